What follows belongs to an exercise in optimizing a design on an open flow for small area and a short achievable clock period; a production flow would make more cautious choices.
RTL that was checked went through simulation tests only; none was proved equivalent to the original.
The runs stand in the order in which they began. Some may have run side by side, so a run need not build on the results above it, and the first need not be the original design.
Not every run is shown, and edits may drop behaviour that the tests do not exercise.
No functional check of the RTL was part of runs 1 and 2.
No activity file was given, so power comes from the tool's default toggle rates.

==> design/flow/run.sh <==
#!/bin/bash
# synth_recipe.tcl (not shown) runs the flow's synth.tcl, then flattens the netlist and writes it again
# the make line also repeats each setting of config.mk as NAME=value (left out here)
make -C /OpenROAD-flow-scripts/flow DESIGN_CONFIG=/design/flow/config.mk WORK_HOME=/design/flow/orfs CLKGATE_MAP_FILE= SYNTH_SCRIPT=/design/flow/synth_recipe.tcl finish
==> design/flow/design.v <==
`timescale 1ns / 1ps
module Instruction_Fetch( clk,
                          reset,
                          imem_data,
                          instruction,
                          pc
                        );
    input clk;
    input reset;
    input [31:0] imem_data;                                              
    output [31:0] instruction;
    output [31:0] pc;
    reg [31:0] instruction;
    reg [31:0] pc;
    always@(posedge clk or posedge reset) begin
        if (reset) begin
            pc <= 0;
            instruction <= 0;
        end
        else begin
            instruction <= imem_data;                                    
            pc <= pc +4;                                                 
        end
    end
endmodule
`timescale 1ns / 1ps
module Instruction_decode( instruction,
                           rs1,
                           rs2,
                           rd,
                           opcode,
                           funct3,
                           funct7,
                           imm
                        );
    input [31:0] instruction;
    output [4:0] rs1;                                            
    output [4:0] rs2;                                            
    output [4:0] rd;                                             
    output [6:0] opcode;                                         
    output [2:0] funct3;
    output [6:0] funct7;
    output [31:0] imm;                                           
    assign opcode = instruction [6:0];
    assign rd     = instruction [11:7];
    assign funct3 = instruction[14:12];
    assign rs1    = instruction[19:15];
    assign rs2    = instruction[24:20];
    assign funct7 = instruction[31:25];
    assign imm = {{20{instruction[31]}}, instruction[31:20]};    
endmodule
`timescale 1ns / 1ps
module Register_File( clk,
                      we,
                      rs1,
                      rs2,
                      rd,
                      rd1,
                      rd2,
                      wd
                    );
    input clk;
    input we;                                                                
    input [4:0] rs1;
    input [4:0] rs2;
    input [4:0] rd;
    input [31:0] wd;                                                         
    output [31:0] rd1;
    output [31:0] rd2;
    reg [31:0] regfile [0:31];
    assign rd1 = (rs1 == 0) ? 0 : regfile[rs1];
    assign rd2 = (rs2 == 0) ? 0 : regfile[rs2];
    always@(posedge clk) begin
        if (rd !== 0 && we) begin
            regfile[rd] <= wd;
        end
    end
endmodule
`timescale 1ns / 1ps
module Execution_Unit_ALU( op1,
                           op2,
                           opcode,
                           funct3,
                           funct7,
                           result
                         );
    input [31:0] op1;
    input [31:0] op2;
    input [6:0] opcode;
    input [2:0] funct3;
    input [6:0] funct7;
    output reg [31:0] result;
    always@(*) begin
        case(opcode)
            7'b0010011: begin 
                case (funct3)
                    3'b000: result = op1 + op2;                                                      
                    3'b010: result = ($signed(op1) < $signed(op2)) ? 32'b1 : 32'b0;                  
                    3'b011: result = (op1 < op2) ? 32'b1 : 32'b0;                                    
                    3'b100: result = op1 ^ op2;                                                      
                    3'b110: result = op1 | op2;                                                      
                    3'b111: result = op1 & op2;                                                      
                    3'b001: result = op1 << op2[4:0];                                                
                    3'b101: begin
                                if (funct7 == 7'b0000000)
                                    result = op1 >> op2[4:0];                                        
                                else if (funct7 == 7'b0100000)
                                    result = $signed(op1) >>> op2[4:0];                              
                                else
                                    result = 32'b0;                                                  
                            end
                    default: result = 32'b0;                                                         
                endcase
            end
            7'b0110011 : begin
                case ({funct7, funct3})
                    10'b0000000000: result = op1 + op2;                                              
                    10'b0100000000: result = op1 - op2;                                              
                    10'b0000000111: result = op1 & op2;                                              
                    10'b0000000110: result = op1 | op2;                                              
                    10'b0000000100: result = op1 ^ op2;                                              
                    10'b0000000001: result = op1 << op2[4:0];                                        
                    10'b0000000101: result = op1 >> op2[4:0];                                        
                    10'b0100000101: result = $signed(op1) >>> op2[4:0];                              
                    10'b0000000010: result = ($signed(op1) < $signed(op2)) ? 32'b1 : 32'b0;          
                    10'b0000000011: result = (op1 < op2) ? 32'b1 : 32'b0;                            
                    default: result = 32'b0;                                                         
                endcase
            end
            default : result = 32'b0;
        endcase
    end     
endmodule
`timescale 1ns / 1ps
module Top_Phase1( clk,
            reset,
            imem_data,
            pc,
            wb_rd,
            wb_data
    );
    input clk;
    input reset;
    input [31:0] imem_data;                                              
    output [31:0] pc;                                                    
    output [4:0] wb_rd;                                                  
    output [31:0] wb_data;                                               
    wire [31:0] instruction;
    wire [6:0] opcode;
    wire [6:0] funct7;
    wire [2:0] funct3;
    wire [4:0] rs1;
    wire [4:0] rs2;
    wire [4:0] rd;
    wire [31:0] rd1, rd2, imm, alu_result;
    Instruction_Fetch IF( .clk(clk),
                       .reset(reset),
                       .imem_data(imem_data),
                       .instruction(instruction),
                       .pc(pc)
                        );
    Instruction_decode ID( .instruction(instruction),
                        .rs1(rs1),
                        .rs2(rs2),
                        .rd(rd),
                        .opcode(opcode),
                        .funct3(funct3),
                        .funct7(funct7),
                        .imm(imm)
                        );
    Register_File RF( .clk(clk),
                   .we(1'b1),                                            
                   .rs1(rs1),
                   .rs2(rs2),
                   .rd(rd),
                   .rd1(rd1),
                   .rd2(rd2),
                   .wd(alu_result)
                    );
    Execution_Unit_ALU ALU( .op1(rd1),
                        .op2((opcode == 7'b0010011) ? imm : rd2),        
                        .opcode(opcode),
                        .funct3(funct3),
                        .funct7(funct7),
                        .result(alu_result)
                         );
    assign wb_rd   = rd;
    assign wb_data = alu_result;
endmodule
==> design/flow/config.mk <==
export PLATFORM = sky130hd
export DESIGN_NAME = Top_Phase1
export DESIGN_NICKNAME = Top_Phase1
export VERILOG_FILES = /design/flow/design.v
export SDC_FILE = /design/flow/constraint.sdc
export NUM_CORES = 4
export LEC_CHECK = 0
export CAP_MARGIN = 20
export CORE_MARGIN = 2
export CORE_UTILIZATION = 40
export SLEW_MARGIN = 20
==> design/flow/constraint.sdc <==
create_clock -name core_clock -period 10.0 [get_ports {clk}]
set_input_delay 2.0000 -clock core_clock [delete_from_list [all_inputs] [get_ports {clk}]]
set_output_delay 2.0000 -clock core_clock [all_outputs]
set_load 0.01 [all_outputs]
==> results of run 1 <==
registers in the layout, indices dropped and copies added, names as in the netlist:
| register | cells |
|---|---|
| IF.pc | 30 |
| IF.instruction | 32 |
| RF.regfile | 1024 |
cell families (layout without fill, tap and decap cells):
kind of cell    count (synthesis)  in the layout  share of synthesized area, %
flops                        1086           1086                          52.7
buf+inv                       473            719                          3.63
simple gates                  884            884                          6.68
other cells                     1             36                       0.00612
compound gates               1138           1138                          12.7
xor+xnor                       69             69                         0.986
fa+ha+maj                     103            103                          2.13
mux                           871            871                          21.1
repair_timing:
action / CTS / global route
endpoints found under the setup margin: 7 / 10
gates resized for setup: 4 / 12
pin swaps: 1 / 2
hold buffers: 0 / 0
gates cloned: 0 / 0
setup buffers: 1 / 17
cell type report:
cell class	instances	area (µm²)	area share, %
clock buffer	150	3050	4.38
inverter	106	403	0.578
timing repair buffer	402	3540	5.09
tap	2030	2540	3.65
clock inverter	61	477	0.684
multi-input combinational	3099	27300	39.2
sequential	1086	32300	46.4
antenna	2	5.00	0.00718
worst max-delay path: stages, from the launching register on:
cell       delay (ps)
dfrtp_4           630
buf_16            400
buf_6             350
mux4_2            360
a221oi_1          350
nand3_2           390
nand2_1           370
inv_1             110
ha_2              480
nand2b_1          180
a21oi_1            80
o21bai_1          180
a21oi_1           150
nor3_1            420
buf_4             200
o21ai_0           200
a221o_1           360
xnor2_1           130
o2111ai_1         240
nor2_1             60
o21a_1            170
o211ai_1          750
buf_4             270
buf_4             120
how the worst max path moves through the flow:
stage                                   from  cells past startpoint  slack (ps)           to
after CTS                 IF.instruction[16]                     22          50  wb_data[29]
final                     IF.instruction[17]                     23         130  wb_data[29]
after global routing      IF.instruction[15]                     25          10  wb_data[29]
after floorplan           IF.instruction[20]                     25        1280  wb_data[29]
after global placement    IF.instruction[15]                     22         310  wb_data[29]
after detailed placement  IF.instruction[15]                     23         510  wb_data[29]
synthesized netlist by cell type, types with 17 or more instances:
library cell	instances	area, µm²
edfxtp_1	1024	30700
mux2i_1	498	4980
mux4_2	333	7500
nor2_1	265	995
nand2_1	253	950
a21oi_1	231	1160
a22oi_1	219	1640
clkbuf_1	188	706
o21ai_0	172	861
nand3_1	130	651
ha_1	101	1260
inv_1	99	372
buf_2	92	460
dfrtp_1	62	1550
o22ai_1	62	388
xnor2_1	57	499
nor3_1	46	230
o221ai_1	43	377
a211oi_1	40	300
mux2_2	40	450
buf_4	37	278
a21o_1	36	270
o211ai_1	35	263
o21a_1	30	225
a22o_1	29	254
nor2b_1	27	169
and3_1	26	163
buf_6	26	293
nand4_1	26	163
a221oi_1	24	210
a31oi_1	24	150
buf_1	24	90.1
and2_1	20	125
a211o_1	17	149
nand2b_1	17	106
per-stage QoR:
stage	utilization [%]	total power, mW
after floorplan	-	6.57
after global placement	43.3	7.50
after detailed placement	43.3	7.48
after CTS	45.7	11.5
after global routing	45.8	11.8
final	45.8	11.6
per-layer routing:
layer / routed length, µm / GRT usage [%] / up-vias
met5: 22 / 0 / -
met4: 15000 / 16.1 / 4
met3: 27000 / 7.18 / 699
met2: 116000 / 49.6 / 3058
met1: 97400 / 41.9 / 23797
li1: - / - / 18852
power by group through the flow:
stage | Combinational (mW) | Clock (mW) | Sequential, mW
after global routing | 2.57 | 4.26 | 5.02
after CTS | 2.38 | 4.09 | 5.02
final | 2.48 | 4.06 | 5.02
after detailed placement | 2.36 | 0 | 5.12
after global placement | 2.39 | 0 | 5.12
after floorplan | 1.48 | 0 | 5.09
==> summary.md, run 1 <==
| Metric | Value |
|---|---|
| Final Skew | between 90 and 100 ps |
| Area of the core | around 0.15 mm² |
| Synth Area per Inst | 13.2 µm² |
| Dominant synthesized flop cell | edfxtp_1 |
| Post-DP HPWL | approximately 170000 µm |
| RSZ-0062 raised after global routing | false |
| Slew Limit Fails | 0 |
| Logic pwr share | 21.5% |
| Synth Register Bits | between 1000 and 1500 |
| Num CTS Buffers | approximately 120 |
| Worst r2r dst | RF.regfile[12][29] |
| WP data arrival | 7870 ps |
| Status | no timing/DRC/antenna violations |
| Via count | 46410 |
| Port buffer count | 100 |
| Rel. slew slack | 14.6% |
| Reg clk slew, reported paths | approximately 60 ps |
| Hold/Removal Path Class | reg2reg |
| Max Freq | 101 MHz |
| Row count | 143 |
| Reg2reg start | IF.instruction[17] |
| Switching share of power | 30.6% |
| Layout cell share with drive strength beyond 1 | 19.6% |
| Yosys synthesis warning count | 3 |
| Die height | 395 µm |
| Ys async rst share | ~5.7% |
| Register area share after synthesis | approximately 53% |
| H-tree depth | 3 |
| Number of clock sinks | 1086 |
| Drt wl/cell | ~37 µm |
| Critical path startpoint category | flip-flop |
| Hold Violations, Final | 0 |
| Static Leak | ~24 nW |
| Tmin final | 9870 ps |
| Clock Tree Buf Depth | 3 |
| Worst Path Max Fanout | 70 |
| Largest net degree at the start of global routing | 73 |
| P per Cell Area | between 150 and 200 mW/mm² |
| Clk network pwr share | 35.1% |
| Post-Route Setup TNS | 0 ps |
| First-pass GRT wire length | approximately 350000 µm |
| Hold Path Depth | 1 |
| Gpl congestion | 1.04 |
| DRT iter0 DRCs | 6662 |
| Placed cells | ~6700 |
| Vias in the first global route | roughly 45000 |
| DRT antenna net count | 0 |
| I/O pins | 103 |
| Unique masters post-synth | 97 |
| Fill count | 13619 |
| DIE AREA | 0.156 mm² |
| Area of the mapped netlist | roughly 0.061 mm² |
| Initial antenna violation count | 7 |
| DRC | 0 |
| Worst R2R Path Depth | 23 |
| Seq pwr share | 43.4% |
| Nets | between 4000 and 5000 |
| Setup-failing EPs final | 0 |
| Hold Crit Start | IF.pc[31] |
| Number of enable flip-flop cells after synthesis | 1024 |
| Die width | roughly 400 µm |
| Crit end category | output pin |
| Pre-CTS setup slack | 508 ps |
| CTS root buffer | clkbuf_16 |
| Final WS setup | 133 ps |
| Area growth syn-to-layout | 13.7% |
| Initial Util | around 40% |
| Via density | around 6.7 |
| Cell area after layout | 0.0697 mm² |
| Max_cap viols | 0 |
| Pint | 8.02 mW |
| Most common cell after layout, fill and taps aside | edfxtp_1 |
| Clock latency on the worst-skew pair | 780 ps |
| Overall Global Routing Usage | 31.9% |
| Worst ir drop on vdd | 167 µV |
| DR pass1 iterations | 6 |
| Worst EP required | 8000 ps |
| Hold EP | IF.pc[31] |
| Reg2reg setup slack | ~2500 ps |
| Final Cycle Share | 98.7% |
| Hold Slack | 480 ps |
| Drt total wl | approximately 260000 µm |
| Worst Setup Path Type | reg2out |
| Placed inst area | 0.0659 mm² |
| Least-Margin Pin Slew | 1280 ps |
| Commonest cells after routing, fill and taps aside | edfxtp_1 (1024), mux2i_1 (498), mux4_2 (333) |
| Cell Count, Final, Fillers Out | 6936 |
| GRT overflow | 0 |
| Synthesized instance count | between 4000 and 5000 |
| Switching power | 3.54 mW |
| CTS tree | done |
==> run 2: changes to the inputs <==
==> design/flow/design.v (replaced) <==
`timescale 1ns / 1ps
module Instruction_Fetch( clk,
                          reset,
                          pc
                        );
    input clk;
    input reset;
    output [31:0] pc;
    reg [31:2] pc_q;
    wire [31:2] pfx [0:5];
    assign pfx[0] = pc_q;
    genvar l, i;
    generate
        for (l = 0; l < 5; l = l + 1) begin : lvl
            for (i = 2; i < 32; i = i + 1) begin : bit_
                if (((i - 2) >> l) & 1)
                    assign pfx[l+1][i] = pfx[l][i] & pfx[l][((((i - 2) >> l) << l) - 1) + 2];
                else
                    assign pfx[l+1][i] = pfx[l][i];
            end
        end
    endgenerate
    wire [31:2] carry = {pfx[5][30:2], 1'b1};
    always @(posedge clk or posedge reset) begin
        if (reset)
            pc_q <= 30'd0;
        else
            pc_q <= pc_q ^ carry;
    end
    assign pc = {pc_q, 2'b00};
endmodule
`timescale 1ns / 1ps
module Instruction_decode( instruction,
                           rs1,
                           rs2,
                           rd,
                           is_imm,
                           inv,
                           sel_add,
                           sel_slt,
                           sel_sltu,
                           sel_xor,
                           sel_or,
                           sel_and,
                           sel_sll,
                           sel_sr,
                           arith,
                           imm
                        );
    input [31:0] instruction;
    output [4:0] rs1;
    output [4:0] rs2;
    output [4:0] rd;
    output is_imm;                       
    output inv;                          
    output sel_add, sel_slt, sel_sltu, sel_xor, sel_or, sel_and, sel_sll, sel_sr;
    output arith;                        
    output [31:0] imm;
    wire [6:0] opcode = instruction[6:0];
    wire [2:0] funct3 = instruction[14:12];
    wire [6:0] funct7 = instruction[31:25];
    assign rd  = instruction[11:7];
    assign rs1 = instruction[19:15];
    assign rs2 = instruction[24:20];
    assign imm = {{20{instruction[31]}}, instruction[31:20]};
    wire op_i = (opcode == 7'b0010011);
    wire op_r = (opcode == 7'b0110011);
    wire f7_0 = (funct7 == 7'b0000000);
    wire f7_s = (funct7 == 7'b0100000);
    wire base = op_i | (op_r & f7_0);    
    assign is_imm   = op_i;
    assign sel_add  = (funct3 == 3'b000) & (op_i | (op_r & (f7_0 | f7_s)));
    assign sel_slt  = (funct3 == 3'b010) & base;
    assign sel_sltu = (funct3 == 3'b011) & base;
    assign sel_xor  = (funct3 == 3'b100) & base;
    assign sel_or   = (funct3 == 3'b110) & base;
    assign sel_and  = (funct3 == 3'b111) & base;
    assign sel_sll  = (funct3 == 3'b001) & base;
    assign sel_sr   = (funct3 == 3'b101) & (op_i | op_r) & (f7_0 | f7_s);
    assign arith    = f7_s;
    assign inv      = ((funct3 == 3'b000) & op_r & f7_s) | sel_slt | sel_sltu;
endmodule
`timescale 1ns / 1ps
module Register_File( clk,
                      rs1,
                      rs2,
                      rd,
                      rd1,
                      rd2,
                      wd
                    );
    input clk;
    input [4:0] rs1;
    input [4:0] rs2;
    input [4:0] rd;                                                          
    input [31:0] wd;
    output reg [31:0] rd1;
    output reg [31:0] rd2;
    wire [32*32-1:0] q;
    assign q[31:0] = 32'd0;
    genvar g;
    generate
        for (g = 1; g < 32; g = g + 1) begin : x
            reg [31:0] r;
            always @(posedge clk)
                if (rd == g)
                    r <= wd;
            assign q[32*g +: 32] = r;
        end
    endgenerate
    integer k;
    always @(*) begin
        rd1 = 32'd0;
        rd2 = 32'd0;
        for (k = 1; k < 32; k = k + 1) begin
            rd1 = rd1 | ({32{rs1 == k}} & q[32*k +: 32]);
            rd2 = rd2 | ({32{rs2 == k}} & q[32*k +: 32]);
        end
    end
endmodule
`timescale 1ns / 1ps
module Execution_Unit_ALU( op1,
                           op2,
                           inv,
                           sel_add,
                           sel_slt,
                           sel_sltu,
                           sel_xor,
                           sel_or,
                           sel_and,
                           sel_sll,
                           sel_sr,
                           sh1,
                           sh2,
                           sh3,
                           sra,
                           result
                         );
    input [31:0] op1;
    input [31:0] op2;
    input inv;
    input sel_add, sel_slt, sel_sltu, sel_xor, sel_or, sel_and, sel_sll, sel_sr;
    input [7:0] sh1;                     
    input [3:0] sh2;                     
    input [1:0] sh3;                     
    input sra;                           
    output [31:0] result;
    wire [32:0] sum = {1'b0, op1} + {1'b0, op2} + {32'd0, inv};
    wire cout = sum[32];
    wire sltu = ~cout;
    wire slt  = cout ^ op1[31] ^ op2[31];
    wire fill = sra & op1[31];          
    reg [31:0] t1, t2, t3, rev;
    integer i, k;
    always @(*) begin
        for (i = 0; i < 32; i = i + 1) begin
            t1[i] = 1'b0;
            for (k = 0; k < 4; k = k + 1) begin
                t1[i] = t1[i] | (sh1[k]   & ((i + k < 32) ? op1[i + k] : fill))
                              | (sh1[4+k] & ((i + k < 32) ? op1[31 - i - k] : 1'b0));
            end
        end
        for (i = 0; i < 32; i = i + 1) begin
            t2[i] = 1'b0;
            for (k = 0; k < 4; k = k + 1)
                t2[i] = t2[i] | (sh2[k] & ((i + 4*k < 32) ? t1[i + 4*k] : fill));
        end
        for (i = 0; i < 32; i = i + 1) begin
            t3[i] = (sh3[0] & t2[i]) | (sh3[1] & ((i + 16 < 32) ? t2[i + 16] : fill));
            rev[31 - i] = t3[i];
        end
    end
    assign result = ({32{sel_add}} & sum[31:0])
                  | ({32{sel_xor}} & (op1 ^ op2))
                  | ({32{sel_or}}  & (op1 | op2))
                  | ({32{sel_and}} & (op1 & op2))
                  | ({32{sel_sr}}  & t3)
                  | ({32{sel_sll}} & rev)
                  | {31'd0, (sel_slt & slt) | (sel_sltu & sltu)};
endmodule
`timescale 1ns / 1ps
module Top_Phase1( clk,
            reset,
            imem_data,
            pc,
            wb_rd,
            wb_data
    );
    input clk;
    input reset;
    input [31:0] imem_data;                                              
    output [31:0] pc;                                                    
    output [4:0] wb_rd;                                                  
    output [31:0] wb_data;                                               
    Instruction_Fetch IF( .clk(clk),
                          .reset(reset),
                          .pc(pc)
                        );
    wire [4:0] n_rs1, n_rs2, n_rd;
    wire n_is_imm, n_inv;
    wire n_add, n_slt, n_sltu, n_xor, n_or, n_and, n_sll, n_sr, n_arith;
    wire [31:0] n_imm;
    Instruction_decode ID( .instruction(imem_data),
                           .rs1(n_rs1),
                           .rs2(n_rs2),
                           .rd(n_rd),
                           .is_imm(n_is_imm),
                           .inv(n_inv),
                           .sel_add(n_add),
                           .sel_slt(n_slt),
                           .sel_sltu(n_sltu),
                           .sel_xor(n_xor),
                           .sel_or(n_or),
                           .sel_and(n_and),
                           .sel_sll(n_sll),
                           .sel_sr(n_sr),
                           .arith(n_arith),
                           .imm(n_imm)
                         );
    reg [4:0]  rd_q;                                                     
    reg [31:0] a_q, b_q;                                                 
    reg inv_q, add_q, slt_q, sltu_q, xor_q, or_q, and_q, sll_q, sr_q, sra_q;
    reg [7:0] sh1_q;
    reg [3:0] sh2_q;
    reg [1:0] sh3_q;
    wire [31:0] alu_result;
    wire [31:0] rf1, rf2;
    Register_File RF( .clk(clk),
                      .rs1(n_rs1),
                      .rs2(n_rs2),
                      .rd(rd_q),
                      .rd1(rf1),
                      .rd2(rf2),
                      .wd(alu_result)
                    );
    wire byp1 = (rd_q != 5'd0) && (n_rs1 == rd_q);
    wire byp2 = (rd_q != 5'd0) && (n_rs2 == rd_q) && !n_is_imm;
    wire [31:0] a_d = byp1 ? alu_result : rf1;
    wire [31:0] b_slow = (n_is_imm ? n_imm : rf2) ^ {32{n_inv}};
    wire [31:0] b_d = byp2 ? (alu_result ^ {32{n_inv}}) : b_slow;
    wire [4:0] shamt = n_is_imm ? n_imm[4:0] : (byp2 ? alu_result[4:0] : rf2[4:0]);
    always @(posedge clk or posedge reset) begin
        if (reset)
            rd_q <= 5'd0;
        else
            rd_q <= n_rd;
    end
    integer j;
    always @(posedge clk) begin
        a_q    <= a_d;
        b_q    <= b_d;
        inv_q  <= n_inv;
        add_q  <= n_add;
        slt_q  <= n_slt;
        sltu_q <= n_sltu;
        xor_q  <= n_xor;
        or_q   <= n_or;
        and_q  <= n_and;
        sll_q  <= n_sll;
        sr_q   <= n_sr;
        sra_q  <= n_sr & n_arith;
        for (j = 0; j < 4; j = j + 1) begin
            sh1_q[j]   <= !n_sll && (shamt[1:0] == j);
            sh1_q[4+j] <=  n_sll && (shamt[1:0] == j);
            sh2_q[j]   <= (shamt[3:2] == j);
        end
        sh3_q[0] <= !shamt[4];
        sh3_q[1] <=  shamt[4];
    end
    Execution_Unit_ALU ALU( .op1(a_q),
                            .op2(b_q),
                            .inv(inv_q),
                            .sel_add(add_q),
                            .sel_slt(slt_q),
                            .sel_sltu(sltu_q),
                            .sel_xor(xor_q),
                            .sel_or(or_q),
                            .sel_and(and_q),
                            .sel_sll(sll_q),
                            .sel_sr(sr_q),
                            .sh1(sh1_q),
                            .sh2(sh2_q),
                            .sh3(sh3_q),
                            .sra(sra_q),
                            .result(alu_result)
                          );
    assign wb_rd   = rd_q;
    assign wb_data = alu_result;
endmodule
==> run 2 against run 1 <==
- clock-buffer cell count fell by 7
- sequential power up 5.6%
- die area shrank 16%
- first-iteration DRC count grew 58%
- largest cell class unchanged
- non-clock buffer count decreased by 161
- utilization increased by 0.17 points
- fmax up 34%
- clock power grew 6.7%
- highest routed layer unchanged
==> summary.md, run 2 <==
| Metric | Value |
|---|---|
| Post-Route Setup TNS | 0 ps (unchanged) |
| Dominant synthesized flop cell | edfxtp_1 |
| Post-synth top area cell | edfxtp_1 |
| Crit path from | a_q[22] |
| CTS root buffer | clkbuf_16 |
| Switching power | 2.92 mW (-18%) |
| Clock Tree Buf Depth | 3 (unchanged) |
| Synthesized instance count | 3922 (-15%) |
| Max_cap viols | 0 (unchanged) |
| First-pass GRT wire length | 339000 µm (-4.0%) |
| Drt wl/cell | 44.1 µm (+20%) |
| Layout cell share with drive strength beyond 1 | 11.8% (-7.8 points) |
| Port buffer count | 100 (unchanged) |
| Clk network pwr share | 39.8% (+4.7 points) |
| Critical path startpoint category | flip-flop |
| Biggest regs | RF.x.r: 992 flops, a_q: 32 flops, b_q: 32 flops |
| Area of the multi-input gates | 0.0178 mm² (-35%) |
| Hold Path Depth | 1 (unchanged) |
| DRT iter0 DRCs | 10515 (+58%) |
| Register area share after synthesis | 63.5% (+11 points) |
| Worst ir drop on vdd | 133 µV (-20%) |
| Most frequent cells after synthesis | edfxtp_1 (992), a22oi_1 (670), clkbuf_1 (236) |
| Hold/Removal Path Class | reg2reg |
| Met3 Use GR | 18.1% (+11 points) |
| DR pass1 iterations | 14 (+8) |
| Static Leak | 18.8 nW (-23%) |
| Die width | 361 µm (-8.6%) |
| Cts-stage hold buffer count | 0 (unchanged) |
| Reg clk slew, reported paths | 60 ps (about the same) |
| CP endpoint | wb_data[27] |
| Most common cell after layout, fill and taps aside | edfxtp_1 |
| Number of clock sinks | 1115 (+2.7%) |
| CTS tree | done |
| Final WS setup | 2640 ps (+2500 ps) |
| Fill count | 11231 (-18%) |
| Die height | 361 µm (-8.6%) |
| Overall Global Routing Usage | 37.3% (+5.4 points) |
| Top cell by count, worst path | a21o_1 |
| Pre-CTS setup slack | 3570 ps (+3070 ps) |
| Vias in the first global route | 41458 (-7.3%) |
| Post-Synth XOR/XNOR Area | 1.44% (+0.45 points) |
| DRT antenna net count | 0 (unchanged) |
| FF/Latch Area | 0.0324 mm² (+0.33%) |
| I/O pins | 103 (unchanged) |
| Compound-Gate Fraction of Synth Area | 22.7% (+9.9 points) |
| Switching share of power | 26.8% (-3.8 points) |
| Area of the mapped netlist | 0.0511 mm² (-17%) |
| CP max stage delay | 1060 ps (+310 ps) |
| Yosys synthesis warning count | 4 (+1) |
| Max reg flops | 992 (-3.1%) |
| RSZ-0062 raised after global routing | false |
| Gr busiest metal | met2 |
| Area growth syn-to-layout | 14.5% |
| Gpl congestion | 0.971 (-6.7%) |
| Pint | 7.95 mW (-0.81%) |
| Cell with the most instances after synthesis | edfxtp_1 |
| Num CTS Buffers | 111 (-3.5%) |
| Synth Area per Inst | 13.0 µm² (-1.7%) |
| Reg2reg setup slack | 5400 ps (+2880 ps) |
| Crit end category | output pin |
| Ys async rst share | 3.14% (-2.6 points) |
| Top-area cell type share of the netlist area | 58.3% (+8.1 points) |
| Synth Area in Simple Gates | 7.21% (+0.53 points) |
| Least-Margin Pin Slew | 1270 ps (-1.19 ps) |
| Worst EP required | 8000 ps (about the same) |
| GR Layer Usage met2 | 52.3% (+2.6 points) |
| Unique masters post-synth | 86 (-11%) |
| Worst Path Max Fanout | 32 (-54%) |
| Reg2reg start | a_q[22] |
| Cell Count, Final, Fillers Out | 5718 (-18%) |
| Critical path's slowest cell | dfxtp_1 |
| P per Cell Area | 186 mW/mm² (+12%) |
| Top reg by flops | RF.x.r |
| DRC | 0 (unchanged) |
| Drt total wl | 252000 µm (-1.3%) |
| Via count | 44631 (-3.8%) |
| Sequence of cells on the critical path | inv_1, ha_1, a21o_1, a21o_1, a21o_1, nor4_1, and2_4, a22o_1, a21oi_1, inv_1, clkdlybuf4s50_1 |
| Slew Limit Fails | 0 (unchanged) |
| Synth top area cells | edfxtp_1 (58%), a22oi_1 (9.8%), a22o_1 (3.8%) |
| H-tree depth | 3 (unchanged) |
| Hold Violations, Final | 0 (unchanged) |
| Final Cycle Share | 73.6% (-25 points) |
| Clock latency on the worst-skew pair | 740 ps (-40 ps) |
| Met1 Use GR | 45.6% (+3.6 points) |
| Setup-failing EPs final | 0 (unchanged) |
| Number of enable flip-flop cells after synthesis | 992 (-3.1%) |
| Worst R2R Path Depth | 12 (-48%) |
| Rel. slew slack | 14.7% (+0.13 points) |
| Initial antenna violation count | 14 (+7) |
| # Post-CTS Setup Buffers | 0 (-1) |
| Area of the core | 0.127 mm² (-16%) |
| Tmin final | 7360 ps (-2500 ps) |
| Logic pwr share | 11.4% (-10 points) |
| Commonest cells after routing, fill and taps aside | edfxtp_1 (992), a22oi_1 (670), a22o_1 (221) |
| Synth Register Bits | 1115 (+2.7%) |
| GRT overflow | 0 (unchanged) |
| Post-synthesis mux area share | 0.103% (-21 points) |
| Row count | 131 (-8.4%) |
| Post-DP HPWL | 137000 µm (-18%) |
| Worst Setup Path Type | reg2out |
| Resized Gates After CTS | 0 (-4) |
| Final Skew | 35.7 ps (-55.8 ps) |
| Initial Util | 40.2% (-0.14 points) |
| Nets | 4058 (-18%) |
| Max Freq | 136 MHz (+34%) |
| Synthesized-area fraction occupied by adder cells | 1.77% (-0.36 points) |
| Largest family of logic cells by synthesized area | compound AO/OA/AOI/OAI gates |
| Status | no timing/DRC/antenna violations |
| Largest net degree at the start of global routing | 37 (-49%) |
| Worst r2r dst | a_q[0] |
| WP data arrival | 5360 ps (-2510 ps) |
| Via density | 7.81 (+17%) |
| DIE AREA | 0.131 mm² (-16%) |
| Placed cells | 5502 (-18%) |
| Seq pwr share | 48.8% (+5.4 points) |
| Design Power | 10.9 mW (-5.9%) |
run 2: cell count changes in the layout (fill, tap and decap cells not counted), moves of 136 or more:
cell,previous run,this run
mux2i_1,498,3
buf_4,277,141
a22oi_1,219,670
nor2_1,225,80
a221oi_1,24,220
a22o_1,28,221
mux4_2,333,0
run 2: worst min path at each step:
| stage | startpoint | end | slack (ps) |
|---|---|---|---|
| after global placement | IF.pc_q[2] | IF.pc_q[2] | 440 |
| after floorplan | IF.pc_q[2] | IF.pc_q[2] | 480 |
| after global routing | IF.pc_q[2] | IF.pc_q[2] | 490 |
| after CTS | IF.pc_q[2] | IF.pc_q[2] | 460 |
| after detailed placement | IF.pc_q[2] | IF.pc_q[2] | 440 |
| final | IF.pc_q[2] | IF.pc_q[2] | 460 |
run 2: cells by family after synthesis:
| group | after synthesis |
|---|---|
| DFF | 1115 |
| AOI/OAI and AO/OA | 1504 |
| and+or+nand+nor | 723 |
| muxes | 4 |
| adders and majority gates | 71 |
| xor gates and xnor gates | 84 |
| other | 1 |
| buffers and inverters | 420 |
run 2: per-layer routing:
layer	routed length, µm	up-vias
met5	139	-
li1	-	16400
met4	22800	16
met2	100000	5074
met3	46600	1637
met1	82500	21504
run 2: critical path, delay by kind of cell (launching register included):
kind / cells / cell delay (ps)
adder cells (fa/ha/maj): 1 / 410
buffers and inverters: 3 / 1750
flip-flops: 1 / 1060
AO/OA/AOI/OAI: 5 / 860
AND/OR/NAND/NOR: 2 / 570
run 2: through the flow:
| stage | cell area (µm²) | hold slack (ps) | utilization [%] |
|---|---|---|---|
| 3_5_place_dp | 54700 | 442 | 43.0 |
| 5_1_grt | 58500 | 493 | 46.0 |
| 4_1_cts | 58400 | 464 | 45.9 |
| 6_report | 58500 | 461 | 46.0 |
| 3_3_place_gp | 54700 | 435 | 43.0 |
| 2_1_floorplan | 51100 | 482 | - |
run 2: layout make-up:
| class | instances | area share [%] |
|---|---|---|
| clock inverter | 67 | 1.10 |
| timing repair buffer | 241 | 3.52 |
| antenna | 6 | 0.0257 |
| multi-input combinational | 2388 | 30.4 |
| tap | 1662 | 3.56 |
| inverter | 96 | 0.616 |
| clock buffer | 143 | 5.29 |
| sequential | 1115 | 55.5 |
run 2: power by group through the flow:
stage	combinational, mW	sequential, mW	clock [mW]
3_5_place_dp	1.16	5.39	0
6_report	1.24	5.30	4.33
3_3_place_gp	1.16	5.39	0
5_1_grt	1.29	5.31	4.48
4_1_cts	1.17	5.29	4.31
2_1_floorplan	0.769	5.27	0
==> run 3: changes to the inputs <==
--- a/design/flow/design.v
+++ b/design/flow/design.v
@@ -145,8 +145,9 @@
     input [1:0] sh3;                     
     input sra;                           
     output [31:0] result;
-    wire [32:0] sum = {1'b0, op1} + {1'b0, op2} + {32'd0, inv};
-    wire cout = sum[32];
+    wire [33:0] sum_x = {1'b0, op1, 1'b1} + {1'b0, op2, inv};
+    wire [31:0] sum = sum_x[32:1];
+    wire cout = sum_x[33];
     wire sltu = ~cout;
     wire slt  = cout ^ op1[31] ^ op2[31];
     wire fill = sra & op1[31];          
--- a/design/flow/config.mk
+++ b/design/flow/config.mk
@@ -8,4 +8,6 @@
 export CAP_MARGIN = 20
 export CORE_MARGIN = 2
 export CORE_UTILIZATION = 40
+export SETUP_SLACK_MARGIN = 5
 export SLEW_MARGIN = 20
+export TNS_END_PERCENT = 100
==> run 3 against run 2 <==
- still clean
- area after synthesis decreased by 0.20%
- global-route usage increased by 2.5 points
- utilization increased by 5.6 points
- setup slack improved by 1700 ps
- die area decreased by 0.20%
- clock-buffer cell count decreased by 11
- power increased by 6.8%
- critical path type unchanged
- largest power group unchanged
==> summary.md, run 3 <==
| Metric | Value |
|---|---|
| Tmin final | 5650 ps (-1710 ps) |
| CP delay by family, top | compound AO/OA/AOI/OAI gates |
| Most common cell after layout, fill and taps aside | edfxtp_1 |
| Hold Slack | 447 ps (-14.1 ps) |
| Reg2reg setup slack | 4610 ps (-790 ps) |
| Status | no timing/DRC/antenna violations |
| Dominant synthesized flop cell | edfxtp_1 |
| Ys async rst share | 3.14% (unchanged) |
| Reg clk slew, reported paths | 60 ps (about the same) |
| Worst Setup Path Type | reg2out |
| Slew Limit Fails | 0 (unchanged) |
| GRT overflow | 0 (unchanged) |
| Area growth syn-to-layout | 27.6% |
| Crit end category | output pin |
| Top reg by flops | RF.x.r |
| Switching power | 3.31 mW (+13%) |
| CP max stage delay | 430 ps (-630 ps) |
| DRT antenna net count | 0 (unchanged) |
| Clk network pwr share | 37.5% (-2.3 points) |
| Clock Tree Buf Depth | 3 (unchanged) |
| Unique masters post-synth | 77 (-10%) |
| Worst r2r dst | RF.x[24].r[2] |
| Critical path's slowest cell | a221o_1 |
| Static Leak | 21.8 nW (+16%) |
| Least-Margin Pin Slew | 1180 ps (-98.6 ps) |
| Fill count | 10423 (-7.2%) |
| Synth top area cells | edfxtp_1 (58%), a22oi_1 (10%), a221oi_1 (3.7%) |
| Layout cell share with drive strength beyond 1 | 27.4% (+16 points) |
| Pint | 8.30 mW (+4.3%) |
| I/O pins | 103 (unchanged) |
| Sequence of cells on the critical path | buf_12, a22oi_2, nand4_1, a221o_1, nand2_2, o21ai_4, a221o_1, a221oi_4, inv_2, buf_6, buf_12, buf_8 |
| WP data arrival | 3650 ps (-1710 ps) |
| Critical path startpoint category | flip-flop |
| Port buffer count | 100 (unchanged) |
| First-pass GRT wire length | 362000 µm (+6.7%) |
| Max reg flops | 992 (unchanged) |
| Post-DP HPWL | 139000 µm (+1.7%) |
| Num CTS Buffers | 112 (+0.90%) |
| P per Cell Area | 178 mW/mm² (-4.0%) |
| Number of clock sinks | 1115 (unchanged) |
| DR pass1 iterations | 22 (+8) |
| Nets | 4494 (+11%) |
| Synthesized instance count | 3940 (+0.46%) |
| Via count | 48354 (+8.3%) |
| Critical path buffer and inverter count | 5 (+2) |
| Cell with the most instances after synthesis | edfxtp_1 |
| Seq pwr share | 45.3% (-3.5 points) |
| Overall Global Routing Usage | 39.8% (+2.5 points) |
| Top-area cell type share of the netlist area | 58.4% (+0.12 points) |
| Drt total wl | 272000 µm (+8.0%) |
| Initial antenna violation count | 10 (-4) |
| CTS tree | done |
| DIE AREA | 0.130 mm² (-0.20%) |
| Reg2reg start | sh1_q[0] |
| Register area share after synthesis | 63.6% (+0.13 points) |
| Final WS setup | 4350 ps (+1710 ps) |
| Worst EP required | 8000 ps (about the same) |
| Synth Register Bits | 1115 (unchanged) |
| Row count | 130 (-0.76%) |
| Post-synth top area cell | edfxtp_1 |
| Most frequent cells after synthesis | edfxtp_1 (992), a22oi_1 (680), clkbuf_1 (250) |
| DRC | 0 (unchanged) |
| RSZ-0062 raised after global routing | true |
| Area of the core | 0.126 mm² (-0.89%) |
| Die height | 361 µm (-0.10%) |
| Max_cap viols | 0 (unchanged) |
| Hold Violations, Final | 0 (unchanged) |
| Worst Path Max Fanout | 8 (-75%) |
| Design Power | 11.6 mW (+6.8%) |
| Setup-failing EPs final | 0 (unchanged) |
| Number of enable flip-flop cells after synthesis | 992 (unchanged) |
| Worst R2R Path Depth | 33 (+21) |
| Logic pwr share | 17.2% (+5.8 points) |
| Die width | 361 µm (-0.10%) |
| Pre-CTS setup slack | 3520 ps (-56.5 ps) |
| Final Cycle Share | 56.5% (-17 points) |
| Cts-stage hold buffer count | 0 (unchanged) |
| Commonest cells after routing, fill and taps aside | edfxtp_1 (992), a22oi_1 (645), buf_4 (404) |
| Rel. slew slack | 20.9% (+6.1 points) |
| Util after Layout | 51.6% (+5.6 points) |
| Hold Crit Start | IF.pc_q[2] |
| Clock latency on the worst-skew pair | 760 ps (+20 ps) |
| Initial Util | 40.4% (+0.28 points) |
| Worst ir drop on vdd | 143 µV (+7.0%) |
| DRT iter0 DRCs | 11035 (+4.9%) |
| Post-Route Setup TNS | 0 ps (unchanged) |
| Switching share of power | 28.5% (+1.7 points) |
| Via density | 7.86 (+0.72%) |
| Gpl congestion | 0.997 (+2.6%) |
| Synth Area per Inst | 12.9 µm² (-0.66%) |
| Max Freq | 177 MHz (+30%) |
| Drt wl/cell | 44.3 µm (+0.44%) |
| Biggest regs | RF.x.r: 992 flops, a_q: 32 flops, b_q: 32 flops |
| Vias in the first global route | 44480 (+7.3%) |
| Final Skew | 38.1 ps (+2.46 ps) |
| H-tree depth | 3 (unchanged) |
| Hold EP | IF.pc_q[2] |
| Largest net degree at the start of global routing | 39 (+5.4%) |
| Area of the mapped netlist | 0.0510 mm² (-0.20%) |
| CTS root buffer | clkbuf_16 |
| Yosys synthesis warning count | 4 (unchanged) |
| Hold/Removal Path Class | reg2reg |
| Hold Path Depth | 1 (unchanged) |
-- run 3: cell types whose count changed after synthesis, moves of 14 or more --
cell / before / now
a21oi_1: 133 / 109
a22o_1: 221 / 204
buf_1: 28 / 48
buf_2: 50 / 27
clkbuf_1: 236 / 250
o21ai_0: 65 / 80
-- run 3: routing by layer --
metal	vias up	track usage [%]	share of wire [%]
li1	17314	-	-
met1	23008	46.2	31
met2	5985	55.0	39
met3	2031	22.8	20
met4	16	27.5	10
met5	-	1.55	0.14
-- run 3: logic make-up (layout without fill, tap and decap cells) --
group	count (synthesis)	in the layout	synth area share, %
mux	6	6	0.120
flops	1115	1115	63.6
buf+inv	424	969	3.23
xor+xnor	83	83	1.43
other cells	1	16	0.00736
simple gates	757	757	7.59
fa+ha+maj	70	70	1.73
compound gates	1484	1485	22.3
-- run 3: area by class of cell --
class,instances,area (µm²),share of cell area (%)
Inverter,94,404,0.621
Multi-Input combinational cell,2403,19600,30.1
Timing Repair inverter,2,13.8,0.0212
Sequential cell,1115,32600,50.1
Timing Repair Buffer,662,6680,10.3
Clock inverter,79,736,1.13
Clock buffer,132,2980,4.59
Antenna cell,14,35.0,0.0539
Tap cell,1650,2060,3.17
-- run 3: per-stage QoR --
step                      cells  instance area [µm²]
after floorplan            3941                51100
after global placement     5528                54800
after global routing       6140                65000
after detailed placement   5529                54800
after CTS                  6015                63000
final                      6151                65000
-- run 3: worst max path at each step --
stage / cells after the start / endpoint / slack [ps] / startpoint
3_3_place_gp: 11 / wb_data[31] / 3670 / a_q[20]
4_1_cts: 13 / wb_data[0] / 4410 / b_q[5]
6_report: 12 / wb_data[8] / 4350 / sh1_q[3]
5_1_grt: 13 / wb_data[12] / 4350 / sh1_q[3]
3_5_place_dp: 12 / wb_data[29] / 3520 / a_q[20]
2_1_floorplan: 12 / wb_data[27] / 4800 / a_q[18]
-- run 3: power by group through the flow --
stage / Sequential [mW] / Clock, mW / Combinational (mW)
finish: 5.26 / 4.35 / 2.00
CTS: 5.24 / 4.31 / 1.67
global placement: 5.35 / 0 / 1.22
floorplan: 5.26 / 0 / 0.794
detailed placement: 5.35 / 0 / 1.21
global route: 5.26 / 4.50 / 2.03
-- run 3: what timing repair did --
action                                  CTS  global route
endpoints found under the setup margin   66           128
gates resized for setup                 599           245
gates cloned                             29            10
setup buffers                           246           112
pin swaps                               136           126
==> run 4: changes to the inputs <==
--- a/design/flow/config.mk
+++ b/design/flow/config.mk
@@ -7,7 +7,9 @@
 export LEC_CHECK = 0
 export CAP_MARGIN = 20
 export CORE_MARGIN = 2
-export CORE_UTILIZATION = 40
+export CORE_UTILIZATION = 45
+export CTS_CLUSTER_DIAMETER = 100
+export CTS_CLUSTER_SIZE = 25
 export SETUP_SLACK_MARGIN = 5
 export SLEW_MARGIN = 20
 export TNS_END_PERCENT = 100
==> run 4 against run 3 <==
- synthesized cell count unchanged
- sequential share of layout area up 3.0 points
- utilization up 3.1 points
- largest cell class unchanged
==> summary.md, run 4 <==
| Metric | Value |
|---|---|
| Unique masters post-synth | 77 (unchanged) |
| Nets | 4358 (-3.0%) |
| Placed inst area | 0.0546 mm² (-0.37%) |
| Via density | 8.11 (+3.1%) |
| DR pass1 iterations | 12 (-45%) |
| DIE AREA | 0.116 mm² (-11%) |
| Area of the core | 0.112 mm² (-11%) |
| CTS tree | done |
| Dominant synthesized flop cell | edfxtp_1 |
| Vias in the first global route | 42874 (-3.6%) |
| RSZ-0062 raised after global routing | true |
| Post-synth top area cell | edfxtp_1 |
| Area of the mapped netlist | 0.0510 mm² (unchanged) |
| DRC | 0 (unchanged) |
| Tmin final | 5590 ps (-61.7 ps) |
| Critical path startpoint category | flip-flop |
| Overall Global Routing Usage | 44.2% (+4.3 points) |
| Final Skew | 43.5 ps (+5.34 ps) |
| Worst R2R Path Depth | 19 (-42%) |
| Worst Setup Path Type | reg2out |
| Gr busiest metal | met2 |
| Crit end category | output pin |
| Num CTS Buffers | 51 (-54%) |
| Slew Limit Fails | 0 (unchanged) |
| Cell Count, Final, Fillers Out | 5810 (-5.5%) |
| Worst Path Max Fanout | 15 (+7) |
| Rel. slew slack | 20.2% (-0.66 points) |
| P per Cell Area | 158 mW/mm² (-12%) |
| Clock Tree Buf Depth | 3 (unchanged) |
| Max_cap viols | 0 (unchanged) |
| Initial antenna violation count | 20 (+10) |
| Synth top area cells | edfxtp_1 (58%), a22oi_1 (10%), a221oi_1 (3.7%) |
| Worst EP required | 8000 ps (about the same) |
| Pre-CTS setup slack | 3360 ps (-157 ps) |
| DRT antenna net count | 0 (unchanged) |
| Die height | 341 µm (-5.7%) |
| CTS root buffer | clkbuf_16 |
| Row count | 123 (-5.4%) |
| Largest net degree at the start of global routing | 39 (unchanged) |
| Static Leak | 20.0 nW (-7.9%) |
| Synthesized instance count | 3940 (unchanged) |
| Most frequent cells after synthesis | edfxtp_1 (992), a22oi_1 (680), clkbuf_1 (250) |
| Reg2reg setup slack | 5250 ps (+640 ps) |
| WP data arrival | 3590 ps (-60 ps) |
| Post-DP HPWL | 139000 µm (-0.35%) |
| GRT overflow | 0 (unchanged) |
| Biggest regs | RF.x.r: 992 flops, a_q: 32 flops, b_q: 32 flops |
| Hold Violations, Final | 0 (unchanged) |
| Port buffer count | 100 (unchanged) |
| Status | no timing/DRC/antenna violations |
| GR Layer Usage met2 | 60.9% (+5.9 points) |
| Top reg by flops | RF.x.r |
| Number of clock sinks | 1115 (unchanged) |
| Gpl congestion | 0.984 (-1.3%) |
| Drt wl/cell | 46.0 µm (+3.8%) |
| CP endpoint | wb_data[30] |
| Reg clk slew, reported paths | 100 ps (+40 ps) |
| Via count | 47091 (-2.6%) |
| Ys async rst share | 3.14% (unchanged) |
| Max reg flops | 992 (unchanged) |
| Final Cycle Share | 55.9% (-0.62 points) |
| Met3 Use GR | 24.6% (+1.8 points) |
| I/O pins | 103 (unchanged) |
| Crit path from | sh1_q[0] |
| DRT iter0 DRCs | 10979 (-0.51%) |
| Area growth syn-to-layout | 20.6% |
| Synth Register Bits | 1115 (unchanged) |
| Register area share after synthesis | 63.6% (unchanged) |
| Initial Util | 45.4% (+4.9 points) |
| Cell area after layout | 0.0614 mm² (-5.5%) |
| Final WS setup | 4410 ps (+61.7 ps) |
| Worst r2r dst | a_q[13] |
| Layout cell share with drive strength beyond 1 | 23.6% (-3.8 points) |
| Most common cell after layout, fill and taps aside | edfxtp_1 |
| Synth Area per Inst | 12.9 µm² (unchanged) |
| Hold/Removal Path Class | reg2reg |
| Yosys synthesis warning count | 4 (unchanged) |
| Met1 Use GR | 52.0% (+5.8 points) |
| Clock latency on the worst-skew pair | 730 ps (-30 ps) |
| First-pass GRT wire length | 354000 µm (-2.1%) |
| Cell with the most instances after synthesis | edfxtp_1 |
| Drt total wl | 267000 µm (-1.9%) |
| Hold Slack | 453 ps (+5.96 ps) |
| H-tree depth | 2 (-1) |
| Util after Layout | 54.7% (+3.1 points) |
| Least-Margin Pin Slew | 1200 ps (+20.7 ps) |
| Cts-stage hold buffer count | 0 (unchanged) |
| Post-Route Setup TNS | 0 ps (unchanged) |
| Placed cells | 5374 (-2.8%) |
| Max Freq | 179 MHz (+1.1%) |
| Top-area cell type share of the netlist area | 58.4% (unchanged) |
| Commonest cells after routing, fill and taps aside | edfxtp_1 (992), a22oi_1 (645), buf_4 (384) |
| Design Power | 9.69 mW (-16%) |
| Setup-failing EPs final | 0 (unchanged) |
| Reg2reg start | sh3_q[0] |
| Number of enable flip-flop cells after synthesis | 992 (unchanged) |
| Die width | 341 µm (-5.7%) |
| Worst ir drop on vdd | 104 µV (-27%) |
==> run 4: changes by cell type in the layout (fill, tap and decap cells not counted), sizes merged <==
cell           delta
buf              -80
clkbuf           -51
clkinv           -46
inv              -13
diode            +11
bufinv            -7
bufbuf            -5
clkinvlp          -3
clkdlybuf4s50     +1
dlymetal6s2s      +1
o21ai             +1
==> run 4: report_power, final <==
part           leakage (nW)  switching (mW)  internal, mW  total (mW)
Combinational          9.27            1.17         0.746        1.91
Sequential             10.1           0.126          5.13        5.25
Clock                 0.720            1.51          1.02        2.53
Total                  20.0            2.80          6.89        9.69
==> run 4: what timing repair did <==
action                                 in CTS  in global routing
pin swaps                                 131                112
setup endpoints to repair                  86                 85
gates resized for setup                   511                191
endpoints found under the hold margin       0                  0
setup buffers                             207                 88
cloned                                     25                  7
==> run 4: area by class of cell <==
cell class | count | area [µm²]
Antenna cell | 25 | 62.6
Clock buffer | 79 | 1420
Clock inverter | 5 | 67.6
Fill cell | 9176 | 50900
Inverter | 94 | 407
Multi-Input combinational cell | 2404 | 19300
Sequential cell | 1115 | 32600
Tap cell | 1500 | 1880
Timing Repair Buffer | 581 | 5640
Timing Repair inverter | 7 | 40.0
==> run 4: layer usage <==
metal	vias up	wire length, µm
met3	1941	53300
met1	22503	83000
met2	5669	103000
met4	27	27100
li1	16951	-
met5	-	417
==> run 4: worst max-delay path, cell delays in order (launching register included) <==
cell	delay, ps
dfxtp_4	370
buf_12	150
a222oi_1	340
o21ai_1	110
a221o_1	360
a221o_1	400
o2bb2ai_4	180
a221o_1	400
a21oi_4	160
buf_12	140
clkinvlp_4	120
buf_6	150
==> run 4: worst min-delay path by stage <==
stage | cells after the start | start | end
detailed placement | 1 | IF.pc_q[2] | IF.pc_q[2]
global placement | 1 | IF.pc_q[2] | IF.pc_q[2]
finish | 1 | IF.pc_q[2] | IF.pc_q[2]
floorplan | 1 | IF.pc_q[2] | IF.pc_q[2]
CTS | 1 | IF.pc_q[2] | IF.pc_q[2]
global route | 1 | IF.pc_q[2] | IF.pc_q[2]
==> run 4: cells by family after synthesis <==
| kind of cell | Yosys count | synth area share, % |
|---|---|---|
| and+or+nand+nor | 757 | 7.59 |
| AOI/OAI and AO/OA | 1484 | 22.3 |
| muxes | 6 | 0.120 |
| buffers and inverters | 424 | 3.23 |
| adders and majority gates | 70 | 1.73 |
| xor gates and xnor gates | 83 | 1.43 |
| DFF | 1115 | 63.6 |
| other | 1 | 0.00736 |
==> run 5: changes to the inputs <==
--- a/design/flow/design.v
+++ b/design/flow/design.v
@@ -119,7 +119,8 @@
     end
 endmodule
 `timescale 1ns / 1ps
-module Execution_Unit_ALU( op1,
+module Execution_Unit_ALU( clk,
+                           op1,
                            op2,
                            inv,
                            sel_add,
@@ -130,54 +131,89 @@
                            sel_and,
                            sel_sll,
                            sel_sr,
-                           sh1,
-                           sh2,
-                           sh3,
-                           sra,
+                           arith,
                            result
                          );
+    input clk;
     input [31:0] op1;
     input [31:0] op2;
     input inv;
     input sel_add, sel_slt, sel_sltu, sel_xor, sel_or, sel_and, sel_sll, sel_sr;
-    input [7:0] sh1;                     
-    input [3:0] sh2;                     
-    input [1:0] sh3;                     
-    input sra;                           
-    output [31:0] result;
-    wire [33:0] sum_x = {1'b0, op1, 1'b1} + {1'b0, op2, inv};
-    wire [31:0] sum = sum_x[32:1];
-    wire cout = sum_x[33];
-    wire sltu = ~cout;
-    wire slt  = cout ^ op1[31] ^ op2[31];
-    wire fill = sra & op1[31];          
-    reg [31:0] t1, t2, t3, rev;
+    input arith;                         
+    output reg [31:0] result;
+    wire [31:0] b = op2 ^ {32{inv}};
+    wire [31:0] lg = ({32{sel_xor}} & (op1 ^ op2))
+                   | ({32{sel_or}}  & (op1 | op2))
+                   | ({32{sel_and}} & (op1 & op2));
+    wire [9:0] s_b0 = {1'b0, op1[7:0], 1'b1} + {1'b0, b[7:0], inv};
+    wire [8:0] s0 [1:3];
+    wire [9:0] s1 [1:3];
+    genvar gb;
+    generate
+        for (gb = 1; gb < 4; gb = gb + 1) begin : blk
+            assign s0[gb] = {1'b0, op1[8*gb +: 8]} + {1'b0, b[8*gb +: 8]};
+            assign s1[gb] = {1'b0, op1[8*gb +: 8], 1'b1} + {1'b0, b[8*gb +: 8], 1'b1};
+        end
+    endgenerate
+    wire sx = op1[31] ^ b[31];
+    wire [4:0] shamt = op2[4:0];
+    wire fill = sel_sr & arith & op1[31];
+    reg [31:0] x, t1;
     integer i, k;
     always @(*) begin
+        for (i = 0; i < 32; i = i + 1)
+            x[i] = sel_sll ? op1[31 - i] : op1[i];
         for (i = 0; i < 32; i = i + 1) begin
             t1[i] = 1'b0;
-            for (k = 0; k < 4; k = k + 1) begin
-                t1[i] = t1[i] | (sh1[k]   & ((i + k < 32) ? op1[i + k] : fill))
-                              | (sh1[4+k] & ((i + k < 32) ? op1[31 - i - k] : 1'b0));
+            for (k = 0; k < 4; k = k + 1)
+                t1[i] = t1[i] | ((shamt[1:0] == k) & ((i + k < 32) ? x[i + k] : fill));
+        end
+    end
+    reg [7:0]  r0_q;                     
+    reg [23:0] r_c0_q, r_c1_q;           
+    reg c8_q;                            
+    reg [3:1] co0_q, co1_q;              
+    reg cmp1_q, cmp0_q;                  
+    reg [31:0] sh1_q;
+    reg [7:0] hr_q, hl_q;                
+    reg fill_q;
+    integer j;
+    always @(posedge clk) begin
+        r0_q   <= sel_add ? s_b0[8:1] : lg[7:0];
+        for (j = 1; j < 4; j = j + 1) begin
+            r_c0_q[8*(j-1) +: 8] <= sel_add ? s0[j][7:0] : lg[8*j +: 8];
+            r_c1_q[8*(j-1) +: 8] <= sel_add ? s1[j][8:1] : lg[8*j +: 8];
+            co0_q[j] <= s0[j][8];
+            co1_q[j] <= s1[j][9];
+        end
+        c8_q   <= s_b0[9];
+        cmp1_q <= sel_slt & !sx;
+        cmp0_q <= (sel_slt & sx) | sel_sltu;
+        sh1_q  <= t1;
+        fill_q <= fill;
+        for (j = 0; j < 8; j = j + 1) begin
+            hr_q[j] <= sel_sr  & (shamt[4:2] == j);
+            hl_q[j] <= sel_sll & (shamt[4:2] == j);
+        end
+    end
+    wire c16  = co0_q[1] | (co1_q[1] & c8_q);
+    wire c24  = co0_q[2] | (co1_q[2] & c16);
+    wire cout = co0_q[3] | (co1_q[3] & c24);
+    wire cmp  = cout ? cmp1_q : cmp0_q;
+    wire [31:0] ao = { c24 ? r_c1_q[23:16] : r_c0_q[23:16],
+                       c16 ? r_c1_q[15:8]  : r_c0_q[15:8],
+                       c8_q ? r_c1_q[7:0]  : r_c0_q[7:0],
+                       r0_q[7:1], r0_q[0] | cmp };
+    always @(*) begin
+        for (i = 0; i < 32; i = i + 1) begin
+            result[i] = ao[i];
+            for (k = 0; k < 8; k = k + 1) begin
+                result[i] = result[i]
+                          | (hr_q[k] & ((i + 4*k < 32) ? sh1_q[i + 4*k] : fill_q))
+                          | (hl_q[k] & ((31 - i + 4*k < 32) ? sh1_q[31 - i + 4*k] : 1'b0));
             end
         end
-        for (i = 0; i < 32; i = i + 1) begin
-            t2[i] = 1'b0;
-            for (k = 0; k < 4; k = k + 1)
-                t2[i] = t2[i] | (sh2[k] & ((i + 4*k < 32) ? t1[i + 4*k] : fill));
-        end
-        for (i = 0; i < 32; i = i + 1) begin
-            t3[i] = (sh3[0] & t2[i]) | (sh3[1] & ((i + 16 < 32) ? t2[i + 16] : fill));
-            rev[31 - i] = t3[i];
-        end
-    end
-    assign result = ({32{sel_add}} & sum[31:0])
-                  | ({32{sel_xor}} & (op1 ^ op2))
-                  | ({32{sel_or}}  & (op1 | op2))
-                  | ({32{sel_and}} & (op1 & op2))
-                  | ({32{sel_sr}}  & t3)
-                  | ({32{sel_sll}} & rev)
-                  | {31'd0, (sel_slt & slt) | (sel_sltu & sltu)};
+    end
 endmodule
 `timescale 1ns / 1ps
 module Top_Phase1( clk,
@@ -218,13 +254,8 @@
                            .arith(n_arith),
                            .imm(n_imm)
                          );
-    reg [4:0]  rd_q;                                                     
-    reg [31:0] a_q, b_q;                                                 
-    reg inv_q, add_q, slt_q, sltu_q, xor_q, or_q, and_q, sll_q, sr_q, sra_q;
-    reg [7:0] sh1_q;
-    reg [3:0] sh2_q;
-    reg [1:0] sh3_q;
-    wire [31:0] alu_result;
+    reg [4:0] rd_q;                                                      
+    wire [31:0] alu_result;                                              
     wire [31:0] rf1, rf2;
     Register_File RF( .clk(clk),
                       .rs1(n_rs1),
@@ -235,56 +266,30 @@
                       .wd(alu_result)
                     );
     wire byp1 = (rd_q != 5'd0) && (n_rs1 == rd_q);
-    wire byp2 = (rd_q != 5'd0) && (n_rs2 == rd_q) && !n_is_imm;
-    wire [31:0] a_d = byp1 ? alu_result : rf1;
-    wire [31:0] b_slow = (n_is_imm ? n_imm : rf2) ^ {32{n_inv}};
-    wire [31:0] b_d = byp2 ? (alu_result ^ {32{n_inv}}) : b_slow;
-    wire [4:0] shamt = n_is_imm ? n_imm[4:0] : (byp2 ? alu_result[4:0] : rf2[4:0]);
+    wire byp2 = (rd_q != 5'd0) && (n_rs2 == rd_q);
+    wire [31:0] op1 = byp1 ? alu_result : rf1;
+    wire [31:0] op2 = n_is_imm ? n_imm : (byp2 ? alu_result : rf2);
+    Execution_Unit_ALU ALU( .clk(clk),
+                            .op1(op1),
+                            .op2(op2),
+                            .inv(n_inv),
+                            .sel_add(n_add),
+                            .sel_slt(n_slt),
+                            .sel_sltu(n_sltu),
+                            .sel_xor(n_xor),
+                            .sel_or(n_or),
+                            .sel_and(n_and),
+                            .sel_sll(n_sll),
+                            .sel_sr(n_sr),
+                            .arith(n_arith),
+                            .result(alu_result)
+                          );
     always @(posedge clk or posedge reset) begin
         if (reset)
             rd_q <= 5'd0;
         else
             rd_q <= n_rd;
     end
-    integer j;
-    always @(posedge clk) begin
-        a_q    <= a_d;
-        b_q    <= b_d;
-        inv_q  <= n_inv;
-        add_q  <= n_add;
-        slt_q  <= n_slt;
-        sltu_q <= n_sltu;
-        xor_q  <= n_xor;
-        or_q   <= n_or;
-        and_q  <= n_and;
-        sll_q  <= n_sll;
-        sr_q   <= n_sr;
-        sra_q  <= n_sr & n_arith;
-        for (j = 0; j < 4; j = j + 1) begin
-            sh1_q[j]   <= !n_sll && (shamt[1:0] == j);
-            sh1_q[4+j] <=  n_sll && (shamt[1:0] == j);
-            sh2_q[j]   <= (shamt[3:2] == j);
-        end
-        sh3_q[0] <= !shamt[4];
-        sh3_q[1] <=  shamt[4];
-    end
-    Execution_Unit_ALU ALU( .op1(a_q),
-                            .op2(b_q),
-                            .inv(inv_q),
-                            .sel_add(add_q),
-                            .sel_slt(slt_q),
-                            .sel_sltu(sltu_q),
-                            .sel_xor(xor_q),
-                            .sel_or(or_q),
-                            .sel_and(and_q),
-                            .sel_sll(sll_q),
-                            .sel_sr(sr_q),
-                            .sh1(sh1_q),
-                            .sh2(sh2_q),
-                            .sh3(sh3_q),
-                            .sra(sra_q),
-                            .result(alu_result)
-                          );
     assign wb_rd   = rd_q;
     assign wb_data = alu_result;
 endmodule
--- a/design/flow/config.mk
+++ b/design/flow/config.mk
@@ -9,7 +9,7 @@
 export CORE_MARGIN = 2
 export CORE_UTILIZATION = 45
 export CTS_CLUSTER_DIAMETER = 100
-export CTS_CLUSTER_SIZE = 25
+export CTS_CLUSTER_SIZE = 20
 export SETUP_SLACK_MARGIN = 5
 export SLEW_MARGIN = 20
-export TNS_END_PERCENT = 100
+export TNS_END_PERCENT = 5
==> run 5 against run 4 <==
- still clean on timing, DRC and antenna
- sequential power increased by 3%
- fmax increased by 7.1%
- worst hold slack improved by 7.1 ps
- critical endpoint is now ALU.r_c1_q[7]
- largest power group unchanged
==> summary.md, run 5 <==
| Metric | Value |
|---|---|
| DR pass1 iterations | 14 (+2) |
| CTS root buffer | clkbuf_16 |
| Least-Margin Pin Slew | 1170 ps (-25.2 ps) |
| Final WS setup | 4780 ps (+370 ps) |
| Die height | 350 µm (+2.8%) |
| Max reg flops | 992 (unchanged) |
| Placed cells | 5933 (+10%) |
| Ys async rst share | 3.07% (-0.072 points) |
| Number of clock sinks | 1141 (+2.3%) |
| Clock latency on the worst-skew pair | 720 ps (about the same) |
| Initial antenna violation count | 19 (-5.0%) |
| Register area share after synthesis | 61.1% (-2.5 points) |
| Area of the mapped netlist | 0.0539 mm² (+5.8%) |
| Synthesized instance count | 4373 (+11%) |
| Worst r2r dst | ALU.c8_q |
| Crit path from | imem_data[17] |
| P per Cell Area | 157 mW/mm² (-0.72%) |
| Hold EP | IF.pc_q[2] |
| Port buffer count | 100 (unchanged) |
| Via count | 48542 (+3.1%) |
| Yosys synthesis warning count | 4 (unchanged) |
| Max Freq | 191 MHz (+7.1%) |
| Setup-failing EPs final | 0 (unchanged) |
| Overall Global Routing Usage | 43.1% (-1.0 points) |
| Drt total wl | 272000 µm (+2.0%) |
| Hold/Removal Path Class | reg2reg |
| Final Cycle Share | 52.2% (-3.7 points) |
| Area growth syn-to-layout | 19.6% |
| Worst R2R Path Depth | 12 (-7) |
| Worst Setup Path Type | in2reg |
| Via density | 7.67 (-5.4%) |
| Synth Register Bits | 1141 (+2.3%) |
| DRT iter0 DRCs | 11400 (+3.8%) |
| Clock Tree Buf Depth | 3 (unchanged) |
| Layout cell share with drive strength beyond 1 | 20.1% (-3.4 points) |
| Cts-stage hold buffer count | 0 (unchanged) |
| Static Leak | 22.7 nW (+13%) |
| Most common cell after layout, fill and taps aside | edfxtp_1 |
| First-pass GRT wire length | 365000 µm (+3.0%) |
| Largest net degree at the start of global routing | 70 (+79%) |
| Worst Path Max Fanout | 17 (+2) |
| Most frequent cells after synthesis | edfxtp_1 (992), a22oi_1 (888), nand2_1 (307) |
| Dominant synthesized flop cell | edfxtp_1 |
| Crit end category | flip-flop |
| Top reg by flops | RF.x.r |
| Number of enable flip-flop cells after synthesis | 992 (unchanged) |
| Biggest regs | RF.x.r: 992 flops, ALU.sh1_q: 32 flops, IF.pc_q: 30 flops |
| Slew Limit Fails | 0 (unchanged) |
| DIE AREA | 0.123 mm² (+5.7%) |
| Row count | 126 (+2.4%) |
| Tmin final | 5220 ps (-370 ps) |
| Num CTS Buffers | 67 (+31%) |
| CTS tree | done |
| Die width | 350 µm (+2.8%) |
| Hold Crit Start | IF.pc_q[2] |
| Cell with the most instances after synthesis | edfxtp_1 |
| Drt wl/cell | 43.0 µm (-6.4%) |
| Initial Util | 45.5% (+0.17 points) |
| Hold Slack | 460 ps (+7.08 ps) |
| Hold Path Depth | 1 (unchanged) |
| Max_cap viols | 0 (unchanged) |
| Critical path startpoint category | input port |
| WP data arrival | 5790 ps (+2200 ps) |
| Synth Area per Inst | 12.3 µm² (-4.7%) |
| Unique masters post-synth | 77 (unchanged) |
| Area of the core | 0.118 mm² (+5.4%) |
| RSZ-0062 raised after global routing | true |
| Pre-CTS setup slack | 2620 ps (-744 ps) |
| Worst ir drop on vdd | 129 µV (+24%) |
| Post-synth top area cell | edfxtp_1 |
| DRT antenna net count | 0 (unchanged) |
| Worst EP required | 10560 ps (+2560 ps) |
| Hold Violations, Final | 0 (unchanged) |
| H-tree depth | 3 (+1) |
| Synth top area cells | edfxtp_1 (55%), a22oi_1 (12%), dfxtp_1 (4.2%) |
| Vias in the first global route | 44733 (+4.3%) |
| Post-Route Setup TNS | 0 ps (unchanged) |
| Reg2reg setup slack | 5300 ps (+50 ps) |
| Commonest cells after routing, fill and taps aside | edfxtp_1 (992), a22oi_1 (879), buf_4 (353) |
| Design Power | 10.1 mW (+4.2%) |
| Cell Count, Final, Fillers Out | 6328 (+8.9%) |
| Post-DP HPWL | 153000 µm (+11%) |
| Reg clk slew, reported paths | 80 ps (-20 ps) |
| Gpl congestion | 1.00 (+1.6%) |
| Fill count | 9777 (+6.5%) |
| DRC | 0 (unchanged) |
| Top-area cell type share of the netlist area | 55.2% (-3.2 points) |
| Rel. slew slack | 21.7% (+1.5 points) |
| Nets | 4825 (+11%) |
| I/O pins | 103 (unchanged) |
| Reg2reg start | rd_q[4] |
| Final Skew | 64.5 ps (+21.0 ps) |
| GRT overflow | 0 (unchanged) |
| Status | no timing/DRC/antenna violations |
==> run 5: changes by cell type in the layout (fill, tap and decap cells not counted), moves of 69 or more <==
cell | before | now
a22oi_1 | 645 | 879
nand2_1 | 118 | 303
a22o_1 | 204 | 25
a221oi_1 | 199 | 33
mux2i_1 | 4 | 85
dfxtp_1 | 31 | 102
nand3_1 | 112 | 181
==> run 5: how the worst max path moves through the flow <==
stage                           to  slack (ps)  depth (start not counted)
finish               ALU.r_c1_q[7]        4780                         15
global route           wb_data[28]        4730                          6
CTS                    wb_data[18]        4760                          7
floorplan                 ALU.c8_q        4860                         16
global placement    ALU.r_c1_q[15]        2600                         17
detailed placement  ALU.r_c0_q[15]        2620                         17
==> run 5: report_power, final <==
part | switching, mW | total, mW | leakage (nW) | internal, mW
clock | 1.67 | 2.95 | 0.915 | 1.28
combinational | 1.05 | 1.74 | 11.6 | 0.695
sequential | 0.199 | 5.41 | 10.2 | 5.21
==> run 5: layout make-up <==
| class | count | area [µm²] | share of cell area, % |
|---|---|---|---|
| Clock buffer | 95 | 1800 | 2.80 |
| Antenna cell | 13 | 32.5 | 0.0504 |
| Multi-Input combinational cell | 2787 | 21200 | 32.9 |
| Tap cell | 1600 | 2000 | 3.10 |
| Sequential cell | 1141 | 33000 | 51.1 |
| Timing Repair Buffer | 589 | 6060 | 9.39 |
| Inverter | 95 | 359 | 0.557 |
| Clock inverter | 8 | 91.3 | 0.142 |
==> run 5: cell families after synthesis <==
logic type	count (synthesis)	share of synthesized area, %
other cells	1	0.00695
mux	128	2.47
fa+ha+maj	110	2.64
xor+xnor	111	1.80
flops	1141	61.1
compound gates	1343	18.5
simple gates	1091	10.0
buf+inv	448	3.44
==> run 5: worst max-delay path, stage by stage <==
cell,delay [ps]
buf_4,180
nor3b_2,170
buf_6,180
and2_2,520
a2111oi_2,520
nand4_1,180
or4_1,660
o21a_1,260
ha_4,210
a21o_1,190
a21o_1,180
a21oi_2,200
o21ai_2,90
xnor2_1,150
o21ai_1,60
==> run 5: per-stage QoR <==
stage,utilization [%],cell area (µm²)
2_1_floorplan,-,54400
3_3_place_gp,48.8,57800
3_5_place_dp,48.8,57800
4_1_cts,53.6,63500
5_1_grt,54.5,64500
6_report,54.5,64500
==> run 5: metal layers <==
layer	GRT usage [%]	wire length [µm]
met2	60.2	107000
met3	20.1	48700
met1	51.7	87300
met4	32.0	28200
met5	2.39	634
==> run 5: what timing repair did <==
action,in CTS,in global routing
gates cloned,12,3
pin swaps,122,87
setup endpoints to repair,143,83
hold endpoints to repair,0,0
gates resized for setup,388,122
buffers inserted,213,49
==> run 6: changes to the inputs <==
--- a/design/flow/design.v
+++ b/design/flow/design.v
@@ -119,101 +119,78 @@
     end
 endmodule
 `timescale 1ns / 1ps
-module Execution_Unit_ALU( clk,
-                           op1,
-                           op2,
+module Execution_Unit_ALU( gen,
+                           prop,
                            inv,
+                           cmp1,
+                           cmp0,
                            sel_add,
-                           sel_slt,
-                           sel_sltu,
                            sel_xor,
                            sel_or,
                            sel_and,
                            sel_sll,
                            sel_sr,
-                           arith,
+                           sh1,
+                           sh2,
+                           fill,
                            result
                          );
-    input clk;
-    input [31:0] op1;
-    input [31:0] op2;
+    input [31:0] gen;
+    input [31:0] prop;
     input inv;
-    input sel_add, sel_slt, sel_sltu, sel_xor, sel_or, sel_and, sel_sll, sel_sr;
-    input arith;                         
-    output reg [31:0] result;
-    wire [31:0] b = op2 ^ {32{inv}};
-    wire [31:0] lg = ({32{sel_xor}} & (op1 ^ op2))
-                   | ({32{sel_or}}  & (op1 | op2))
-                   | ({32{sel_and}} & (op1 & op2));
-    wire [9:0] s_b0 = {1'b0, op1[7:0], 1'b1} + {1'b0, b[7:0], inv};
-    wire [8:0] s0 [1:3];
-    wire [9:0] s1 [1:3];
-    genvar gb;
-    generate
-        for (gb = 1; gb < 4; gb = gb + 1) begin : blk
-            assign s0[gb] = {1'b0, op1[8*gb +: 8]} + {1'b0, b[8*gb +: 8]};
-            assign s1[gb] = {1'b0, op1[8*gb +: 8], 1'b1} + {1'b0, b[8*gb +: 8], 1'b1};
-        end
-    endgenerate
-    wire sx = op1[31] ^ b[31];
-    wire [4:0] shamt = op2[4:0];
-    wire fill = sel_sr & arith & op1[31];
-    reg [31:0] x, t1;
+    input cmp1;                          
+    input cmp0;                          
+    input sel_add, sel_xor, sel_or, sel_and, sel_sll, sel_sr;
+    input [31:0] sh1;                    
+    input [7:0] sh2;                     
+    input fill;                          
+    output [31:0] result;
+    wire [32:0] c;                       
+    Carry_Prefix CP( .g(gen), .p(prop), .cin(inv), .c(c) );
+    wire [31:0] sum = prop ^ c[31:0];
+    wire cmp = c[32] ? cmp1 : cmp0;
+    reg [31:0] u, rev;
     integer i, k;
     always @(*) begin
-        for (i = 0; i < 32; i = i + 1)
-            x[i] = sel_sll ? op1[31 - i] : op1[i];
         for (i = 0; i < 32; i = i + 1) begin
-            t1[i] = 1'b0;
-            for (k = 0; k < 4; k = k + 1)
-                t1[i] = t1[i] | ((shamt[1:0] == k) & ((i + k < 32) ? x[i + k] : fill));
+            u[i] = 1'b0;
+            for (k = 0; k < 8; k = k + 1)
+                u[i] = u[i] | (sh2[k] & ((i + 4*k < 32) ? sh1[i + 4*k] : fill));
+            rev[31 - i] = u[i];
         end
     end
-    reg [7:0]  r0_q;                     
-    reg [23:0] r_c0_q, r_c1_q;           
-    reg c8_q;                            
-    reg [3:1] co0_q, co1_q;              
-    reg cmp1_q, cmp0_q;                  
-    reg [31:0] sh1_q;
-    reg [7:0] hr_q, hl_q;                
-    reg fill_q;
-    integer j;
-    always @(posedge clk) begin
-        r0_q   <= sel_add ? s_b0[8:1] : lg[7:0];
-        for (j = 1; j < 4; j = j + 1) begin
-            r_c0_q[8*(j-1) +: 8] <= sel_add ? s0[j][7:0] : lg[8*j +: 8];
-            r_c1_q[8*(j-1) +: 8] <= sel_add ? s1[j][8:1] : lg[8*j +: 8];
-            co0_q[j] <= s0[j][8];
-            co1_q[j] <= s1[j][9];
-        end
-        c8_q   <= s_b0[9];
-        cmp1_q <= sel_slt & !sx;
-        cmp0_q <= (sel_slt & sx) | sel_sltu;
-        sh1_q  <= t1;
-        fill_q <= fill;
-        for (j = 0; j < 8; j = j + 1) begin
-            hr_q[j] <= sel_sr  & (shamt[4:2] == j);
-            hl_q[j] <= sel_sll & (shamt[4:2] == j);
-        end
-    end
-    wire c16  = co0_q[1] | (co1_q[1] & c8_q);
-    wire c24  = co0_q[2] | (co1_q[2] & c16);
-    wire cout = co0_q[3] | (co1_q[3] & c24);
-    wire cmp  = cout ? cmp1_q : cmp0_q;
-    wire [31:0] ao = { c24 ? r_c1_q[23:16] : r_c0_q[23:16],
-                       c16 ? r_c1_q[15:8]  : r_c0_q[15:8],
-                       c8_q ? r_c1_q[7:0]  : r_c0_q[7:0],
-                       r0_q[7:1], r0_q[0] | cmp };
-    always @(*) begin
-        for (i = 0; i < 32; i = i + 1) begin
-            result[i] = ao[i];
-            for (k = 0; k < 8; k = k + 1) begin
-                result[i] = result[i]
-                          | (hr_q[k] & ((i + 4*k < 32) ? sh1_q[i + 4*k] : fill_q))
-                          | (hl_q[k] & ((31 - i + 4*k < 32) ? sh1_q[31 - i + 4*k] : 1'b0));
+    assign result = ({32{sel_add}} & sum)
+                  | ({32{sel_xor}} & prop)
+                  | ({32{sel_or}}  & (prop | gen))
+                  | ({32{sel_and}} & gen)
+                  | ({32{sel_sr}}  & u)
+                  | ({32{sel_sll}} & rev)
+                  | {31'd0, cmp};
+endmodule
+module Carry_Prefix( g, p, cin, c );
+    input [31:0] g;
+    input [31:0] p;
+    input cin;
+    output [32:0] c;
+    wire [32:0] gg [0:6];
+    wire [32:0] pp [0:6];
+    assign gg[0] = {g, cin};
+    assign pp[0] = {p, 1'b0};
+    genvar l, i;
+    generate
+        for (l = 0; l < 6; l = l + 1) begin : lvl
+            for (i = 0; i <= 32; i = i + 1) begin : b_
+                if (i >= (1 << l)) begin
+                    assign gg[l+1][i] = gg[l][i] | (pp[l][i] & gg[l][i - (1 << l)]);
+                    assign pp[l+1][i] = pp[l][i] & pp[l][i - (1 << l)];
+                end else begin
+                    assign gg[l+1][i] = gg[l][i];
+                    assign pp[l+1][i] = pp[l][i];
+                end
             end
         end
-    end
+    endgenerate
+    assign c = gg[6];
 endmodule
 `timescale 1ns / 1ps
 module Top_Phase1( clk,
@@ -254,8 +231,13 @@
                            .arith(n_arith),
                            .imm(n_imm)
                          );
-    reg [4:0] rd_q;                                                      
-    wire [31:0] alu_result;                                              
+    reg [4:0]  rd_q;                                                     
+    reg [31:0] sh1_q;                                                    
+    reg [7:0] sh2_q;                                                     
+    reg fill_q;                                                          
+    reg [31:0] g_q, p_q;                                                 
+    reg inv_q, cmp1_q, cmp0_q, add_q, xor_q, or_q, and_q, sll_q, sr_q;
+    wire [31:0] alu_result;
     wire [31:0] rf1, rf2;
     Register_File RF( .clk(clk),
                       .rs1(n_rs1),
@@ -266,30 +248,64 @@
                       .wd(alu_result)
                     );
     wire byp1 = (rd_q != 5'd0) && (n_rs1 == rd_q);
-    wire byp2 = (rd_q != 5'd0) && (n_rs2 == rd_q);
-    wire [31:0] op1 = byp1 ? alu_result : rf1;
-    wire [31:0] op2 = n_is_imm ? n_imm : (byp2 ? alu_result : rf2);
-    Execution_Unit_ALU ALU( .clk(clk),
-                            .op1(op1),
-                            .op2(op2),
-                            .inv(n_inv),
-                            .sel_add(n_add),
-                            .sel_slt(n_slt),
-                            .sel_sltu(n_sltu),
-                            .sel_xor(n_xor),
-                            .sel_or(n_or),
-                            .sel_and(n_and),
-                            .sel_sll(n_sll),
-                            .sel_sr(n_sr),
-                            .arith(n_arith),
-                            .result(alu_result)
-                          );
+    wire byp2 = (rd_q != 5'd0) && (n_rs2 == rd_q) && !n_is_imm;
+    wire [31:0] a_d = byp1 ? alu_result : rf1;
+    wire [31:0] b_slow = (n_is_imm ? n_imm : rf2) ^ {32{n_inv}};
+    wire [31:0] b_d = byp2 ? (alu_result ^ {32{n_inv}}) : b_slow;
+    wire [4:0] shamt = n_is_imm ? n_imm[4:0] : (byp2 ? alu_result[4:0] : rf2[4:0]);
     always @(posedge clk or posedge reset) begin
         if (reset)
             rd_q <= 5'd0;
         else
             rd_q <= n_rd;
     end
+    wire sx = a_d[31] ^ b_d[31];
+    wire n_fill = n_sr & n_arith & a_d[31];
+    reg [31:0] x, t1;
+    integer i, k;
+    always @(*) begin
+        for (i = 0; i < 32; i = i + 1)
+            x[i] = n_sll ? a_d[31 - i] : a_d[i];
+        for (i = 0; i < 32; i = i + 1) begin
+            t1[i] = 1'b0;
+            for (k = 0; k < 4; k = k + 1)
+                t1[i] = t1[i] | ((shamt[1:0] == k) & ((i + k < 32) ? x[i + k] : n_fill));
+        end
+    end
+    integer j;
+    always @(posedge clk) begin
+        sh1_q  <= t1;
+        fill_q <= n_fill;
+        for (j = 0; j < 8; j = j + 1)
+            sh2_q[j] <= (shamt[4:2] == j);
+        g_q    <= a_d & b_d;
+        p_q    <= a_d ^ b_d;
+        inv_q  <= n_inv;
+        cmp1_q <= n_slt & !sx;
+        cmp0_q <= (n_slt & sx) | n_sltu;
+        add_q  <= n_add;
+        xor_q  <= n_xor;
+        or_q   <= n_or;
+        and_q  <= n_and;
+        sll_q  <= n_sll;
+        sr_q   <= n_sr;
+    end
+    Execution_Unit_ALU ALU( .gen(g_q),
+                            .prop(p_q),
+                            .inv(inv_q),
+                            .cmp1(cmp1_q),
+                            .cmp0(cmp0_q),
+                            .sel_add(add_q),
+                            .sel_xor(xor_q),
+                            .sel_or(or_q),
+                            .sel_and(and_q),
+                            .sel_sll(sll_q),
+                            .sel_sr(sr_q),
+                            .sh1(sh1_q),
+                            .sh2(sh2_q),
+                            .fill(fill_q),
+                            .result(alu_result)
+                          );
     assign wb_rd   = rd_q;
     assign wb_data = alu_result;
 endmodule
==> design/flow/config.mk (replaced) <==
export PLATFORM = sky130hd
export DESIGN_NAME = Top_Phase1
export DESIGN_NICKNAME = Top_Phase1
export VERILOG_FILES = /design/flow/design.v
export SDC_FILE = /design/flow/constraint.sdc
export NUM_CORES = 4
export LEC_CHECK = 0
export CAP_MARGIN = 30
export CORE_MARGIN = 2
export CORE_UTILIZATION = 40
export CTS_CLUSTER_DIAMETER = 100
export CTS_CLUSTER_SIZE = 20
export PLACE_DENSITY = 0.75
export SETUP_SLACK_MARGIN = 5
export SLEW_MARGIN = 30
export TNS_END_PERCENT = 5
==> run 6 against run 5 <==
- combinational power is about 20% lower
- register-to-register slack lost 240 ps
- utilization down 7.5 points
- setup slack worse by 170 ps
- routed wire length decreased by 6.4%
- critical path type is now reg2out
- largest cell class unchanged
==> summary.md, run 6 <==
| Metric | Value |
|---|---|
| DRT antenna net count | 0 (unchanged) |
| GR Layer Usage met2 | 49.9% (-10 points) |
| Logic pwr share | 14.2% (-3.1 points) |
| CTS root buffer | clkbuf_16 |
| Switching power | 2.78 mW (-5.0%) |
| Least-Margin Pin Slew | 1150 ps (-18.0 ps) |
| Top cell by count, worst path | a21oi_4 |
| Pint | 7.02 mW (-2.2%) |
| Cell Count, Final, Fillers Out | 6017 (-4.9%) |
| Drt wl/cell | 42.3 µm (-1.6%) |
| Via density | 7.83 (+2.0%) |
| Reg2reg setup slack | 5060 ps (-240 ps) |
| Clock Tree Buf Depth | 3 (unchanged) |
| Worst Setup Path Type | reg2out |
| Seq pwr share | 56.3% (+2.8 points) |
| DIE AREA | 0.132 mm² (+7.8%) |
| DRC | 0 (unchanged) |
| Die height | 364 µm (+3.8%) |
| Cell with the most instances after synthesis | edfxtp_1 |
| Sequence of cells on the critical path | ha_4, o211ai_1, nand2_2, a31o_4, a21oi_4, a31oi_4, xnor2_2, a21oi_4, clkinvlp_4, buf_6 |
| Num CTS Buffers | 67 (unchanged) |
| GRT overflow | 0 (unchanged) |
| Static Leak | 20.2 nW (-11%) |
| Final WS setup | 4610 ps (-168 ps) |
| First-pass GRT wire length | 343000 µm (-6.0%) |
| P per Cell Area | 163 mW/mm² (+4.3%) |
| Row count | 131 (+4.0%) |
| Die width | 364 µm (+3.8%) |
| Placed cells | 5733 (-3.4%) |
| WP data arrival | 3390 ps (-2400 ps) |
| Crit end category | output pin |
| Largest net degree at the start of global routing | 59 (-16%) |
| Tmin final | 5390 ps (+168 ps) |
| DRT iter0 DRCs | 13639 (+20%) |
| Cell area after layout | 0.0600 mm² (-7.0%) |
| Via count | 47088 (-3.0%) |
| Initial Util | 40.4% (-5.1 points) |
| Gr busiest metal | met2 |
| Max Freq | 185 MHz (-3.1%) |
| Vias in the first global route | 43067 (-3.7%) |
| Most frequent cells after synthesis | edfxtp_1 (992), a22oi_1 (901), nand2_1 (328) |
| Rel. slew slack | 22.5% (+0.80 points) |
| RSZ-0062 raised after global routing | true |
| Setup-failing EPs final | 0 (unchanged) |
| CP max stage delay | 350 ps (-310 ps) |
| Post-synth top area cell | edfxtp_1 |
| Worst EP required | 8000 ps (-2560 ps) |
| Commonest cells after routing, fill and taps aside | edfxtp_1 (992), a22oi_1 (899), nand2_1 (321) |
| Worst ir drop on vdd | 148 µV (+15%) |
| Synth top area cells | edfxtp_1 (58%), a22oi_1 (13%), dfxtp_1 (4.4%) |
| Dominant synthesized flop cell | edfxtp_1 |
| Area growth syn-to-layout | 16.1% |
| Synth Area per Inst | 12.5 µm² (+1.6%) |
| Max_cap viols | 0 (unchanged) |
| Reg clk slew, reported paths | 90 ps (about the same) |
| Final Skew | 44.5 ps (-20.0 ps) |
| Design Power | 9.80 mW (-3.0%) |
| Area of the core | 0.128 mm² (+8.0%) |
| Clock latency on the worst-skew pair | 710 ps (about the same) |
| Layout cell share with drive strength beyond 1 | 15.8% (-4.3 points) |
| Clk network pwr share | 29.5% (+0.3 points) |
| Yosys synthesis warning count | 5 (+1) |
| Status | no timing/DRC/antenna violations |
| Critical path buffer and inverter count | 2 (unchanged) |
| Critical path's slowest cell | dfxtp_2 |
| Number of enable flip-flop cells after synthesis | 992 (unchanged) |
| Final Cycle Share | 53.9% (+1.7 points) |
| Max reg flops | 992 (unchanged) |
| Area of the mapped netlist | 0.0517 mm² (-4.1%) |
| Met3 Use GR | 23.1% (+2.9 points) |
| Worst Path Max Fanout | 4 (-13) |
| I/O pins | 103 (unchanged) |
| DR pass1 iterations | 17 (+3) |
| Overall Global Routing Usage | 37.2% (-5.9 points) |
| Slew Limit Fails | 0 (unchanged) |
| Synth Register Bits | 1141 (unchanged) |
| Hold Violations, Final | 0 (unchanged) |
| Hold/Removal Path Class | reg2reg |
| CP delay by family, top | compound AO/OA/AOI/OAI gates |
| Switching share of power | 28.3% (-0.59 points) |
| Nets | 4378 (-9.3%) |
| Port buffer count | 100 (unchanged) |
| Gpl congestion | 1.05 (+5.4%) |
| Drt total wl | 255000 µm (-6.4%) |
| Placed inst area | 0.0555 mm² (-4.0%) |
| Ys async rst share | 3.07% (unchanged) |
| Unique masters post-synth | 92 (+19%) |
| CTS tree | done |
| H-tree depth | 3 (unchanged) |
| Number of clock sinks | 1141 (unchanged) |
| Critical path startpoint category | flip-flop |
| Top reg by flops | RF.x.r |
| Synthesized instance count | 4126 (-5.6%) |
| Post-DP HPWL | 138000 µm (-10%) |
| Pre-CTS setup slack | 3330 ps (+717 ps) |
| Initial antenna violation count | 26 (+7) |
| Post-Route Setup TNS | 0 ps (unchanged) |
| Register area share after synthesis | 63.7% (+2.6 points) |
| Met1 Use GR | 43.3% (-8.3 points) |
| Top-area cell type share of the netlist area | 57.6% (+2.4 points) |
| Most common cell after layout, fill and taps aside | edfxtp_1 |
==> run 6: changes by cell type after synthesis, sizes merged, moves of 22 or more <==
cell,previous run,this run
buf,155,62
ha,104,38
a21oi,63,125
inv,95,41
a31oi,59,7
clkbuf,198,245
nand3,188,147
o21ai,102,69
mux2i,89,59
and2,41,14
mux2,39,13
a221oi,40,17
a222oi,81,58
nand2,307,329
==> run 6: through the flow <==
stage               utilization [%]  hold WS [ps]
global placement               43.4           437
detailed placement             43.4           443
finish                         46.9           449
global route                   46.9           476
CTS                            46.2           456
floorplan                         -           482
==> run 6: logic make-up after synthesis <==
group,Yosys count,share of synthesized area [%]
multiplexers,72,1.46
AND/OR/NAND/NOR,1090,10.5
adder cells (fa/ha/maj),38,0.920
flip-flops,1141,63.7
XOR/XNOR,75,1.27
buffers and inverters,349,2.66
other,1,0.00725
AO/OA/AOI/OAI,1360,19.5
==> run 6: worst paths after layout <==
check,start,endpoint,cells after the start
worst max-delay path,p_q[0],wb_data[25],10
worst min-delay path,IF.pc_q[2],IF.pc_q[2],1
worst max register to register,sh2_q[7],p_q[6],29
worst min register to register,IF.pc_q[2],IF.pc_q[2],1
max in group asynchronous,reset,IF.pc_q[25],3
min in group asynchronous,reset,rd_q[2],3
==> run 6: final cells by class <==
type,count,area [µm²]
Timing Repair Buffer,409,3870
Inverter,42,171
Sequential cell,1141,33000
Clock buffer,96,1850
Clock inverter,3,41.3
Multi-Input combinational cell,2643,19000
Tap cell,1662,2080
Antenna cell,19,47.5
Fill cell,11076,67800
Timing Repair inverter,2,11.3
==> run 6: timing repair <==
action,CTS,global route
gates cloned,15,2
setup buffers,110,37
setup endpoints to repair,139,132
pin swaps,55,36
resized for setup,225,165
hold buffers,0,0
==> run 6: worst register-to-register path: cells and delay by family (launching register included) <==
kind	cells	cell delay, ps
DFF	1	590
AOI/OAI and AO/OA	5	910
xor gates and xnor gates	1	200
and+or+nand+nor	1	260
adders and majority gates	1	270
buffers and inverters	21	2600
==> run 6: power groups by stage <==
stage	registers (mW)	clock network, mW	logic (mW)
after floorplan	5.46	0	0.746
after global placement	5.61	0	1.13
after detailed placement	5.60	0	1.14
after CTS	5.49	2.85	1.25
after global routing	5.52	3.03	1.41
final	5.52	2.89	1.39
==> run 6: layer usage <==
| layer | up-vias | share of wire (%) |
|---|---|---|
| li1 | 17086 | - |
| met1 | 21925 | 31 |
| met2 | 5941 | 38 |
| met3 | 2092 | 21 |
| met4 | 44 | 11 |
| met5 | - | 0.38 |
==> run 7: changes to the inputs <==
==> design/flow/design.v: back to that of run 5 <==
==> run 7 against run 6 <==
- setup slack is essentially flat
- clock skew grew 7.0 ps
- sequential cell count is the same
- largest power group unchanged
- clock power grew 2%
- sequential share of layout area shrank 3.5 points
- die area grew 4.2%
- critical path type is now in2reg
- register-to-register slack gained 330 ps
==> summary.md, run 7 <==
| Metric | Value |
|---|---|
| Crit end category | flip-flop |
| WP data arrival | 5970 ps (+2580 ps) |
| Area growth syn-to-layout | 18.9% |
| Die height | 371 µm (+2.1%) |
| Status | no timing/DRC/antenna violations |
| Unique masters post-synth | 77 (-16%) |
| Number of enable flip-flop cells after synthesis | 992 (unchanged) |
| Drt wl/cell | 41.6 µm (-1.8%) |
| Synth Register Bits | 1141 (unchanged) |
| Row count | 134 (+2.3%) |
| P per Cell Area | 158 mW/mm² (-3.3%) |
| Final Skew | 51.5 ps (+6.99 ps) |
| Area of the core | 0.134 mm² (+4.5%) |
| Drt total wl | 269000 µm (+5.7%) |
| Setup-failing EPs final | 0 (unchanged) |
| Dominant synthesized flop cell | edfxtp_1 |
| Vias in the first global route | 45655 (+6.0%) |
| DR pass1 iterations | 20 (+3) |
| Port buffer count | 100 (unchanged) |
| Static Leak | 22.6 nW (+12%) |
| Max reg flops | 992 (unchanged) |
| Register area share after synthesis | 61.1% (-2.6 points) |
| Rel. slew slack | 22.2% (-0.31 points) |
| Worst Setup Path Type | in2reg |
| Top-area cell type share of the netlist area | 55.2% (-2.4 points) |
| Max Freq | 185 MHz (about the same) |
| Clock Tree Buf Depth | 3 (unchanged) |
| Worst ir drop on vdd | 125 µV (-16%) |
| Initial Util | 40.4% (-0.093 points) |
| Gpl congestion | 1.03 (-2.5%) |
| Hold Violations, Final | 0 (unchanged) |
| I/O pins | 103 (unchanged) |
| CTS tree | done |
| Initial antenna violation count | 21 (-19%) |
| Tmin final | 5390 ps (+0.110 ps) |
| RSZ-0062 raised after global routing | true |
| Hold/Removal Path Class | reg2reg |
| DRT iter0 DRCs | 13786 (+1.1%) |
| Most common cell after layout, fill and taps aside | edfxtp_1 |
| Reg2reg start | rd_q[4] |
| Util after Layout | 48.0% (+1.0 points) |
| Post-Route Setup TNS | 0 ps (unchanged) |
| Hold Slack | 452 ps (+3.26 ps) |
| Nets | 4804 (+9.7%) |
| DRT antenna net count | 0 (unchanged) |
| Reg clk slew, reported paths | 80 ps (about the same) |
| Layout cell share with drive strength beyond 1 | 19.3% (+3.5 points) |
| Synth top area cells | edfxtp_1 (55%), a22oi_1 (12%), dfxtp_1 (4.2%) |
| Area of the mapped netlist | 0.0539 mm² (+4.3%) |
| Cell with the most instances after synthesis | edfxtp_1 |
| Ys async rst share | 3.07% (unchanged) |
| Die width | 371 µm (+2.1%) |
| Final Cycle Share | 53.9% (about the same) |
| Via count | 50308 (+6.8%) |
| Largest net degree at the start of global routing | 70 (+19%) |
| Overall Global Routing Usage | 37.6% (+0.41 points) |
| Post-DP HPWL | 148000 µm (+7.8%) |
| Num CTS Buffers | 67 (unchanged) |
| Cts-stage hold buffer count | 0 (unchanged) |
| Final WS setup | 4610 ps (-0.110 ps) |
| Design Power | 10.1 mW (+3.2%) |
| Pre-CTS setup slack | 1940 ps (-1390 ps) |
| Biggest regs | RF.x.r: 992 flops, ALU.sh1_q: 32 flops, IF.pc_q: 30 flops |
| Worst Path Max Fanout | 10 (+6) |
| Least-Margin Pin Slew | 1170 ps (+13.5 ps) |
| H-tree depth | 3 (unchanged) |
| Worst EP required | 10580 ps (+2580 ps) |
| GRT overflow | 0 (unchanged) |
| Most frequent cells after synthesis | edfxtp_1 (992), a22oi_1 (888), nand2_1 (307) |
| DRC | 0 (unchanged) |
| Via density | 7.77 (-0.73%) |
| Max_cap viols | 0 (unchanged) |
| Post-synth top area cell | edfxtp_1 |
| CTS root buffer | clkbuf_16 |
| DIE AREA | 0.138 mm² (+4.2%) |
| First-pass GRT wire length | 361000 µm (+5.4%) |
| Hold Crit Start | IF.pc_q[2] |
| Crit path from | imem_data[20] |
| Yosys synthesis warning count | 4 (-1) |
| Commonest cells after routing, fill and taps aside | edfxtp_1 (992), a22oi_1 (883), buf_4 (376) |
| Slew Limit Fails | 0 (unchanged) |
| Synth Area per Inst | 12.3 µm² (-1.6%) |
| Clock latency on the worst-skew pair | 720 ps (about the same) |
| Synthesized instance count | 4373 (+6.0%) |
| Number of clock sinks | 1141 (unchanged) |
| Top reg by flops | RF.x.r |
| Critical path startpoint category | input port |
-- run 7: final cells by class --
type | instances | area [µm²]
multi-input cells | 2786 | 21000
repair inverters | 1 | 5.00
clock buffers | 97 | 1930
diodes | 18 | 45.0
repair buffers | 568 | 5520
inverters | 95 | 360
fillers | 11426 | 69500
well taps | 1768 | 2210
clock inverters | 2 | 21.3
flip-flops and latches | 1141 | 33000
-- run 7: kinds of logic (layout without fill, tap and decap cells) --
family	after synthesis	in the layout	share of synthesized area (%)
fa+ha+maj	110	110	2.64
xor+xnor	111	111	1.80
flops	1141	1141	61.1
mux	128	128	2.47
buf+inv	448	763	3.44
other cells	1	20	0.00695
simple gates	1091	1092	10.0
compound gates	1343	1343	18.5
-- run 7: final timing paths --
kind,end,slack [ps],cells past startpoint
max in group asynchronous,IF.pc_q[26],7980,3
min in group asynchronous,IF.pc_q[20],1710,3
hold / removal,IF.pc_q[2],450,1
hold reg to reg,IF.pc_q[2],450,1
setup reg to reg,ALU.c8_q,5390,14
setup / recovery,ALU.c8_q,4610,22
-- run 7: where the power goes --
part           leakage (nW)  internal, mW  switching, mW
registers              10.2          5.21          0.191
logic                  11.4         0.679           1.07
clock network         0.945          1.34           1.62
-- run 7: per-layer routing --
layer	vias to the layer above	share of wire [%]	global-route usage (%)
met1	23335	30	41.9
met4	35	12	29.1
met5	-	0.43	2.76
met3	2461	21	24.3
met2	6459	38	50.3
li1	18018	-	-
-- run 7: worst max-delay path: stages --
cell	delay (ps)
clkdlybuf4s15_2	200
buf_12	150
buf_12	130
nand2b_4	120
buf_6	130
nor2_4	40
buf_12	160
buf_4	140
buf_4	150
buf_6	170
a22oi_1	200
nand3_1	170
nor4_4	310
a211oi_2	130
a21oi_2	290
xnor2_1	130
ha_1	330
a21o_1	230
a2111oi_4	340
nor3_2	110
a21o_1	170
a21o_1	140
-- run 7: stage by stage --
step / instances / cell area, µm²
2_1_floorplan: 4374 / 54400
3_3_place_gp: 6102 / 58000
3_5_place_dp: 6102 / 58000
4_1_cts: 6405 / 63100
5_1_grt: 6461 / 64100
6_report: 6476 / 64100
-- run 7: repair_timing --
| action | CTS | global route |
|---|---|---|
| buffers inserted | 192 | 52 |
| gates resized for setup | 302 | 90 |
| setup endpoints to repair | 137 | 82 |
| pin swaps | 89 | 78 |
| gates cloned | 12 | 0 |
==> run 8: changes to the inputs <==
==> design/flow/design.v: back to that of run 6 <==
--- a/design/flow/config.mk
+++ b/design/flow/config.mk
@@ -7,10 +7,9 @@
 export LEC_CHECK = 0
 export CAP_MARGIN = 30
 export CORE_MARGIN = 2
-export CORE_UTILIZATION = 40
+export CORE_UTILIZATION = 45
 export CTS_CLUSTER_DIAMETER = 100
 export CTS_CLUSTER_SIZE = 20
-export PLACE_DENSITY = 0.75
 export SETUP_SLACK_MARGIN = 5
 export SLEW_MARGIN = 30
 export TNS_END_PERCENT = 5
==> run 8 against run 7 <==
- clock power is essentially flat
- still clean on timing, DRC and antenna
- critical endpoint is now RF.x[3].r[0]
- worst hold slack better by 24 ps
- combinational power fell by 19%
- largest cell class unchanged
- synthesized cell count is 5.6% lower
- sequential share of layout area is 3.1 points higher
- routed wire length increased by 0.60%
- first-iteration DRC count decreased by 21%
- register-to-register slack worse by 780 ps
==> summary.md, run 8 <==
| Metric | Value |
|---|---|
| Most common cell after layout, fill and taps aside | edfxtp_1 |
| DRT antenna net count | 0 (unchanged) |
| Post-Route Setup TNS | 0 ps (unchanged) |
| Reg2reg start | sh2_q[4] |
| Logic pwr share | 14.2% (-3.1 points) |
| Worst R2R Path Depth | 30 (+16) |
| Static Leak | 20.6 nW (-8.6%) |
| H-tree depth | 3 (unchanged) |
| GRT overflow | 0 (unchanged) |
| Tmin final | 5390 ps (-6.31 ps) |
| Register area share after synthesis | 63.7% (+2.6 points) |
| First-pass GRT wire length | 358000 µm (-0.97%) |
| Max_cap viols | 0 (unchanged) |
| Seq pwr share | 55.8% (+2.4 points) |
| Switching share of power | 28.8% (+0.33 points) |
| CP max stage delay | 480 ps (+140 ps) |
| Worst Path Max Fanout | 16 (+6) |
| Worst EP required | 10440 ps (-140 ps) |
| Clock Tree Buf Depth | 3 (unchanged) |
| Largest net degree at the start of global routing | 41 (-41%) |
| Post-synth top area cell | edfxtp_1 |
| Least-Margin Pin Slew | 1200 ps (+28.4 ps) |
| Ys async rst share | 3.07% (unchanged) |
| Hold Violations, Final | 0 (unchanged) |
| Initial antenna violation count | 20 (-4.8%) |
| Nets | 4444 (-7.5%) |
| Max reg flops | 992 (unchanged) |
| Switching power | 2.86 mW (-1.0%) |
| Clock latency on the worst-skew pair | 700 ps (-20 ps) |
| DRC | 0 (unchanged) |
| Synthesized instance count | 4126 (-5.6%) |
| Unique masters post-synth | 92 (+19%) |
| Die width | 343 µm (-7.6%) |
| Synth Register Bits | 1141 (unchanged) |
| Util after Layout | 53.0% (+5.0 points) |
| Vias in the first global route | 42755 (-6.4%) |
| Row count | 124 (-7.5%) |
| Synth Area per Inst | 12.5 µm² (+1.6%) |
| Number of enable flip-flop cells after synthesis | 992 (unchanged) |
| Overall Global Routing Usage | 44.4% (+6.8 points) |
| Fill count | 9705 (-15%) |
| RSZ-0062 raised after global routing | true |
| Final Skew | 39.3 ps (-12.2 ps) |
| Rel. slew slack | 20.3% (-1.9 points) |
| Design Power | 9.90 mW (-2.1%) |
| Setup-failing EPs final | 0 (unchanged) |
| Placed cells | 5613 (-8.0%) |
| Gpl congestion | 0.997 (-3.0%) |
| Initial Util | 45.3% (+4.9 points) |
| Area of the mapped netlist | 0.0517 mm² (-4.1%) |
| Top-area cell type share of the netlist area | 57.6% (+2.4 points) |
| Crit path from | sh2_q[4] |
| DRT iter0 DRCs | 10908 (-21%) |
| Top cell by count, worst path | buf_4 |
| CTS tree | done |
| Critical path's slowest cell | or4_4 |
| DIE AREA | 0.118 mm² (-15%) |
| Commonest cells after routing, fill and taps aside | edfxtp_1 (992), a22oi_1 (900), nand2_1 (318) |
| Dominant synthesized flop cell | edfxtp_1 |
| Area growth syn-to-layout | 17.0% |
| Synth top area cells | edfxtp_1 (58%), a22oi_1 (13%), dfxtp_1 (4.4%) |
| Number of clock sinks | 1141 (unchanged) |
| CP endpoint | RF.x[3].r[0] |
| Die height | 343 µm (-7.6%) |
| Port buffer count | 100 (unchanged) |
| Slew Limit Fails | 0 (unchanged) |
| Via count | 47208 (-6.2%) |
| Worst r2r dst | RF.x[3].r[0] |
| Most frequent cells after synthesis | edfxtp_1 (992), a22oi_1 (901), nand2_1 (328) |
| Pint | 7.05 mW (-2.6%) |
| CTS root buffer | clkbuf_16 |
| Hold Slack | 476 ps (+24.3 ps) |
| Worst Setup Path Type | reg2reg |
| P per Cell Area | 164 mW/mm² (+3.7%) |
| Reg clk slew, reported paths | 90 ps (about the same) |
| Max Freq | 186 MHz (+0.12%) |
| WP data arrival | 5830 ps (-140 ps) |
| Drt wl/cell | 45.6 µm (+9.7%) |
| I/O pins | 103 (unchanged) |
| Critical path startpoint category | flip-flop |
| Worst ir drop on vdd | 129 µV (+3.8%) |
| Num CTS Buffers | 68 (+1.5%) |
| Crit end category | flip-flop |
| Cell Count, Final, Fillers Out | 5939 (-8.3%) |
| Status | no timing/DRC/antenna violations |
| Clk network pwr share | 30.0% (+0.7 points) |
| Via density | 7.95 (+2.3%) |
| Post-DP HPWL | 153000 µm (+3.3%) |
| Hold/Removal Path Class | reg2reg |
| Area of the core | 0.114 mm² (-15%) |
| Layout cell share with drive strength beyond 1 | 17.1% (-2.3 points) |
| DR pass1 iterations | 17 (-15%) |
| Yosys synthesis warning count | 5 (+1) |
| Reg2reg setup slack | 4610 ps (-780 ps) |
| Cell with the most instances after synthesis | edfxtp_1 |
| Final Cycle Share | 53.9% (-0.063 points) |
| Top reg by flops | RF.x.r |
| Drt total wl | 271000 µm (+0.60%) |
[run 8: cell types whose count changed after synthesis, sizes merged, moves of 47 or more]
cell	before	now
a21oi	63	125
a31oi	59	7
buf	155	62
clkbuf	198	245
ha	104	38
inv	95	41
[run 8: worst min-delay path by stage]
stage,cells after the start,slack [ps],endpoint,from
after CTS,1,480,IF.pc_q[31],IF.pc_q[31]
after detailed placement,1,470,IF.pc_q[31],IF.pc_q[31]
after floorplan,1,480,IF.pc_q[2],IF.pc_q[2]
after global placement,1,440,IF.pc_q[2],IF.pc_q[2]
final,1,480,IF.pc_q[31],IF.pc_q[31]
after global routing,1,500,IF.pc_q[31],IF.pc_q[31]
[run 8: timing repair]
action                                  CTS  global route
setup buffers                           126            56
cloned                                   13             6
pin swaps                                67            29
endpoints found under the setup margin  139           152
hold endpoints to repair                  0             0
hold buffers                              0             0
resized for setup                       253           114
[run 8: logic make-up (layout without fill, tap and decap cells)]
| group | Yosys count | in the layout | share of synthesized area [%] |
|---|---|---|---|
| compound gates | 1360 | 1361 | 19.5 |
| flops | 1141 | 1141 | 63.7 |
| simple gates | 1090 | 1093 | 10.5 |
| buf+inv | 349 | 626 | 2.66 |
| xor+xnor | 75 | 75 | 1.27 |
| mux | 72 | 72 | 1.46 |
| fa+ha+maj | 38 | 38 | 0.920 |
| other cells | 1 | 21 | 0.00725 |
[run 8: layout make-up]
type	instances	area (µm²)	share of cell area (%)
antenna	19	47.5	0.0786
clock buffer	95	1850	3.05
clock inverter	11	98.8	0.163
inverter	42	179	0.296
multi-input combinational	2641	18800	31.2
sequential	1141	33000	54.6
tap	1512	1890	3.13
timing repair buffer	477	4580	7.57
timing repair inverter	1	5.00	0.00827
[run 8: power groups by stage]
stage	clock network (mW)	registers [mW]	logic [mW]
3_3_place_gp	0	5.61	1.17
2_1_floorplan	0	5.46	0.746
3_5_place_dp	0	5.61	1.18
5_1_grt	3.10	5.53	1.43
4_1_cts	2.93	5.50	1.28
6_report	2.97	5.52	1.41
[run 8: metrics by stage]
step,setup slack (ps),area (µm²)
floorplan,4980,51700
global placement,3010,55500
detailed placement,3090,55600
CTS,4600,59600
global route,4530,60500
finish,4610,60500
[run 8: worst max-delay path, delay by kind of cell (launching register included)]
kind | cells | cell delay, ps
AND/OR/NAND/NOR | 3 | 750
buffers and inverters | 25 | 3350
AO/OA/AOI/OAI | 2 | 690
flip-flops | 1 | 340
[run 8: metal layers]
layer | global-route usage, % | routed length (µm) | vias to the layer above
li1 | - | - | 17239
met1 | 54.2 | 88300 | 22635
met2 | 61.7 | 106000 | 5517
met5 | 1.84 | 510 | -
met3 | 22.7 | 50600 | 1793
met4 | 28.3 | 25300 | 24

[separate check: timing with driven ports]
Ports are ideal in the flow. The routed layouts listed here were re-timed in OpenROAD. Step 1: set_driving_cell puts a clkbuf_16 on clk and a buf_2 on each other input, an assumption about the parent block. Step 2, shift: input delay + t, output delay - t, t = (earliest + latest rising clock arrival at the registers) / 2. This alone moves slack from input paths to output paths. Slacks: no drivers / after step 1 / after step 2; pairs: no drivers / after step 1.
run | t (ns) | setup slack, ns | clock arrival spread, ns
run 1 | 0.807 | 0.133 / 0.057 / 0.864 | 0.091 / 0.091
run 2 | 0.802 | 2.636 / 2.559 / 3.361 | 0.035 / 0.036
run 3 | 0.821 | 4.345 / 4.269 / 4.070 | 0.038 / 0.038
run 4 | 0.782 | 4.407 / 4.332 / 3.966 | 0.043 / 0.043
run 5 | 0.766 | 4.776 / 4.717 / 4.002 | 0.068 / 0.068
run 6 | 0.764 | 4.608 / 4.530 / 3.946 | 0.046 / 0.045
run 7 | 0.777 | 4.608 / 4.644 / 3.867 | 0.052 / 0.052
run 8 | 0.764 | 4.614 / 4.533 / 4.103 | 0.041 / 0.041
After both steps every run listed still meets setup and hold. The setup slack of run 5, which loses most, moves by -0.059 ns with the drivers and by -0.774 ns with both steps.
